This design comes from an exercise in tuning for small area on the open sky130 flow, not from production work.
At most, simulation tests tie the RTL to the original design; equivalence was not proved.
The runs stand in the order in which they began. Some may have run side by side, so a run need not build on the results above it, and the first need not be the original design.
Some runs may be left out. An edit can pass the tests and still lose a function that they never use.
The RTL of runs 4 and 5 was laid out without a check of its function.

==> flow/config.mk <==
export PLATFORM = sky130hd
export DESIGN_NAME = compact_bf
export DESIGN_NICKNAME = compact_bf
export VERILOG_FILES = /design/flow/design.v
export SDC_FILE = /design/flow/constraint.sdc
export NUM_CORES = 4
export LEC_CHECK = 0
export CAP_MARGIN = 20
export CORE_MARGIN = 2
export CORE_UTILIZATION = 40
export SLEW_MARGIN = 20
==> flow/constraint.sdc <==
create_clock -name core_clock -period 10.0 [get_ports {clk}]
set_input_delay 2.0000 -clock core_clock [delete_from_list [all_inputs] [get_ports {clk}]]
set_output_delay 2.0000 -clock core_clock [all_outputs]
set_load 0.01 [all_outputs]
==> flow/design.v <==
module foldk (input [23:0] p, output [14:0] s);
    wire t1 = p[1] ^ p[18] ^ p[19];
    wire t2 = (p[1] & p[18]) | (p[1] & p[19]) | (p[18] & p[19]);
    wire t3 = ~p[12] ^ ~p[13];
    wire t4 = ~p[12] & ~p[13];
    wire t5 = p[2] ^ ~p[14] ^ ~p[16];
    wire t6 = (p[2] & ~p[14]) | (p[2] & ~p[16]) | (~p[14] & ~p[16]);
    wire t7 = p[3] ^ ~p[15] ^ ~p[17];
    wire t8 = (p[3] & ~p[15]) | (p[3] & ~p[17]) | (~p[15] & ~p[17]);
    wire t9 = p[4] ^ p[18] ^ ~p[16];
    wire t10 = (p[4] & p[18]) | (p[4] & ~p[16]) | (p[18] & ~p[16]);
    wire t11 = p[5] ^ p[18] ^ p[19];
    wire t12 = (p[5] & p[18]) | (p[5] & p[19]) | (p[18] & p[19]);
    wire t13 = ~p[17] ^ ~p[20];
    wire t14 = ~p[17] & ~p[20];
    wire t15 = p[6] ^ p[19];
    wire t16 = p[6] & p[19];
    wire t17 = p[0] ^ p[19];
    wire t18 = p[0] & p[19];
    wire t19 = ~p[15] ^ ~p[20] ^ ~p[21];
    wire t20 = (~p[15] & ~p[20]) | (~p[15] & ~p[21]) | (~p[20] & ~p[21]);
    wire t21 = 1'b1 ^ t1;
    wire t22 = 1'b1 & t1;
    wire t23 = ~p[21] ^ ~p[22] ^ 1'b1;
    wire t24 = (~p[21] & ~p[22]) | (~p[21] & 1'b1) | (~p[22] & 1'b1);
    wire t25 = t5 ^ t2 ^ t4;
    wire t26 = (t5 & t2) | (t5 & t4) | (t2 & t4);
    wire t27 = ~p[20] ^ ~p[22] ^ ~p[23];
    wire t28 = (~p[20] & ~p[22]) | (~p[20] & ~p[23]) | (~p[22] & ~p[23]);
    wire t29 = 1'b1 ^ t7 ^ t6;
    wire t30 = (1'b1 & t7) | (1'b1 & t6) | (t7 & t6);
    wire t31 = ~p[20] ^ ~p[21] ^ ~p[23];
    wire t32 = (~p[20] & ~p[21]) | (~p[20] & ~p[23]) | (~p[21] & ~p[23]);
    wire t33 = 1'b1 ^ t9 ^ t8;
    wire t34 = (1'b1 & t9) | (1'b1 & t8) | (t9 & t8);
    wire t35 = ~p[21] ^ ~p[22] ^ 1'b1;
    wire t36 = (~p[21] & ~p[22]) | (~p[21] & 1'b1) | (~p[22] & 1'b1);
    wire t37 = t11 ^ t13 ^ t10;
    wire t38 = (t11 & t13) | (t11 & t10) | (t13 & t10);
    wire t39 = ~p[21] ^ ~p[22] ^ ~p[23];
    wire t40 = (~p[21] & ~p[22]) | (~p[21] & ~p[23]) | (~p[22] & ~p[23]);
    wire t41 = t15 ^ t12 ^ t14;
    wire t42 = (t15 & t12) | (t15 & t14) | (t12 & t14);
    wire t43 = p[7] ^ p[18] ^ ~p[22];
    wire t44 = (p[7] & p[18]) | (p[7] & ~p[22]) | (p[18] & ~p[22]);
    wire t45 = ~p[23] ^ t16;
    wire t46 = ~p[23] & t16;
    wire t47 = p[8] ^ p[18] ^ ~p[13];
    wire t48 = (p[8] & p[18]) | (p[8] & ~p[13]) | (p[18] & ~p[13]);
    wire t49 = ~p[14] ^ ~p[23] ^ 1'b1;
    wire t50 = (~p[14] & ~p[23]) | (~p[14] & 1'b1) | (~p[23] & 1'b1);
    wire t51 = p[9] ^ p[19] ^ ~p[12];
    wire t52 = (p[9] & p[19]) | (p[9] & ~p[12]) | (p[19] & ~p[12]);
    wire t53 = ~p[13] ^ ~p[15] ^ 1'b1;
    wire t54 = (~p[13] & ~p[15]) | (~p[13] & 1'b1) | (~p[15] & 1'b1);
    wire t55 = p[10] ^ p[19] ^ ~p[13];
    wire t56 = (p[10] & p[19]) | (p[10] & ~p[13]) | (p[19] & ~p[13]);
    wire t57 = p[11] ^ p[18];
    wire t58 = p[11] & p[18];
    wire t59 = ~p[13] ^ ~p[14];
    wire t60 = ~p[13] & ~p[14];
    wire t61 = t3 ^ t19 ^ t21;
    wire t62 = (t3 & t19) | (t3 & t21) | (t19 & t21);
    wire t63 = t23 ^ t25 ^ t20;
    wire t64 = (t23 & t25) | (t23 & t20) | (t25 & t20);
    wire t65 = t27 ^ t29 ^ t24;
    wire t66 = (t27 & t29) | (t27 & t24) | (t29 & t24);
    wire t67 = t31 ^ t33 ^ t28;
    wire t68 = (t31 & t33) | (t31 & t28) | (t33 & t28);
    wire t69 = t35 ^ t37 ^ t32;
    wire t70 = (t35 & t37) | (t35 & t32) | (t37 & t32);
    wire t71 = t39 ^ t41 ^ t36;
    wire t72 = (t39 & t41) | (t39 & t36) | (t41 & t36);
    wire t73 = t43 ^ t45 ^ t40;
    wire t74 = (t43 & t45) | (t43 & t40) | (t45 & t40);
    wire t75 = t47 ^ t49 ^ t44;
    wire t76 = (t47 & t49) | (t47 & t44) | (t49 & t44);
    wire t77 = t51 ^ t53 ^ t48;
    wire t78 = (t51 & t53) | (t51 & t48) | (t53 & t48);
    wire t79 = ~p[16] ^ t55 ^ t52;
    wire t80 = (~p[16] & t55) | (~p[16] & t52) | (t55 & t52);
    wire t81 = ~p[12] ^ ~p[17] ^ t57;
    wire t82 = (~p[12] & ~p[17]) | (~p[12] & t57) | (~p[17] & t57);
    wire t83 = ~p[20] ^ t17;
    wire t84 = ~p[20] & t17;
    wire t85 = t18 ^ t61 ^ t60;
    wire t86 = (t18 & t61) | (t18 & t60) | (t61 & t60);
    wire t87 = t22 ^ t63 ^ t62;
    wire t88 = (t22 & t63) | (t22 & t62) | (t63 & t62);
    wire t89 = t26 ^ t65 ^ t64;
    wire t90 = (t26 & t65) | (t26 & t64) | (t65 & t64);
    wire t91 = t30 ^ t67 ^ t66;
    wire t92 = (t30 & t67) | (t30 & t66) | (t67 & t66);
    wire t93 = t34 ^ t69 ^ t68;
    wire t94 = (t34 & t69) | (t34 & t68) | (t69 & t68);
    wire t95 = t38 ^ t71 ^ t70;
    wire t96 = (t38 & t71) | (t38 & t70) | (t71 & t70);
    wire t97 = t42 ^ t73 ^ t72;
    wire t98 = (t42 & t73) | (t42 & t72) | (t73 & t72);
    wire t99 = t46 ^ t75 ^ t74;
    wire t100 = (t46 & t75) | (t46 & t74) | (t75 & t74);
    wire t101 = t50 ^ t77 ^ t76;
    wire t102 = (t50 & t77) | (t50 & t76) | (t77 & t76);
    wire t103 = t54 ^ t79 ^ t78;
    wire t104 = (t54 & t79) | (t54 & t78) | (t79 & t78);
    wire t105 = t56 ^ t81 ^ t80;
    wire t106 = (t56 & t81) | (t56 & t80) | (t81 & t80);
    wire t107 = t58 ^ t82;
    wire t108 = t58 & t82;
    wire [14:0] ra = {1'b0, t108, t107, t105, t103, t101, t99, t97, t95, t93, t91, t89, t87, t85, t59};
    wire [14:0] rb = {1'b0, 1'b0, t106, t104, t102, t100, t98, t96, t94, t92, t90, t88, t86, t84, t83};
    assign s = ra + rb;
endmodule
`timescale 1ns / 1ps
module compact_bf #(parameter data_width = 12)(
        input clk,rst,
        input [data_width-1:0] u0,v0,u1,v1,
        input [data_width-1:0] wa1,wa2,wa3,
        input sel_0,sel_1,KD_mode,
        output [data_width-1:0] bf_0_upper,bf_0_lower,bf_1_upper,bf_1_lower
        );
    localparam [11:0] KQ = 12'd3329;
    localparam [23:0] DQ = 24'd8380417;
    wire isD  = KD_mode;
    wire isK4 = sel_0 & ~KD_mode;
    wire isK2 = ~sel_0 & ~KD_mode;
    wire inv  = sel_1;
    wire k2n = isK2 & ~inv;
    wire k2i = isK2 & inv;
    wire k4n = isK4 & ~inv;
    wire k4i = isK4 & inv;
    wire dn  = isD & ~inv;
    wire di  = isD & inv;
    function [11:0] addK(input [11:0] a, input [11:0] b);
        reg [12:0] s;
        begin
            s = a + b;
            addK = (s >= KQ) ? s - KQ : s[11:0];
        end
    endfunction
    function [11:0] subK(input [11:0] a, input [11:0] b);
        reg [12:0] d;
        begin
            d = {1'b0,a} - {1'b0,b};
            subK = d[12] ? d[11:0] + KQ : d[11:0];
        end
    endfunction
    function [11:0] hK(input [11:0] x);
        hK = x[0] ? {1'b0,x[11:1]} + 12'd1665 : {1'b0,x[11:1]};
    endfunction
    function [23:0] hD(input [23:0] x);
        hD = x[0] ? {1'b0,x[23:1]} + 24'd4190209 : {1'b0,x[23:1]};
    endfunction
    function [11:0] corrK(input [14:0] s);
        reg [5:0] st;
        reg [2:0] k;
        reg [14:0] kq;
        reg [12:0] v, v2;
        begin
            st = s[14:9];
            k = (st >= 6'd7) + (st >= 6'd14) + (st >= 6'd20) + (st >= 6'd27) + (st >= 6'd33);
            case (k)
                3'd0: kq = 15'd0;
                3'd1: kq = 15'd3329;
                3'd2: kq = 15'd6658;
                3'd3: kq = 15'd9987;
                3'd4: kq = 15'd13316;
                default: kq = 15'd16645;
            endcase
            v = s - kq;
            v2 = v - 13'd3329;
            corrK = v2[12] ? v[11:0] : v2[11:0];
        end
    endfunction
    function [13:0] redD(input [35:0] a);
        reg [26:0] y;
        reg [23:0] z;
        begin
            y = {a[35:23], 13'b0} - a[35:23] + a[22:0];
            z = {y[26:23], 13'b0} - y[26:23] + y[22:0];
            redD = {(z >= DQ), z[12:0]};
        end
    endfunction
    function [23:0] qd(input [12:0] b);
        qd = b[12] ? {12'b0, b[11:0]} + 24'd8396799 : {12'b0, b[11:0]};
    endfunction
    reg [23:0] rP0, rP1, rP2, rP3;           
    reg [14:0] rS0, rS1, rS2, rS3;           
    reg [13:0] rZ1, rZ2;                     
    reg [11:0] rU, rU2, rV, rV2;             
    reg [11:0] rT3pre, rT2, rT2b, rT1;            
    reg        rC1, rC2, rC3;                
    reg [11:0] rS, rSd, rAS, rA, rA2, rD3;        
    reg [11:0] rWx, rW3, rW1b, rW3b, rW1c, rW3c;  
    reg [23:0] rR;                           
    reg [11:0] L0 [1:15];
    reg [11:0] L1 [1:13];
    reg [11:0] L2 [1:13];
    reg [11:0] L3 [1:11];
    wire [12:0] dU = {1'b0,u0} + (KQ - {1'b0,u1});    
    wire [12:0] dV = {1'b0,v0} + (KQ - {1'b0,v1});    
    wire [11:0] sU = addK(u0, u1);
    wire [11:0] sV = addK(v0, v1);
    wire [11:0] A  = hK(sU);                           
    wire [23:0] F0 = {u0, v0};
    wire [23:0] F2 = {u1, v1};
    wire [24:0] dF = {1'b0,F0} - {1'b0,F2};
    wire [23:0] r  = dF[24] ? dF[23:0] + DQ : dF[23:0];  
    wire        oddr = dF[0] ^ dF[24];
    wire [25:0] tr = {dF[24],dF} + (dF[24] ? (oddr ? {DQ,1'b0} : {2'b0,DQ}) : (oddr ? {2'b0,DQ} : 26'd0));
    wire [11:0] aAD = addK(rA2, rD3);
    wire [11:0] sAD = subK(rA2, rD3);
    reg [12:0] x0, x1, x2, x3;
    reg [11:0] y0, y1, y2, y3;
    always @(*) begin
        x0 = {1'b0,u1}; y0 = wa2;
        x1 = {1'b0,v1}; y1 = wa2;
        x2 = {1'b0,v1}; y2 = wa3;
        x3 = {1'b0,u1}; y3 = wa3;
        if (k2n) begin
            x0 = {1'b0,u1}; y0 = 12'd2642;
            x1 = {1'b0,v1}; y1 = 12'd2642;
        end else if (k2i) begin
            x0 = dU; y0 = 12'd687;
            x1 = dV; y1 = 12'd687;
        end else if (k4n) begin
            x0 = {1'b0,u1};     y0 = wa2;
            x1 = {1'b0,v0};     y1 = wa1;
            x2 = {1'b0,v1};     y2 = wa3;
            x3 = {1'b0,rT3pre}; y3 = 12'd1821;
        end else if (k4i) begin
            x0 = {1'b0,rAS}; y0 = wa2;
            x1 = {1'b0,aAD}; y1 = rW1c;
            x2 = {1'b0,sAD}; y2 = rW3c;
            x3 = dV;         y3 = 12'd317;
        end else if (di) begin
            x0 = {1'b0,rR[23:12]}; y0 = rWx;
            x1 = {1'b0,rR[23:12]}; y1 = rW3;
            x2 = {1'b0,rR[11:0]};  y2 = rW3;
            x3 = {1'b0,rR[11:0]};  y3 = rWx;
        end
    end
    wire [24:0] p0 = x0 * y0;
    wire [24:0] p1 = x1 * y1;
    wire [24:0] p2 = x2 * y2;
    wire [24:0] p3 = x3 * y3;
    wire [14:0] f0, f1, f2, f3;
    foldk fk0 (.p(rP0), .s(f0));
    foldk fk1 (.p(rP1), .s(f1));
    foldk fk2 (.p(rP2), .s(f2));
    foldk fk3 (.p(rP3), .s(f3));
    wire [35:0] a1 = {rP1, 12'b0} + rP2;
    wire [35:0] a2 = {rP0[11:0], rP3[11:0], 12'b0};
    wire [13:0] z1 = redD(a1);
    wire [13:0] z2 = redD(a2);
    wire [11:0] R0 = corrK(rS0);
    wire [11:0] R1 = corrK(rS1);
    wire [11:0] R2 = corrK(rS2);
    wire [11:0] R3 = corrK(rS3);
    wire [12:0] B  = rZ1[12:0] + rZ2[12:0] - rZ1[13] - rZ2[13];
    wire [11:0] T1  = subK(rU2, R0);
    wire        c   = R0 < rU2;
    wire [11:0] T2  = addK(R1, R2);
    wire [11:0] T3p = subK(R1, R2);
    wire [11:0] X   = (12'd0 - R3) + (rC3 ? KQ : 12'd0);
    wire [11:0] Qa  = (rA - rSd) + ((rSd < rA) ? KQ : 12'd0);
    wire [24:0] zs = {1'b0,F0} + qd(B);
    wire [23:0] z  = (zs >= DQ) ? zs - DQ : zs[23:0];
    wire [23:0] hr = tr[24:1];
    wire [23:0] hq = hD(qd(B));
    reg [11:0] h0, h1, h2, h3;
    always @(*) begin
        if (k2n) begin
            h0 = addK(rU2, R0); h1 = subK(rU2, R0);
            h3 = addK(rV2, R1); h2 = subK(rV2, R1);
        end else if (k2i) begin
            h0 = hK(rU2); h1 = hK(R0);
            h3 = hK(rV2); h2 = hK(R1);
        end else if (k4n) begin
            h0 = R3;
            h1 = addK(rT1, L0[5]);
            h2 = subK(rT1, L0[5]);
            h3 = addK(X, rT2b);
        end else if (k4i) begin
            h0 = hK(Qa); h1 = hK(R0); h3 = hK(R1); h2 = hK(R2);
        end else if (dn) begin
            h0 = z[23:12]; h3 = z[11:0];
            h1 = hq[23:12]; h2 = hq[11:0];
        end else begin
            h0 = hr[23:12]; h3 = hr[11:0];
            h1 = hq[23:12]; h2 = hq[11:0];
        end
    end
    integer i;
    always @(posedge clk) begin
        rP0 <= p0[23:0]; rP1 <= p1[23:0]; rP2 <= p2[23:0]; rP3 <= p3[23:0];
        rS0 <= f0; rS1 <= f1; rS2 <= f2; rS3 <= f3;
        rZ1 <= z1; rZ2 <= z2;
        rU  <= k2i ? sU : u0;
        rV  <= k2i ? sV : v0;
        rU2 <= rU;
        rV2 <= rV;
        rT3pre <= T3p;
        rT2 <= T2;
        rT1 <= T1;
        rT2b <= rT2;
        rC1 <= c;
        rC2 <= rC1;
        rC3 <= rC2;
        rS  <= sV;
        rSd <= rS;
        rAS <= addK(A, rS);
        rA  <= A;
        rA2 <= rA;
        rD3 <= hK(R3);
        rWx <= k4i ? wa1 : wa2;
        rW3 <= wa3;
        rW1b <= rWx;
        rW3b <= rW3;
        rW1c <= rW1b;
        rW3c <= rW3b;
        rR  <= r;
        L0[1] <= h0; L1[1] <= h1; L2[1] <= h2; L3[1] <= h3;
        for (i = 2; i <= 15; i = i + 1) L0[i] <= L0[i-1];
        for (i = 2; i <= 13; i = i + 1) L1[i] <= L1[i-1];
        for (i = 2; i <= 13; i = i + 1) L2[i] <= L2[i-1];
        for (i = 2; i <= 11; i = i + 1) L3[i] <= L3[i-1];
    end
    assign bf_0_upper = k4i ? L0[15] : k4n ? L3[11] : isK2 ? L0[5] : L0[7];
    assign bf_1_upper = k4i ? L1[13] : k4n ? L1[13] : isK2 ? L1[5] : dn ? L0[7] : L1[6];
    assign bf_0_lower = isK4 ? L3[11] : isK2 ? L3[6] : L3[7];
    assign bf_1_lower = k4i ? L2[11] : k4n ? L2[13] : isK2 ? L2[6] : dn ? L3[7] : L2[6];
endmodule
==> flow/run.sh <==
#!/bin/bash
# synth_recipe.tcl (not shown) runs the flow's synth.tcl, then flattens the netlist and writes it again
# the make line also repeats each setting of config.mk as NAME=value (left out here)
make -C /OpenROAD-flow-scripts/flow DESIGN_CONFIG=/design/flow/config.mk WORK_HOME=/design/flow/orfs CLKGATE_MAP_FILE= SYNTH_SCRIPT=/design/flow/synth_recipe.tcl finish
==> results of run 1 <==
[layout make-up]
cell class | count | area, um^2
fill | 20180 | 112400
clock buffer | 145 | 3263
multi-input combinational | 6716 | 56040
tap | 2788 | 3488
antenna | 15 | 37.54
timing repair buffer | 528 | 4432
sequential | 1075 | 21520
clock inverter | 74 | 1044
inverter | 1358 | 5099
[stage by stage]
step	cell area (um^2)	utilization, %
after detailed placement	90510	43.67
final	94920	45.80
after global placement	90510	43.67
after CTS	94820	45.75
after floorplan	83580	-
after global routing	94910	45.79
[layer usage]
metal / GRT usage (%) / share of wire [%] / wire length (um) / up-vias
met2: 41.64 / 46 / 124400 / 2045
li1: - / - / - / 32100
met1: 33.20 / 44 / 118500 / 32740
met3: 3.302 / 5.7 / 15500 / 475
met5: 0 / 0.020 / 54 / -
met4: 11.16 / 5.1 / 13760 / 8
[kinds of logic (layout without fill, tap and decap cells)]
family	count (synthesis)	in the layout	synth area share, %
xor+xnor	793	793	8.442
compound gates	1866	1866	14.88
other cells	2	28	0.008990
simple gates	2434	2434	13.91
mux	91	91	1.179
fa+ha+maj	1519	1519	28.49
flops	1075	1075	25.76
buf+inv	1614	2105	7.324
[registers in the layout, indices dropped and copies added (netlist names), 24 cells and up]
name  flops
L0      180
L1      156
L2      156
L3      132
rP0      24
rP1      24
rP2      24
rP3      24
rR       24
[worst min path at each step]
| stage | startpoint | end | slack, ns | depth (start not counted) |
|---|---|---|---|---|
| 2_1_floorplan | L0[9][0]$_DFF_P_ | L0[10][0]$_DFF_P_ | 0.31 | 0 |
| 3_3_place_gp | L0[6][1]$_DFF_P_ | L0[7][1]$_DFF_P_ | 0.31 | 0 |
| 3_5_place_dp | L0[14][6]$_DFF_P_ | L0[15][6]$_DFF_P_ | 0.31 | 0 |
| 4_1_cts | L0[3][10]$_DFF_P_ | L0[4][10]$_DFF_P_ | 0.31 | 0 |
| 5_1_grt | rV[6]$_DFF_P_ | rV2[6]$_DFF_P_ | 0.31 | 0 |
| 6_report | L0[3][10]$_DFF_P_ | L0[4][10]$_DFF_P_ | 0.30 | 0 |
[layout by cell type (no fill, tap or decap), types with 85 or more instances in the layout]
cell type / n
nor2b_1: 123
clkbuf_16: 117
clkdlybuf4s50_1: 131
nand2_1: 903
dfxtp_1: 1074
fa_1: 639
o21a_1: 85
a21o_1: 111
nor3_1: 134
inv_1: 1349
nand3_1: 149
o21bai_1: 98
o21ai_0: 341
and2_1: 131
ha_1: 880
xor2_1: 209
buf_4: 384
nand2b_1: 94
xnor2_1: 572
nor2_1: 510
a21oi_1: 505
[repair_timing]
action / CTS / global route
resized for setup: 0 / 11
buffers inserted: 0 / 0
setup endpoints to repair: 0 / 18
==> impl_metrics.tcl, run 1 <==
set metrics [dict create \
    fin_setup_tns_ns 0 \
    critical_path.top_delay_family "compound AO/OA/AOI/OAI gates" \
    ctsHtreeMaxLevel 3 \
    critPathArrivalTime_ns 10.20 \
    tritoncts "yes" \
    worst_r2r_endpoint "L3[1][3]$_DFF_P_" \
    whs_ns 0.3010 \
    final_max_slew_viol_count 0 \
    yosys.area.top_type_share_pct 25.76 \
    cp_num_buf_inv 4 \
    gp_congestion 0.9637 \
    relSlewSlack_pct 31.32 \
    hold_class "reg -> reg" \
    period_share_pct 95.22 \
    routed_via_density 5.304 \
    cts_max_path_buffers 3 \
    firstDrtPassIters 6 \
    cts_root_buf "clkbuf_16" \
    syn2layout_area_growth_pct 13.63 \
    cp_common_cell "fa_1" \
    maxCapViolations 0 \
    worst_pin_slew_ns 1.023 \
    synth-seq-cells 1075 \
    syn_area_um2 83530 \
    synth.area.top_cells "dfxtp_1, fa_1, ha_1" \
    worstSetupPathType "reg -> reg" \
    slowest_stage "fa_1" \
    cp_num_cells 34 \
    finalSetupViolCount 0 \
    r2r_slack_ns 0.48 \
    grt_max_degree 74 \
    setup_ws_ns 0.4785 \
    status "no timing/DRC/antenna violations" \
    yosys_warnings 5 \
    min_period_ns 9.522 \
    placed_cells 12460 \
    clock.fmax_mhz 105.0 \
    synth_area_leader_cell "dfxtp_1" \
    ys_types 135 \
    ant_nets 0 \
    die_y_um 461.0 \
    synth_edf_count 0 \
    cp_slowest_stage_delay_ns 0.60 \
    async_flop_share_pct 0 \
    antenna_found_initial 28 \
    rsz0062_at_grt "no" \
    vias 67360 \
    path_clk_slew_ns 0.07 \
    cp-endpoint "L3[1][3]$_DFF_P_" \
    cp-end-kind "flip-flop" \
    synth.most_common_cell "inv_1" \
    drive_gt1_share_pct 8.124 \
    cts-buffers-inserted 117 \
    path_max_fanout 11 \
    grt_usage_pct 25.33 \
    grt_overflow 0 \
    post_drt_wl_per_cell_um 21.44 \
    r2r_cells 34 \
    synth_commonest_cells "inv_1, dfxtp_1, nand2_1" \
    place_ws_ns -0.3751 \
    avgSynthCellArea_um2 8.892 \
    startpoint "rS3[11]$_DFF_P_" \
    ios 137 \
    grt_pass1_vias 66690 \
    dp.final_hpwl_mm 225.3 \
    finalHoldViolCount 0 \
    first_iter_violations 4985 \
    grt_pass1_wl_mm 408.6 \
    clkSinkCount 1075 \
    drt-total-wl_mm 272.3 \
    drc 0 \
    cp-start-kind "flip-flop" \
    portBuffers 135 \
    regToRegStartpoint "rS3[11]$_DFF_P_" \
    num_rows 167 \
    initial_utilization_pct 40.30 \
    die_w_um 461.0 \
    ctsHoldBuffers 0 \
    instances_no_fill 12700 \
    core-area_um2 207300 \
    fin_skew_ns 0.06699 \
    synthFlopType "dfxtp_1" \
    dieArea_um2 212500 \
    nets 11400 \
    synth_cells 9394 \
    clk_latency_ns 0.82 \
    cp.required_ns 10.68 \
    seq_area_frac_synth_pct 25.76 \
]
Power of run 1 is left out: the tool's default activity adds up to more than one toggle a clock period on the data nets, which glitch-free logic cannot reach.
==> run 2, diff against run 1 <==
--- a/flow/design.v
+++ b/flow/design.v
@@ -152,9 +152,9 @@
         hD = x[0] ? {1'b0,x[23:1]} + 24'd4190209 : {1'b0,x[23:1]};
     endfunction
-    function [11:0] corrK(input [14:0] s);
+    function [11:0] corrA(input [14:0] s);
         reg [5:0] st;
         reg [2:0] k;
         reg [14:0] kq;
-        reg [12:0] v, v2;
+        reg [14:0] v;
         begin
             st = s[14:9];
@@ -169,15 +169,19 @@
             endcase
             v = s - kq;
-            v2 = v - 13'd3329;
-            corrK = v2[12] ? v[11:0] : v2[11:0];
+            corrA = v[11:0];
         end
     endfunction
-    function [13:0] redD(input [35:0] a);
-        reg [26:0] y;
+    function [11:0] corrB(input [11:0] v);
+        reg [12:0] v2;
+        begin
+            v2 = {1'b0,v} - 13'd3329;
+            corrB = v2[12] ? v : v2[11:0];
+        end
+    endfunction
+    function [13:0] redDz(input [26:0] y);
         reg [23:0] z;
         begin
-            y = {a[35:23], 13'b0} - a[35:23] + a[22:0];
             z = {y[26:23], 13'b0} - y[26:23] + y[22:0];
-            redD = {(z >= DQ), z[12:0]};
+            redDz = {(z >= DQ), z[12:0]};
         end
     endfunction
@@ -186,5 +190,5 @@
     endfunction
     reg [23:0] rP0, rP1, rP2, rP3;           
-    reg [14:0] rS0, rS1, rS2, rS3;           
+    reg [11:0] rS0, rS1, rS2, rS3;           
     reg [13:0] rZ1, rZ2;                     
     reg [11:0] rU, rU2, rV, rV2;             
@@ -209,6 +213,4 @@
     wire        oddr = dF[0] ^ dF[24];
     wire [25:0] tr = {dF[24],dF} + (dF[24] ? (oddr ? {DQ,1'b0} : {2'b0,DQ}) : (oddr ? {2'b0,DQ} : 26'd0));
-    wire [11:0] aAD = addK(rA2, rD3);
-    wire [11:0] sAD = subK(rA2, rD3);
     reg [12:0] x0, x1, x2, x3;
     reg [11:0] y0, y1, y2, y3;
@@ -250,21 +252,36 @@
     foldk fk2 (.p(rP2), .s(f2));
     foldk fk3 (.p(rP3), .s(f3));
-    wire [35:0] a1 = {rP1, 12'b0} + rP2;
-    wire [35:0] a2 = {rP0[11:0], rP3[11:0], 12'b0};
-    wire [13:0] z1 = redD(a1);
-    wire [13:0] z2 = redD(a2);
-    wire [11:0] R0 = corrK(rS0);
-    wire [11:0] R1 = corrK(rS1);
-    wire [11:0] R2 = corrK(rS2);
-    wire [11:0] R3 = corrK(rS3);
+    wire [26:0] yD1 = rP2[22:0] + {rP1[10:0], 12'b0} + {rP1[23:11], 13'b0} - rP1[23:11]
+                   + {rP2[23], 13'b0} - rP2[23];
+    wire [12:0] ah2 = {rP0[11:0], rP3[11]};
+    wire [26:0] yD2 = {rP3[10:0], 12'b0} + {ah2, 13'b0} - ah2;
+    wire [13:0] z1 = redDz(yD1);
+    wire [13:0] z2 = redDz(yD2);
+    wire [11:0] R0 = corrB(rS0);
+    wire [11:0] R1 = corrB(rS1);
+    wire [11:0] R2 = corrB(rS2);
+    wire [11:0] R3 = corrB(rS3);
     wire [12:0] B  = rZ1[12:0] + rZ2[12:0] - rZ1[13] - rZ2[13];
-    wire [11:0] T1  = subK(rU2, R0);
+    wire [11:0] Qa  = (rA - rSd) + ((rSd < rA) ? KQ : 12'd0);
+    wire [11:0] sub1 = subK(rU2, R0);                       
+    wire [11:0] add1 = addK(k4n ? R1 : rU2, k4n ? R2 : R0);  
+    wire [11:0] sub2 = subK(k4n ? R1 : rV2, k4n ? R2 : R1);  
+    wire [11:0] aAD  = addK(rA2, rD3);                      
+    wire [11:0] sAD  = subK(rA2, rD3);
+    wire [11:0] add2 = addK(k4n ? rT1 : rV2, k4n ? L0[5] : R1);  
+    wire [11:0] sub3 = subK(rT1, L0[5]);                    
+    wire [11:0] hk0 = hK(k4i ? Qa : rU2);                    
+    wire [11:0] hk1 = hK(R0);                                
+    wire [11:0] hk2 = hK(k4i ? R2 : R1);                     
+    wire [11:0] hk3 = hK(k4i ? R1 : rV2);                    
+    wire [11:0] T1  = sub1;
     wire        c   = R0 < rU2;
-    wire [11:0] T2  = addK(R1, R2);
-    wire [11:0] T3p = subK(R1, R2);
+    wire [11:0] T2  = add1;
+    wire [11:0] T3p = sub2;
     wire [11:0] X   = (12'd0 - R3) + (rC3 ? KQ : 12'd0);
-    wire [11:0] Qa  = (rA - rSd) + ((rSd < rA) ? KQ : 12'd0);
-    wire [24:0] zs = {1'b0,F0} + qd(B);
-    wire [23:0] z  = (zs >= DQ) ? zs - DQ : zs[23:0];
+    wire [11:0] bf0n = addK(X, rT2b);
+    wire [24:0] zA = {1'b0,F0} + {13'b0,B[11:0]} + (B[12] ? 25'd8396799 : 25'd0);
+    wire [25:0] zB = {2'b0,F0} + {14'b0,B[11:0]} + (B[12] ? 26'd16382 : (26'h3FFFFFF - 26'd8380416));
+    wire [23:0] z  = zB[25] ? zA[23:0] : zB[23:0];
     wire [23:0] hr = tr[24:1];
     wire [23:0] hq = hD(qd(B));
@@ -272,16 +289,9 @@
     always @(*) begin
         if (k2n) begin
-            h0 = addK(rU2, R0); h1 = subK(rU2, R0);
-            h3 = addK(rV2, R1); h2 = subK(rV2, R1);
-        end else if (k2i) begin
-            h0 = hK(rU2); h1 = hK(R0);
-            h3 = hK(rV2); h2 = hK(R1);
+            h0 = add1; h1 = sub1; h3 = add2; h2 = sub2;
+        end else if (k2i | k4i) begin
+            h0 = hk0; h1 = hk1; h3 = hk3; h2 = hk2;
         end else if (k4n) begin
-            h0 = R3;
-            h1 = addK(rT1, L0[5]);
-            h2 = subK(rT1, L0[5]);
-            h3 = addK(X, rT2b);
-        end else if (k4i) begin
-            h0 = hK(Qa); h1 = hK(R0); h3 = hK(R1); h2 = hK(R2);
+            h0 = R3; h1 = add2; h2 = sub3; h3 = bf0n;
         end else if (dn) begin
             h0 = z[23:12]; h3 = z[11:0];
@@ -295,5 +305,5 @@
     always @(posedge clk) begin
         rP0 <= p0[23:0]; rP1 <= p1[23:0]; rP2 <= p2[23:0]; rP3 <= p3[23:0];
-        rS0 <= f0; rS1 <= f1; rS2 <= f2; rS3 <= f3;
+        rS0 <= corrA(f0); rS1 <= corrA(f1); rS2 <= corrA(f2); rS3 <= corrA(f3);
         rZ1 <= z1; rZ2 <= z2;
         rU  <= k2i ? sU : u0;
==> run 2 against run 1 <==
  * Sequential share of layout area increased by 0.45 points
  * Register-to-register slack got worse by 0.03 ns
  * Synthesized area fell by 1.8%
  * Core utilization is 0.72 points lower
  * Critical path depth rose by 1
  * Clock skew is 0.027 ns higher
  * First-iteration DRC count rose by 13%
  * Count of clock-buffer cells in the layout down 8
  * Critical endpoint is now rS3[11]$_DFF_P_
  * Highest routed layer unchanged
==> impl_metrics.tcl, run 2 <==
set metrics [dict create \
    critPathArrivalTime_ns 10.24 \
    syn_area_um2 82000 \
    synth.area.top_cells "dfxtp_1, fa_1, ha_1" \
    drive_gt1_share_pct 6.882 \
    dp.final_hpwl_mm 235.2 \
    regArea_um2 21280 \
    nets 11180 \
    min_period_ns 9.547 \
    finalSetupViolCount 0 \
    synth_area_leader_cell "dfxtp_1" \
    synth_commonest_cells "inv_1, dfxtp_1, ha_1" \
    synth.most_common_cell "inv_1" \
    largestRegisters "L0: 180 flops, L1: 156 flops, L2: 156 flops" \
    setup_ws_ns 0.4528 \
    placed_cells 12140 \
    instances_no_fill 12350 \
    place_ws_ns -0.06610 \
    synth-seq-cells 1063 \
    grt_pass1_wl_mm 418.4 \
    drc 0 \
    worstSetupPathType "reg -> reg" \
    path_clk_slew_ns 0.07 \
    startpoint "rP3[16]$_DFF_P_" \
    final_max_slew_viol_count 0 \
    vias 67230 \
    period_share_pct 95.47 \
    cp-endpoint "rS3[11]$_DFF_P_" \
    cp-start-kind "flip-flop" \
    yosys.area.top_type_share_pct 25.95 \
    ant_nets 0 \
    ios 137 \
    slowest_stage "fa_1" \
    num_rows 166 \
    cp.required_ns 10.69 \
    ys_types 100 \
    layout_commonest_cell "inv_1" \
    cts_max_path_buffers 3 \
    r2r_slack_ns 0.45 \
    grt_usage_pct 26.59 \
    cp_common_cell "fa_1" \
    first_iter_violations 5630 \
    avgSynthCellArea_um2 8.870 \
    ctsHtreeMaxLevel 3 \
    cts_root_buf "clkbuf_16" \
    grt_overflow 0 \
    largest_reg_flops 180 \
    regToRegStartpoint "rP3[16]$_DFF_P_" \
    synth_edf_count 0 \
    hold_class "reg -> reg" \
    most-common-layout-cells "inv_1, dfxtp_1, ha_1" \
    worst_r2r_endpoint "rS3[11]$_DFF_P_" \
    synthFlopType "dfxtp_1" \
    synth_cells 9245 \
    largest_register "L0" \
    routed_via_density 5.445 \
    antenna_found_initial 26 \
    relSlewSlack_pct 22.00 \
    drt-total-wl_mm 283.0 \
    worstHoldStart "rW1b[3]$_DFF_P_" \
    path_max_fanout 4 \
    status "no timing/DRC/antenna violations" \
    r2r_cells 35 \
    clock.fmax_mhz 104.7 \
    cp-end-kind "flip-flop" \
    final_util_pct 45.07 \
    die_w_um 456.8 \
    core-area_um2 204200 \
    async_flop_share_pct 0 \
    maxCapViolations 0 \
    worst_pin_slew_ns 1.162 \
    post_drt_wl_per_cell_um 22.92 \
    seq_area_frac_synth_pct 25.95 \
    yosys_warnings 5 \
    cp_slowest_stage_delay_ns 0.53 \
    clkSinkCount 1063 \
    firstDrtPassIters 7 \
    grt_pass1_vias 65600 \
    tritoncts "yes" \
    syn2layout_area_growth_pct 12.23 \
    dieArea_um2 208600 \
    initial_utilization_pct 40.16 \
    portBuffers 135 \
    finalHoldViolCount 0 \
    cts-buffers-inserted 104 \
    post_cts_buffers 0 \
    die_y_um 456.8 \
    gp_congestion 1.004 \
    multi_input_area_um2 54730 \
    grt_max_degree 66 \
    fin_skew_ns 0.09443 \
    n_fill_cell 19820 \
    clk_latency_ns 0.80 \
    whs_ns 0.2767 \
]
run 2: routing by layer:
metal	global-route usage (%)	wire (um)	vias to the layer above	share of wire, %
met3	3.660	18320	618	6.5
met1	35.08	121400	32610	43
li1	-	-	31520	-
met2	42.35	126500	2469	45
met4	13.87	16710	14	5.9
met5	0	103	-	0.036
run 2: cell type report:
type / count / share of cell area [%]
diodes: 12 / 0.03263
clock buffers: 137 / 3.148
clock inverters: 60 / 0.7818
inverters: 1362 / 5.555
multi-input cells: 6564 / 59.47
flip-flops and latches: 1063 / 23.12
well taps: 2688 / 3.655
repair buffers: 462 / 4.231
run 2: how the worst min path moves through the flow:
| stage | to | slack, ns | cells after the start |
|---|---|---|---|
| 6_report | rW1c[3]$_DFF_P_ | 0.28 | 0 |
| 5_1_grt | rW1c[3]$_DFF_P_ | 0.28 | 0 |
| 4_1_cts | rW1c[3]$_DFF_P_ | 0.27 | 0 |
| 3_5_place_dp | L1[9][6]$_DFF_P_ | 0.31 | 0 |
| 3_3_place_gp | rW1c[7]$_DFF_P_ | 0.31 | 0 |
| 2_1_floorplan | L0[10][0]$_DFF_P_ | 0.31 | 0 |
run 2: cell families (layout without fill, tap and decap cells):
| family | Yosys count | count (layout) | synth area share (%) |
|---|---|---|---|
| flip-flops | 1063 | 1063 | 25.95 |
| AND/OR/NAND/NOR | 2454 | 2454 | 14.11 |
| XOR/XNOR | 634 | 634 | 6.816 |
| multiplexers | 101 | 101 | 1.349 |
| AO/OA/AOI/OAI | 1828 | 1828 | 14.79 |
| buffers and inverters | 1629 | 2021 | 7.497 |
| other | 2 | 25 | 0.009159 |
| adder cells (fa/ha/maj) | 1534 | 1534 | 29.49 |
run 2: metrics by stage:
step	setup TNS, ns	area (um^2)
after floorplan	0	82040
after global placement	0	88330
after detailed placement	-0.1066	88340
after CTS	0	91950
after global routing	-0.01921	92010
final	0	92030
run 2: what timing repair did:
| action | in CTS | in global routing |
|---|---|---|
| endpoints found under the hold margin | 0 | 0 |
| resized for setup | 0 | 5 |
| hold buffers | 0 | 0 |
| endpoints found under the setup margin | 0 | 2 |
run 2: critical path: cells and delay by family (launching register included):
| kind | cells | cell delay (ns) |
|---|---|---|
| fa+ha+maj | 9 | 3.70 |
| compound gates | 12 | 2.84 |
| simple gates | 7 | 1.68 |
| xor+xnor | 2 | 0.40 |
| buf+inv | 5 | 0.45 |
| flops | 1 | 0.46 |
Power of run 2 is left out for the same reason.
==> run 3, diff against run 2 <==
--- a/flow/design.v
+++ b/flow/design.v
@@ -186,4 +186,14 @@
         end
     endfunction
+    function [23:0] hqf(input [12:0] b);
+        reg [11:0] m;
+        reg [11:0] hi;
+        begin
+            m = b[12] ? b[11:0] - 12'd1 : b[11:0];
+            if (b[12] && b[11:0] == 12'd0) hqf = 24'h800000;
+            else if (m[0]) hqf = {(b[12] ? 12'h800 : 12'h3FF), {1'b0, m[11:1]} + 12'd1};
+            else hqf = {(b[12] ? 12'h401 : 12'h000), 1'b0, m[11:1]};
+        end
+    endfunction
     function [23:0] qd(input [12:0] b);
         qd = b[12] ? {12'b0, b[11:0]} + 24'd8396799 : {12'b0, b[11:0]};
@@ -191,16 +201,15 @@
     reg [23:0] rP0, rP1, rP2, rP3;           
     reg [11:0] rS0, rS1, rS2, rS3;           
-    reg [13:0] rZ1, rZ2;                     
     reg [11:0] rU, rU2, rV, rV2;             
-    reg [11:0] rT3pre, rT2, rT2b, rT1;            
+    reg [11:0] H1, H2, H3, H4;
+    wire [11:0] rT3pre = H1, rT2 = H2, rT2b = H3, rT1 = H4;     
+    wire [11:0] rS = H1, rSd = H2, rA = H3, rA2 = H4;           
     reg        rC1, rC2, rC3;                
-    reg [11:0] rS, rSd, rAS, rA, rA2, rD3;        
+    reg [11:0] rAS, rD3;                     
     reg [11:0] rWx, rW3, rW1b, rW3b, rW1c, rW3c;  
-    reg [23:0] rR;                           
     reg [11:0] L0 [1:15];
     reg [11:0] L1 [1:13];
     reg [11:0] L2 [1:13];
     reg [11:0] L3 [1:11];
-    wire [12:0] dU = {1'b0,u0} + (KQ - {1'b0,u1});    
     wire [12:0] dV = {1'b0,v0} + (KQ - {1'b0,v1});    
     wire [11:0] sU = addK(u0, u1);
@@ -224,6 +233,8 @@
             x1 = {1'b0,v1}; y1 = 12'd2642;
         end else if (k2i) begin
-            x0 = dU; y0 = 12'd687;
-            x1 = dV; y1 = 12'd687;
+            x0 = {1'b0,u0}; y0 = 12'd687;
+            x2 = {1'b0,u1}; y2 = 12'd687;
+            x1 = {1'b0,v0}; y1 = 12'd687;
+            x3 = {1'b0,v1}; y3 = 12'd687;
         end else if (k4n) begin
             x0 = {1'b0,u1};     y0 = wa2;
@@ -237,8 +248,8 @@
             x3 = dV;         y3 = 12'd317;
         end else if (di) begin
-            x0 = {1'b0,rR[23:12]}; y0 = rWx;
-            x1 = {1'b0,rR[23:12]}; y1 = rW3;
-            x2 = {1'b0,rR[11:0]};  y2 = rW3;
-            x3 = {1'b0,rR[11:0]};  y3 = rWx;
+            x0 = {1'b0,rW1b}; y0 = rWx;       
+            x1 = {1'b0,rW1b}; y1 = rW3;
+            x2 = {1'b0,rW3b}; y2 = rW3;
+            x3 = {1'b0,rW3b}; y3 = rWx;
         end
     end
@@ -262,16 +273,16 @@
     wire [11:0] R2 = corrB(rS2);
     wire [11:0] R3 = corrB(rS3);
-    wire [12:0] B  = rZ1[12:0] + rZ2[12:0] - rZ1[13] - rZ2[13];
+    wire [12:0] B  = {rS2[0], rS0} + {rS2[2], rS1} - rS2[1] - rS2[3];
     wire [11:0] Qa  = (rA - rSd) + ((rSd < rA) ? KQ : 12'd0);
     wire [11:0] sub1 = subK(rU2, R0);                       
     wire [11:0] add1 = addK(k4n ? R1 : rU2, k4n ? R2 : R0);  
-    wire [11:0] sub2 = subK(k4n ? R1 : rV2, k4n ? R2 : R1);  
+    wire [11:0] sub2 = subK((k4n | k2i) ? R1 : rV2, k4n ? R2 : k2i ? R3 : R1);  
     wire [11:0] aAD  = addK(rA2, rD3);                      
     wire [11:0] sAD  = subK(rA2, rD3);
     wire [11:0] add2 = addK(k4n ? rT1 : rV2, k4n ? L0[5] : R1);  
-    wire [11:0] sub3 = subK(rT1, L0[5]);                    
+    wire [11:0] sub3 = subK(k2i ? R0 : rT1, k2i ? R2 : L0[5]);  
     wire [11:0] hk0 = hK(k4i ? Qa : rU2);                    
-    wire [11:0] hk1 = hK(R0);                                
-    wire [11:0] hk2 = hK(k4i ? R2 : R1);                     
+    wire [11:0] hk1 = hK(k2i ? sub3 : R0);                   
+    wire [11:0] hk2 = hK(k4i ? R2 : sub2);                   
     wire [11:0] hk3 = hK(k4i ? R1 : rV2);                    
     wire [11:0] T1  = sub1;
@@ -285,5 +296,5 @@
     wire [23:0] z  = zB[25] ? zA[23:0] : zB[23:0];
     wire [23:0] hr = tr[24:1];
-    wire [23:0] hq = hD(qd(B));
+    wire [23:0] hq = hqf(B);
     reg [11:0] h0, h1, h2, h3;
     always @(*) begin
@@ -305,30 +316,27 @@
     always @(posedge clk) begin
         rP0 <= p0[23:0]; rP1 <= p1[23:0]; rP2 <= p2[23:0]; rP3 <= p3[23:0];
-        rS0 <= corrA(f0); rS1 <= corrA(f1); rS2 <= corrA(f2); rS3 <= corrA(f3);
-        rZ1 <= z1; rZ2 <= z2;
+        rS0 <= isD ? z1[11:0] : corrA(f0);
+        rS1 <= isD ? z2[11:0] : corrA(f1);
+        rS2 <= isD ? {8'b0, z2[13:12], z1[13:12]} : corrA(f2);
+        rS3 <= corrA(f3);
         rU  <= k2i ? sU : u0;
         rV  <= k2i ? sV : v0;
         rU2 <= rU;
         rV2 <= rV;
-        rT3pre <= T3p;
-        rT2 <= T2;
-        rT1 <= T1;
-        rT2b <= rT2;
+        H1 <= k4n ? T3p : sV;
+        H2 <= k4n ? T2 : H1;
+        H3 <= k4n ? H2 : A;
+        H4 <= k4n ? T1 : H3;
         rC1 <= c;
         rC2 <= rC1;
         rC3 <= rC2;
-        rS  <= sV;
-        rSd <= rS;
         rAS <= addK(A, rS);
-        rA  <= A;
-        rA2 <= rA;
         rD3 <= hK(R3);
         rWx <= k4i ? wa1 : wa2;
         rW3 <= wa3;
-        rW1b <= rWx;
-        rW3b <= rW3;
+        rW1b <= k4i ? rWx : r[23:12];
+        rW3b <= k4i ? rW3 : r[11:0];
         rW1c <= rW1b;
         rW3c <= rW3b;
-        rR  <= r;
         L0[1] <= h0; L1[1] <= h1; L2[1] <= h2; L3[1] <= h3;
         for (i = 2; i <= 15; i = i + 1) L0[i] <= L0[i-1];
==> run 3 against run 2 <==
  * Sequential cell count decreased by 100
  * Die area decreased by 3.0%
  * Synthesized area decreased by 3.0%
  * Clock skew increased by 0.0011 ns
  * Maximum frequency increased by 0.64%
  * Sequential share of layout area decreased by 1.5 points
  * First-iteration DRC count increased by 12%
  * Cell area decreased by 3.0%
  * Register-to-register slack improved by 0.06 ns
==> impl_metrics.tcl, run 3 <==
set metrics [dict create \
    drive_gt1_share_pct 6.454 \
    clk_latency_ns 0.79 \
    relSlewSlack_pct 13.42 \
    worst_pin_slew_ns 1.290 \
    fin_skew_ns 0.09552 \
    cts_max_path_buffers 3 \
    gp_congestion 1.026 \
    finalSetupViolCount 0 \
    hold_class "reg -> reg" \
    synth-seq-cells 963 \
    ctsHtreeMaxLevel 3 \
    portBuffers 135 \
    most-common-layout-cells "inv_1, nand2_1, dfxtp_1" \
    whs_ns 0.2460 \
    period_share_pct 94.87 \
    ys_types 101 \
    clkSinkCount 963 \
    place_ws_ns -0.07580 \
    grt_max_degree 147 \
    path_clk_slew_ns 0.07 \
    setup_ws_ns 0.5135 \
    initial_utilization_pct 40.28 \
    ios 137 \
    nets 11030 \
    cp_num_cells 37 \
    finalHoldViolCount 0 \
    largest_register "L0" \
    critical_path.top_delay_family "adder cells" \
    worstSetupPathType "reg -> reg" \
    num_rows 163 \
    core-area_um2 197400 \
    dieArea_um2 202400 \
    cp_slowest_stage_delay_ns 0.53 \
    yosys.area.top_type_share_pct 24.24 \
    placed_cells 11980 \
    synth_area_leader_cell "dfxtp_1" \
    regArea_um2 19280 \
    r2r_cells 37 \
    n_fill_cell 19400 \
    cp-start-kind "flip-flop" \
    antenna_found_initial 29 \
    cp-end-kind "flip-flop" \
    syn_area_um2 79520 \
    layout_commonest_cell "inv_1" \
    synthFlopType "dfxtp_1" \
    cp_num_buf_inv 6 \
    dp.final_hpwl_mm 237.9 \
    die_w_um 449.9 \
    syn2layout_area_growth_pct 12.26 \
    synth.most_common_cell "inv_1" \
    hold-path-cell-count 0 \
    routed_via_density 5.549 \
    final_max_slew_viol_count 0 \
    multi_input_area_um2 54290 \
    instances_no_fill 12190 \
    ant_nets 0 \
    drt-total-wl_mm 289.0 \
    maxCapViolations 0 \
    grt_pass1_vias 65930 \
    min_period_ns 9.487 \
    synth_commonest_cells "inv_1, nand2_1, dfxtp_1" \
    post_drt_wl_per_cell_um 23.72 \
    critPathArrivalTime_ns 10.09 \
    clock.fmax_mhz 105.4 \
    async_flop_share_pct 0 \
    largestRegisters "L0: 180 flops, L1: 156 flops, L2: 156 flops" \
    grt_usage_pct 28.01 \
    firstDrtPassIters 6 \
    slowest_stage "fa_1" \
    synth_cells 9195 \
    cp.required_ns 10.61 \
    first_iter_violations 6321 \
    status "no timing/DRC/antenna violations" \
    cts_root_buf "clkbuf_16" \
    avgSynthCellArea_um2 8.649 \
    seq_area_frac_synth_pct 24.24 \
    synth_edf_count 0 \
    largest_reg_flops 180 \
    vias 67610 \
    synth.area.top_cells "dfxtp_1, fa_1, ha_1" \
    drc 0 \
    cts-buffers-inserted 101 \
    path_max_fanout 4 \
    tritoncts "yes" \
    grt_pass1_wl_mm 425.0 \
    grt_overflow 0 \
    yosys_warnings 5 \
    die_y_um 449.9 \
]
==> run 3: cell types whose count changed after synthesis, sizes merged, moves of 36 or more <==
| cell | before | now |
|---|---|---|
| dfxtp | 1063 | 963 |
| nor2 | 643 | 543 |
| nand2 | 782 | 981 |
| inv | 1359 | 1323 |
| o21ai | 387 | 466 |
| a21oi | 423 | 477 |
| mux2i | 70 | 106 |
==> run 3: cell type report <==
cell class                 count  share of cell area (%)
multi-input combinational   6625                   60.81
sequential                   963                   21.60
inverter                    1324                   5.569
timing repair buffer         428                   4.053
tap                         2640                   3.700
clock buffer                 122                   3.054
clock inverter                67                   1.172
antenna                       16                 0.04485
==> run 3: stage by stage <==
stage | setup TNS [ns] | instance area (um^2) | utilization, %
finish | 0 | 89280 | 45.22
global route | -0.01970 | 89260 | 45.21
CTS | 0 | 89210 | 45.19
detailed placement | -0.1659 | 85430 | 43.28
global placement | -0.1903 | 85430 | 43.27
floorplan | 0 | 79540 | -
==> run 3: cell families (layout without fill, tap and decap cells) <==
| family | Yosys count | count (layout) | synth area share [%] |
|---|---|---|---|
| multiplexers | 125 | 125 | 1.660 |
| flip-flops | 963 | 963 | 24.24 |
| AO/OA/AOI/OAI | 1869 | 1869 | 15.13 |
| buffers and inverters | 1610 | 1941 | 7.659 |
| other | 2 | 21 | 0.009444 |
| XOR/XNOR | 645 | 645 | 7.168 |
| adder cells (fa/ha/maj) | 1499 | 1499 | 29.60 |
| AND/OR/NAND/NOR | 2482 | 2482 | 14.54 |
==> run 3: worst paths after layout <==
kind	startpoint	to	slack, ns
min	rV[11]$_DFF_P_	rV2[11]$_DFF_P_	0.25
max reg2reg	rP3[14]$_DFF_P_	rS3[11]$_DFF_P_	0.51
max	rP3[14]$_DFF_P_	rS3[11]$_DFF_P_	0.51
min reg2reg	rV[11]$_DFF_P_	rV2[11]$_DFF_P_	0.25
==> run 3: layer usage <==
| metal | track usage (%) | wire, um | share of wire (%) | up-vias |
|---|---|---|---|---|
| met4 | 16.96 | 20200 | 7.0 | 14 |
| met3 | 3.962 | 20930 | 7.2 | 688 |
| met1 | 36.11 | 118700 | 41 | 32930 |
| met2 | 44.44 | 129100 | 45 | 2810 |
| met5 | 0 | 93 | 0.032 | - |
| li1 | - | - | - | 31170 |
==> run 3: what timing repair did <==
action	CTS	global route
resized for setup	0	13
hold buffers	0	0
buffers inserted	0	0
endpoints found under the setup margin	0	8
Power of run 3 is left out for the same reason.
==> run 4, diff against run 3 <==
--- a/flow/design.v
+++ b/flow/design.v
@@ -180,8 +180,8 @@
     endfunction
     function [13:0] redDz(input [26:0] y);
-        reg [23:0] z;
+        reg [24:0] zp;
         begin
-            z = {y[26:23], 13'b0} - y[26:23] + y[22:0];
-            redDz = {(z >= DQ), z[12:0]};
+            zp = {y[26:23], 13'b0} - y[26:23] + y[22:0] + 25'd8396799;
+            redDz = {zp[24], zp[12:0]};
         end
     endfunction
@@ -273,5 +273,5 @@
     wire [11:0] R2 = corrB(rS2);
     wire [11:0] R3 = corrB(rS3);
-    wire [12:0] B  = {rS2[0], rS0} + {rS2[2], rS1} - rS2[1] - rS2[3];
+    wire [12:0] B  = {rS2[0], rS0} + {rS2[2], rS1} + !rS2[1] + !rS2[3];
     wire [11:0] Qa  = (rA - rSd) + ((rSd < rA) ? KQ : 12'd0);
     wire [11:0] sub1 = subK(rU2, R0);                       
@@ -292,6 +292,7 @@
     wire [11:0] X   = (12'd0 - R3) + (rC3 ? KQ : 12'd0);
     wire [11:0] bf0n = addK(X, rT2b);
-    wire [24:0] zA = {1'b0,F0} + {13'b0,B[11:0]} + (B[12] ? 25'd8396799 : 25'd0);
-    wire [25:0] zB = {2'b0,F0} + {14'b0,B[11:0]} + (B[12] ? 26'd16382 : (26'h3FFFFFF - 26'd8380416));
+    wire [24:0] zF = {1'b0,F0} + {13'b0,B[11:0]};
+    wire [24:0] zA = zF + (B[12] ? 25'd8396799 : 25'd0);
+    wire [25:0] zB = {1'b0,zF} + (B[12] ? 26'd16382 : (26'h3FFFFFF - 26'd8380416));
     wire [23:0] z  = zB[25] ? zA[23:0] : zB[23:0];
     wire [23:0] hr = tr[24:1];
--- a/flow/config.mk
+++ b/flow/config.mk
@@ -8,4 +8,4 @@
 export CAP_MARGIN = 20
 export CORE_MARGIN = 2
-export CORE_UTILIZATION = 40
+export CORE_UTILIZATION = 65
 export SLEW_MARGIN = 20
==> run 4 against run 3 <==
  * Still clean on timing, DRC and antenna
  * Via count increased by 4.1%
  * Non-clock buffer count decreased by 6
  * Critical endpoint is now rP3[23]$_DFF_P_
  * Count of clock-buffer cells in the layout increased by 10
  * Register-to-register slack got worse by 0.07 ns
  * Synthesized cell count decreased by 0.11%
  * Worst hold slack improved by 0.034 ns
  * Core utilization increased by 27 points
  * Sequential share of layout area increased by 0.42 points
  * Clock skew increased by 0.014 ns
  * Maximum frequency decreased by 1.1%
  * Sequential cell count unchanged
  * Cell count decreased by 8.6%
==> impl_metrics.tcl, run 4 <==
set metrics [dict create \
    status "no timing/DRC/antenna violations" \
    r2r_cells 37 \
    path_max_fanout 4 \
    finalSetupViolCount 0 \
    core-area_um2 121600 \
    period_share_pct 95.91 \
    hold-path-cell-count 0 \
    finalHoldViolCount 0 \
    routed_via_density 6.319 \
    syn2layout_area_growth_pct 10.25 \
    layout_commonest_cell "inv_1" \
    largestRegisters "L0: 180 flops, L1: 156 flops, L2: 156 flops" \
    dieArea_um2 125000 \
    worstHoldStart "L0[1][10]$_DFF_P_" \
    async_flop_share_pct 0 \
    post_drt_wl_per_cell_um 26.29 \
    synth_edf_count 0 \
    grt_usage_pct 46.05 \
    synth_commonest_cells "inv_1, dfxtp_1, nand2_1" \
    ios 137 \
    rsz0062_at_grt "no" \
    grt_pass1_wl_mm 433.1 \
    drive_gt1_share_pct 6.359 \
    ctsHtreeMaxLevel 3 \
    cts_max_path_buffers 3 \
    seq_area_frac_synth_pct 24.27 \
    clkSinkCount 963 \
    first_iter_violations 8384 \
    cp-end-kind "flip-flop" \
    worstSetupPathType "in -> reg" \
    grt_max_degree 102 \
    cp-start-kind "input pin" \
    largest_reg_flops 180 \
    clk_latency_ns 0.77 \
    vias 70390 \
    cts-buffers-inserted 95 \
    avgSynthCellArea_um2 8.648 \
    min_period_ns 9.591 \
    n_fill_cell 8849 \
    antenna_found_initial 16 \
    synthFlopType "dfxtp_1" \
    firstDrtPassIters 7 \
    yosys.area.top_type_share_pct 24.27 \
    cp.required_ns 10.58 \
    grt_pass1_vias 70610 \
    most-common-layout-cells "inv_1, dfxtp_1, nand2_1" \
    clock.fmax_mhz 104.3 \
    drt-total-wl_mm 292.9 \
    tritoncts "yes" \
    r2r_slack_ns 0.44 \
    initial_utilization_pct 65.35 \
    gp_congestion 1.072 \
    critPathArrivalTime_ns 10.17 \
    cp_slowest_stage_delay_ns 0.59 \
    slowest_stage "clkdlybuf4s50_1" \
    ant_nets 0 \
    grt_overflow 0 \
    fin_setup_tns_ns 0 \
    min_to "L0[2][10]$_DFF_P_" \
    final_max_slew_viol_count 0 \
    stdcell_area_um2 87570 \
    relSlewSlack_pct 14.11 \
    yosys_warnings 5 \
    synth-seq-cells 963 \
    placed_area_um2 84090 \
    syn_area_um2 79430 \
    num_rows 128 \
    die_y_um 353.6 \
    ctsHoldBuffers 0 \
    regToRegStartpoint "rP1[14]$_DFF_P_" \
    ys_types 110 \
    dp.final_hpwl_mm 231.8 \
    cts_root_buf "clkbuf_16" \
    drc 0 \
    worst_pin_slew_ns 1.279 \
    fin_skew_ns 0.1096 \
    maxCapViolations 0 \
    nets 11030 \
    path_clk_slew_ns 0.06 \
    worst_r2r_endpoint "rS1[11]$_DFF_P_" \
    synth.area.top_cells "dfxtp_1, fa_1, ha_1" \
    largest_register "L0" \
    synth.most_common_cell "inv_1" \
    hold_class "reg -> reg" \
    portBuffers 135 \
    synth_cells 9185 \
    synth_area_leader_cell "dfxtp_1" \
    die_w_um 353.6 \
]
-- run 4: how the worst max path moves through the flow --
stage	from	end	slack, ns
finish	v0[1]	rP3[23]$_DFF_P_	0.41
global route	v0[1]	rP3[23]$_DFF_P_	0.02
CTS	v0[1]	rP3[20]$_DFF_P_	0.32
detailed placement	v0[1]	rP3[20]$_DFF_P_	-0.32
global placement	v0[1]	rP3[20]$_DFF_P_	-0.06
floorplan	v0[1]	rP3[20]$_DFF_P_	0.73
-- run 4: final cells by class --
class	instances	area [um^2]	area share, %
antenna	15	37.54	0.04286
clock inverter	40	605.6	0.6915
sequential	963	19280	22.01
multi-input combinational	6629	54380	62.09
inverter	1313	4931	5.631
tap	1625	2033	2.322
clock buffer	132	2716	3.102
timing repair buffer	422	3596	4.106
-- run 4: metrics by stage --
stage / instances / worst slack [ns] / hold WS (ns) / util [%]
after floorplan: 9189 / 0.7344 / 0.3096 / -
after global placement: 10950 / -0.06339 / 0.3098 / 69.17
after detailed placement: 10950 / -0.3225 / 0.3121 / 69.18
after CTS: 11120 / 0.3172 / 0.2879 / 71.91
after global routing: 11130 / 0.02128 / 0.2855 / 72.02
final: 11140 / 0.4086 / 0.2805 / 72.04
-- run 4: cells by family after synthesis --
family,count (synthesis),synth area share [%]
xor gates and xnor gates,654,7.221
DFF,963,24.27
and+or+nand+nor,2448,14.22
buffers and inverters,1597,7.572
muxes,111,1.457
adders and majority gates,1518,29.80
AOI/OAI and AO/OA,1893,15.45
other,1,0.004721
-- run 4: worst max-delay path, delay by kind of cell --
family	cells	cell delay [ns]
AOI/OAI and AO/OA	16	2.88
buffers and inverters	9	1.27
adders and majority gates	8	3.28
and+or+nand+nor	3	0.56
xor gates and xnor gates	1	0.16
-- run 4: timing repair --
item | CTS | global route
buffers inserted | 0 | 2
setup endpoints to repair | 0 | 13
gates resized for setup | 0 | 28
-- run 4: metal layers --
layer | vias up | part of all wire (%) | track usage (%)
met5 | - | 0.052 | 0
met4 | 22 | 8.0 | 31.35
met3 | 1200 | 12 | 13.17
met2 | 4338 | 43 | 70.18
met1 | 33820 | 37 | 56.66
li1 | 31010 | - | -
Power of run 4 is left out for the same reason.
==> run 5, diff against run 4 <==
--- a/flow/config.mk
+++ b/flow/config.mk
@@ -9,3 +9,5 @@
 export CORE_MARGIN = 2
 export CORE_UTILIZATION = 65
+export CTS_CLUSTER_DIAMETER = 100
+export CTS_CLUSTER_SIZE = 30
 export SLEW_MARGIN = 20
==> run 5 against run 4 <==
  * Clock skew down 0.016 ns
  * Still clean on timing, DRC and antenna
  * Wire length decreased by 2.4%
  * Highest routed layer unchanged
  * Maximum frequency decreased by 0.20%
  * Non-clock buffer count down 1
  * Setup slack worse by 0.019 ns
  * Count of clock-buffer cells in the layout is 85 lower
  * Critical path type unchanged
==> impl_metrics.tcl, run 5 <==
set metrics [dict create \
    cts_root_buf "clkbuf_16" \
    tritoncts "yes" \
    ant_nets 0 \
    portBuffers 135 \
    finalSetupViolCount 0 \
    worst_r2r_endpoint "rP2[22]$_DFF_P_" \
    use_met3_pct 11.52 \
    post_drt_wl_per_cell_um 25.93 \
    dieArea_um2 125000 \
    synth.most_common_cell "inv_1" \
    die_w_um 353.6 \
    ys_types 110 \
    gp_congestion 1.072 \
    cp-start-kind "input pin" \
    largest_register "L0" \
    path_clk_slew_ns 0.12 \
    ctsHtreeMaxLevel 2 \
    clkSinkCount 963 \
    met2_usage_pct 69.32 \
    synth.area.top_cells "dfxtp_1, fa_1, ha_1" \
    r2r_slack_ns 0.42 \
    relSlewSlack_pct 12.79 \
    async_flop_share_pct 0 \
    seq_area_frac_synth_pct 24.27 \
    grt_pass1_wl_mm 423.0 \
    path_max_fanout 4 \
    first_iter_violations 8285 \
    grt_pass1_vias 69120 \
    num_rows 128 \
    ctsHoldBuffers 0 \
    synth-seq-cells 963 \
    layout_commonest_cell "inv_1" \
    initial_utilization_pct 65.35 \
    yosys_warnings 5 \
    syn2layout_area_growth_pct 8.052 \
    antenna_found_initial 16 \
    vias 69390 \
    synth_area_leader_cell "dfxtp_1" \
    avgSynthCellArea_um2 8.648 \
    cts_max_path_buffers 3 \
    synth_commonest_cells "inv_1, dfxtp_1, nand2_1" \
    most-common-layout-cells "inv_1, dfxtp_1, nand2_1" \
    maxCapViolations 0 \
    core-area_um2 121600 \
    regToRegStartpoint "H4[0]$_DFF_P_" \
    cp-endpoint "rP3[23]$_DFF_P_" \
    period_share_pct 96.11 \
    critPathArrivalTime_ns 10.22 \
    finalHoldViolCount 0 \
    synth_edf_count 0 \
    r2r_cells 40 \
    clock.fmax_mhz 104.1 \
    hold-path-cell-count 0 \
    drive_gt1_share_pct 5.471 \
    clk_latency_ns 0.75 \
    fin_skew_ns 0.09388 \
    grt_max_degree 102 \
    synth_cells 9185 \
    largest_reg_flops 180 \
    cp_slowest_stage_delay_ns 0.59 \
    cp.required_ns 10.61 \
    yosys.area.top_type_share_pct 24.27 \
    firstDrtPassIters 9 \
    syn_area_um2 79430 \
    whs_ns 0.3204 \
    grt_usage_pct 44.91 \
    die_y_um 353.6 \
    worstSetupPathType "in -> reg" \
    startpoint "v0[1]" \
    drc 0 \
    hold_class "reg -> reg" \
    grt_overflow 0 \
    final_max_slew_viol_count 0 \
    drt-total-wl_mm 286.0 \
    ios 137 \
    nets 10980 \
    cp-end-kind "flip-flop" \
    cp_common_cell "fa_1" \
    gr-usage-met1_pct 56.18 \
    status "no timing/DRC/antenna violations" \
    routed_via_density 6.292 \
    synthFlopType "dfxtp_1" \
    worst_pin_slew_ns 1.299 \
    cts-buffers-inserted 47 \
    slowest_stage "clkdlybuf4s50_1" \
    largestRegisters "L0: 180 flops, L1: 156 flops, L2: 156 flops" \
    grt_busiest_layer "met2" \
    dp.final_hpwl_mm 231.8 \
    min_period_ns 9.611 \
]
[run 5: how the worst min path moves through the flow]
stage                                 start                 to  slack, ns
final                      L0[4][5]$_DFF_P_   L0[5][5]$_DFF_P_       0.32
after global routing          rV[3]$_DFF_P_     rV2[3]$_DFF_P_       0.32
after CTS                  L0[8][1]$_DFF_P_   L0[9][1]$_DFF_P_       0.31
after detailed placement  L0[14][0]$_DFF_P_  L0[15][0]$_DFF_P_       0.31
after global placement     L3[3][1]$_DFF_P_   L3[4][1]$_DFF_P_       0.31
after floorplan            L0[9][0]$_DFF_P_  L0[10][0]$_DFF_P_       0.31
[run 5: cell families (layout without fill, tap and decap cells)]
kind of cell / Yosys count / in the layout / synth area share, %
AND/OR/NAND/NOR: 2448 / 2448 / 14.22
AO/OA/AOI/OAI: 1893 / 1893 / 15.45
buffers and inverters: 1597 / 1803 / 7.572
adder cells (fa/ha/maj): 1518 / 1518 / 29.80
flip-flops: 963 / 963 / 24.27
XOR/XNOR: 654 / 654 / 7.221
multiplexers: 111 / 111 / 1.457
other: 1 / 13 / 0.004721
[run 5: layout make-up]
class                      count  area [um^2]
antenna                        8        20.02
clock buffer                  47         1176
clock inverter                22        440.4
fill                        9152        35730
inverter                    1313         4931
multi-input combinational   6629        54360
sequential                   963        19280
tap                         1625         2033
timing repair buffer         421         3588
[run 5: worst max-delay path, delay by kind of cell]
family                   cells  cell delay, ns
AO/OA/AOI/OAI               14            2.70
AND/OR/NAND/NOR              4            0.59
buffers and inverters        6            0.94
XOR/XNOR                     2            0.24
adder cells (fa/ha/maj)      9            3.78
[run 5: through the flow]
step	instance area, um^2	util [%]	setup WS (ns)	setup TNS [ns]	std cells
finish	85830	70.61	0.3893	0	11030
global route	85810	70.59	-0.005173	-0.005173	11020
global placement	84080	69.17	-0.06339	-0.1420	10950
CTS	85700	70.51	0.2220	0	11020
detailed placement	84090	69.18	-0.3225	-1.107	10950
floorplan	79450	-	0.7344	0	9189
[run 5: timing repair]
action,in CTS,in global routing
setup endpoints to repair,0,12
resized for setup,0,23
setup buffers,0,1
[run 5: routing by layer]
layer / share of wire, % / routed length [um]
met1: 37 / 106400
met4: 7.7 / 22160
met5: 0.040 / 115
met3: 12 / 33900
met2: 43 / 123300
Power of run 5 is left out for the same reason.
==> run 6, diff against run 5 <==
--- a/flow/design.v
+++ b/flow/design.v
@@ -1,2 +1,3 @@
+`timescale 1ns / 1ps
 module foldk (input [23:0] p, output [14:0] s);
     wire t1 = p[1] ^ p[18] ^ p[19];
==> run 6 against run 5 <==
  * Maximum frequency did not move
  * Cell area did not move
  * First-iteration DRC count unchanged
  * Clock skew is the same
  * Synthesized cell count is the same
  * Still clean on timing, DRC and antenna
  * Count of clock-buffer cells in the layout unchanged
  * Wire length is the same
  * Register-to-register slack is essentially flat
  * Cell count is the same
  * Critical path type unchanged
  * Worst hold slack unchanged
==> impl_metrics.tcl, run 6 <==
set metrics [dict create \
    status "no timing/DRC/antenna violations" \
    initial_utilization_pct 65.35 \
    ios 137 \
    cts-buffers-inserted 47 \
    post_drt_wl_per_cell_um 25.93 \
    path_clk_slew_ns 0.12 \
    final_max_slew_viol_count 0 \
    synth.most_common_cell "inv_1" \
    synth_area_leader_cell "dfxtp_1" \
    clkSinkCount 963 \
    cts_max_path_buffers 3 \
    grt_usage_pct 44.91 \
    cp_common_cell "fa_1" \
    ctsHtreeMaxLevel 2 \
    num_rows 128 \
    routed_via_density 6.292 \
    instances_no_fill 11030 \
    cp.required_ns 10.61 \
    grt_pass1_vias 69120 \
    first_iter_violations 8285 \
    synth_cells 9185 \
    clk_latency_ns 0.75 \
    synth.area.top_cells "dfxtp_1, fa_1, ha_1" \
    path_max_fanout 4 \
    synth_commonest_cells "inv_1, dfxtp_1, nand2_1" \
    antenna_found_initial 16 \
    relSlewSlack_pct 12.79 \
    worstSetupPathType "in -> reg" \
    dp.final_hpwl_mm 231.8 \
    placed_cells 10950 \
    avgSynthCellArea_um2 8.648 \
    core-area_um2 121600 \
    ys_types 110 \
    firstDrtPassIters 9 \
    die_w_um 353.6 \
    tritoncts "yes" \
    grt_overflow 0 \
    finalHoldViolCount 0 \
    nets 10980 \
    syn_area_um2 79430 \
    clock.fmax_mhz 104.1 \
    cp-start-kind "input pin" \
    worst_pin_slew_ns 1.299 \
    grt_max_degree 102 \
    critPathArrivalTime_ns 10.22 \
    synthFlopType "dfxtp_1" \
    syn2layout_area_growth_pct 8.052 \
    layout_commonest_cell "inv_1" \
    maxCapViolations 0 \
    gp_congestion 1.072 \
    period_share_pct 96.11 \
    drive_gt1_share_pct 5.471 \
    largest_reg_flops 180 \
    min_period_ns 9.611 \
    yosys_warnings 5 \
    die_y_um 353.6 \
    finalSetupViolCount 0 \
    most-common-layout-cells "inv_1, dfxtp_1, nand2_1" \
    seq_area_frac_synth_pct 24.27 \
    async_flop_share_pct 0 \
    grt_pass1_wl_mm 423.0 \
    synth-seq-cells 963 \
    yosys.area.top_type_share_pct 24.27 \
    ctsHoldBuffers 0 \
    largest_register "L0" \
    fin_setup_tns_ns 0 \
    portBuffers 135 \
    drt-total-wl_mm 286.0 \
    drc 0 \
    hold_class "reg -> reg" \
    slowest_stage "clkdlybuf4s50_1" \
    cts_root_buf "clkbuf_16" \
    fin_skew_ns 0.09388 \
    largestRegisters "L0: 180 flops, L1: 156 flops, L2: 156 flops" \
    vias 69390 \
    whs_ns 0.3204 \
    synth_edf_count 0 \
    dieArea_um2 125000 \
    n_fill_cell 9152 \
    cp-end-kind "flip-flop" \
    ant_nets 0 \
    cp_slowest_stage_delay_ns 0.59 \
]
## run 6: cell counts in the layout (fill, tap and decap cells not counted)
No cell type changed its count.
## run 6: worst paths after layout
kind,slack [ns],from,end,depth (start not counted)
max,0.39,v0[1],rP3[23]$_DFF_P_,35
min,0.32,L0[4][5]$_DFF_P_,L0[5][5]$_DFF_P_,0
max reg2reg,0.42,H4[0]$_DFF_P_,rP2[22]$_DFF_P_,40
min reg2reg,0.32,L0[4][5]$_DFF_P_,L0[5][5]$_DFF_P_,0
## run 6: routing by layer
metal  wire length [um]  track usage, %  share of wire [%]  vias to the layer above
met5                115               0              0.040                        -
met4              22160           28.52                7.7                       16
met3              33900           11.52                 12                     1092
met2             123300           69.32                 43                     4082
met1             106400           56.18                 37                    33350
li1                   -               -                  -                    30850
## run 6: metrics by stage
step	instance area [um^2]	util [%]	setup WS, ns
2_1_floorplan	79450	-	0.7344
3_5_place_dp	84090	69.18	-0.3225
4_1_cts	85700	70.51	0.2220
6_report	85830	70.61	0.3893
5_1_grt	85810	70.59	-0.005173
3_3_place_gp	84080	69.17	-0.06339
## run 6: layout make-up
cell class | instances | area [um^2] | area share, %
multi-input cells | 6629 | 54360 | 63.34
flip-flops and latches | 963 | 19280 | 22.46
inverters | 1313 | 4931 | 5.745
repair buffers | 421 | 3588 | 4.181
well taps | 1625 | 2033 | 2.369
clock buffers | 47 | 1176 | 1.370
clock inverters | 22 | 440.4 | 0.5131
diodes | 8 | 20.02 | 0.02332
## run 6: critical path, delay by kind of cell
kind / cells / cell delay [ns]
fa+ha+maj: 9 / 3.78
buf+inv: 6 / 0.94
compound gates: 14 / 2.70
xor+xnor: 2 / 0.24
simple gates: 4 / 0.59
## run 6: timing repair
action,CTS,global route
setup endpoints to repair,0,12
gates resized for setup,0,23
setup buffers,0,1
## run 6: kinds of logic after synthesis
logic type / after synthesis / share of synthesized area, %
AND/OR/NAND/NOR: 2448 / 14.22
AO/OA/AOI/OAI: 1893 / 15.45
buffers and inverters: 1597 / 7.572
adder cells (fa/ha/maj): 1518 / 29.80
flip-flops: 963 / 24.27
XOR/XNOR: 654 / 7.221
multiplexers: 111 / 1.457
other: 1 / 0.004721
Power of run 6 is left out for the same reason.

[afterwards: timing with drivers on the ports]
The results above use ideal ports. As a check the final layouts listed here were re-extracted and re-timed, cells and wires unchanged.
Step 1, drivers: a clkbuf_16 drives clk and a buf_2 each remaining input, both assumed.
Step 2 times the ports against the registers' clock, not the clock port: input delays grow and output delays shrink by t, the midpoint of the rising clock arrivals with the driver on.
Slacks: no drivers / after step 1 / after step 2; pairs: no drivers / after step 1.
| run | shift t [ns] | setup slack, ns | clock arrival spread, ns |
|---|---|---|---|
| run 1 | 0.869 | 0.478 / 0.478 / -0.241 | 0.075 / 0.075 |
| run 2 | 0.847 | 0.453 / 0.453 / -0.178 | 0.105 / 0.106 |
| run 3 | 0.834 | 0.513 / 0.476 / -0.358 | 0.101 / 0.100 |
| run 4 | 0.805 | 0.409 / 0.439 / -0.335 | 0.115 / 0.114 |
| run 5 | 0.793 | 0.389 / 0.416 / -0.341 | 0.095 / 0.095 |
| run 6 | 0.793 | 0.389 / 0.416 / -0.341 | 0.095 / 0.095 |
Met with ideal ports but missed after step 2: setup timing in every run listed. For run 3, which loses most, drivers alone change the setup slack by -0.037 ns; drivers and shift together by -0.871 ns.
